From an optimization exercise on the open Yosys and OpenROAD flow, aimed at small area; shortcuts taken in it are not production practice. Only simulation tests tie the RTL to the original design; equivalence was not proved. Runs are listed by start time; runs that overlapped did not see each other's results, and the first one shown may already differ from the original design. Some runs may be left out. An edit can pass the tests and still lose a function that they never use. Power and IR drop assume default switching activity.

<file path="flow/flow/run.sh">
#!/bin/bash
# Standard layout, except that ABC maps the logic for area (amap) instead of
# delay: a copy of the ORFS scripts folder with abc_area.script replaced.
set -euo pipefail
here=$(pwd)
rm -rf "$here/scripts_area"
cp -r "$FLOW_HOME/scripts" "$here/scripts_area"
cp "$here/flow/abc_area.script" "$here/scripts_area/abc_area.script"
export SCRIPTS_DIR="$here/scripts_area"
bash "$here/standard.sh" > "$here/standard_flow.log" 2>&1
</file>
<file path="flow/flow/abc_area.script">
strash
dch
amap
topo
dnsize -c
</file>
<file path="flow/standard.sh">
#!/bin/bash
# synth_recipe.tcl (not shown) runs the flow's synth.tcl, then flattens the netlist and writes it again
# the make line also repeats each setting of config.mk as NAME=value (left out here)
make -C /OpenROAD-flow-scripts/flow DESIGN_CONFIG=/design/flow/config.mk WORK_HOME=/design/flow/orfs CLKGATE_MAP_FILE= SYNTH_SCRIPT=/design/flow/synth_recipe.tcl "${@:-finish}"
</file>
<file path="flow/config.mk">
export PLATFORM = sky130hd
export DESIGN_NAME = gpu_lane
export DESIGN_NICKNAME = gpu_lane
export VERILOG_FILES = /design/flow/design.v
export SDC_FILE = /design/flow/constraint.sdc
export NUM_CORES = 4
export LEC_CHECK = 0
export ABC_AREA = 1
export CAP_MARGIN = 20
export CORE_MARGIN = 2
export CORE_UTILIZATION = 40
export SLEW_MARGIN = 20
export SYNTH_HIERARCHICAL = 1
</file>
<file path="flow/constraint.sdc">
create_clock -name core_clock -period 12.0 [get_ports {clk}]
set_input_delay 2.4000 -clock core_clock [delete_from_list [all_inputs] [get_ports {clk}]]
set_output_delay 2.4000 -clock core_clock [all_outputs]
set_load 0.01 [all_outputs]
</file>
<file path="flow/design.v">
module aoi222 (
    input  logic a1, a2, b1, b2, c1, c2,
    output logic y
);
assign y = ~((a1 & a2) | (b1 & b2) | (c1 & c2));
endmodule
module mux16oh (
    input  logic [15:0] d,
    input  logic [15:0] s,
    output logic        y
);
logic [5:0] n;
aoi222 G0 (d[0],  s[0],  d[1],  s[1],  d[2],  s[2],  n[0]);
aoi222 G1 (d[3],  s[3],  d[4],  s[4],  d[5],  s[5],  n[1]);
aoi222 G2 (d[6],  s[6],  d[7],  s[7],  d[8],  s[8],  n[2]);
aoi222 G3 (d[9],  s[9],  d[10], s[10], d[11], s[11], n[3]);
aoi222 G4 (d[12], s[12], d[13], s[13], d[14], s[14], n[4]);
assign n[5] = ~(d[15] & s[15]);
assign y = ~&n;
endmodule
module mux9oh (
    input  logic [8:0] d,
    input  logic [8:0] s,
    input  logic       extra,
    output logic       y
);
logic [2:0] n;
aoi222 G0 (d[0], s[0], d[1], s[1], d[2], s[2], n[0]);
aoi222 G1 (d[3], s[3], d[4], s[4], d[5], s[5], n[1]);
aoi222 G2 (d[6], s[6], d[7], s[7], d[8], s[8], n[2]);
assign y = ~(&n) | extra;
endmodule
module int_fu (
    input  logic [17:0] a,
    input  logic [17:0] b,
    input  logic [4:0]  func,
    output logic [17:0] res
);
localparam logic [4:0] F_ADD = 5'b00000, F_SUB = 5'b00001, F_ABS = 5'b00110,
    F_AND = 5'b00111, F_SLL = 5'b01010, F_SRL = 5'b01011, F_SLT = 5'b11100,
    F_SEQ = 5'b11101, F_LUI = 5'b11111;
logic        sub, cout;
logic [17:0] sum, sh_in, sh_out, a_rev, sh_rev;
always_comb begin
    sub = (func == F_SUB) || (func == F_SLT);
    for (int k = 0; k < 18; k++) a_rev[k] = a[17-k];
    sh_in = func[0] ? a_rev : a;
end
rca #(18) Add (.a(a), .b(b ^ {18{sub}}), .cin(sub), .s(sum), .cout(cout));
always_comb begin
    sh_out = sh_in << b[4:0];
    for (int k = 0; k < 18; k++) sh_rev[k] = sh_out[17-k];
    case (func)
        F_ADD, F_SUB: res = sum;
        F_ABS: res = {1'b0, a[16:0]};
        F_AND: res = a & b;
        F_SLL: res = sh_out;
        F_SRL: res = sh_rev;
        F_SLT: res = {17'b0, ~cout};
        F_SEQ: res = {17'b0, a == b};
        F_LUI: res = b;
        default: res = 18'h0;
    endcase
end
endmodule
module fadd_fu (
    input  logic [17:0] a,
    input  logic [17:0] b,
    input  logic [4:0]  func,
    output logic [17:0] cvtfi_res,
    output logic        d_s,
    output logic [6:0]  d_e,
    output logic [17:0] d_m
);
localparam logic [4:0] F_SUB = 5'b00001, F_CVTIF = 5'b10000, F_CVTFI = 5'b10001,
    F_SLT = 5'b11100, F_SEQ = 5'b11101;
logic        s1, s2, a_gt, is_cvt, fa_s, rb;
logic [6:0]  e1, e2, fa_e, sa, rsh;
logic [11:0] m1, m2, fa_g, fa_l, fa_u;
logic [17:0] sm, sr;
always_comb begin
    is_cvt = (func == F_CVTFI);
    s1 = a[17];
    e1 = a[16:10];
    m1 = {1'b0, e1 != 7'd0, a[9:0]};
    s2 = b[17] ^ (func == F_SUB || func == F_SLT || func == F_SEQ);
    e2 = b[16:10];
    m2 = {1'b0, e2 != 7'd0, b[9:0]};
    a_gt = a[16:0] > b[16:0];
    fa_g = a_gt ? m1 : m2;
    fa_e = a_gt ? e1 : e2;
    fa_s = a_gt ? s1 : s2;
    if (is_cvt) begin
        fa_l = m1;
        sa = 7'd79 - e1;
    end else if (a_gt) begin
        fa_l = m2;
        sa = e1 - e2;
    end else begin
        fa_l = m1;
        sa = e2 - e1;
    end
    sm = {fa_l, 6'b0};
    sr = sm >> sa;
    rsh = sa - 7'd1;
    rb = (rsh[4:0] < 5'd18) ? sm[rsh[4:0]] : 1'b0;
    cvtfi_res = s1 ? (~sr + 18'd1 + {17'b0, rb}) : (sr + {17'b0, rb});
    fa_u = (s1 == s2) ? fa_g + sr[17:6] : fa_g - sr[17:6];
    if (func == F_CVTIF) begin
        d_s = s1;
        d_e = 7'd63;
        d_m = s1 ? (18'd0 - a) : a;
    end else begin
        d_s = fa_s;
        d_e = fa_e - 7'd10;
        d_m = {6'b0, fa_u};
    end
end
endmodule
module cordic_stage
#(
    parameter int i = 1
)(
    input  logic [1:0]  mc,
    input  logic [16:0] x_i,
    input  logic [16:0] y_i,
    input  logic [16:0] z_i,
    output logic [16:0] x_o,
    output logic [16:0] y_o,
    output logic [16:0] z_o
);
localparam logic [11*17-1:0] arctan_table = {
    17'h04000, 17'h025c8, 17'h013f6, 17'h00a22, 17'h00516, 17'h0028c,
    17'h00146, 17'h000a3, 17'h00051, 17'h00029, 17'h00014
};
localparam logic [16:0] c_circ = arctan_table[(10-i)*17 +: 17];
localparam logic [16:0] c_lin  = 17'h04000 >> i;
logic sign, xsub, xlin;
logic [16:0] x_sh, y_sh, cc, xb, yb, zb;
always_comb begin
    sign = mc[1] ? (y_i[16] ~^ x_i[16]) : z_i[16];
    x_sh = 17'($signed(x_i) >>> i);
    y_sh = 17'($signed(y_i) >>> i);
    xsub = mc[0] ? sign : ~sign;
    xlin = mc[0] ^ mc[1];
    xb = xlin ? 17'h0 : (y_sh ^ {17{xsub}});
    yb = x_sh ^ {17{sign}};
    cc = (mc == 2'd0) ? c_circ : c_lin;
    zb = cc ^ {17{~sign}};
end
add17 AX (.a(x_i), .b(xb), .cin(~xlin & xsub), .s(x_o));
add17 AY (.a(y_i), .b(yb), .cin(sign), .s(y_o));
add17 AZ (.a(z_i), .b(zb), .cin(~sign), .s(z_o));
endmodule
module add17 (
    input  logic [16:0] a,
    input  logic [16:0] b,
    input  logic        cin,
    output logic [16:0] s
);
logic c8, u0;
logic [8:0] h0;
logic [8:1] t;
rca #(8) L  (.a(a[7:0]),  .b(b[7:0]),  .cin(cin),  .s(s[7:0]), .cout(c8));
rca #(9) H0 (.a(a[16:8]), .b(b[16:8]), .cin(1'b0), .s(h0),     .cout(u0));
and_prefix #(8) T (.h(h0[7:0]), .t(t));
assign s[16:8] = h0 ^ ({t, 1'b1} & {9{c8}});
endmodule
module and_prefix #(parameter int W = 8) (
    input  logic [W-1:0] h,
    output logic [W:1]   t
);
always_comb begin
    t[1] = h[0];
    for (int k = 2; k <= W; k++) t[k] = t[k-1] & h[k-1];
end
endmodule
module rca #(parameter int W = 8) (
    input  logic [W-1:0] a,
    input  logic [W-1:0] b,
    input  logic         cin,
    output logic [W-1:0] s,
    output logic         cout
);
always_comb begin
    logic c;
    c = cin;
    for (int k = 0; k < W; k++) begin
        s[k] = a[k] ^ b[k] ^ c;
        c = (a[k] & b[k]) | (c & (a[k] ^ b[k]));
    end
    cout = c;
end
endmodule
module cordic_preproc (
    input  logic [17:0] a,
    input  logic [17:0] b,
    input  logic [4:0]  func,
    output logic [16:0] cx,
    output logic [16:0] cy,
    output logic [16:0] cz,
    output logic [1:0]  mc,
    output logic [2:0]  kind,
    output logic        s,
    output logic [6:0]  e,
    output logic [1:0]  ov
);
localparam logic [4:0] F_MUL = 5'b00010, F_DIV = 5'b00100, F_SQRT = 5'b01000,
    F_CVTFR = 5'b10010;
logic [6:0]  e1, e2;
logic [16:0] sq_t, rad, z0;
always_comb begin
    e1 = a[16:10];
    e2 = b[16:10];
    sq_t = {3'b001, a[9:0], 4'b0};
    rad = a[17:1];
    cx = 17'h0;
    cy = 17'h0;
    cz = 17'h0;
    z0 = 17'h0;
    mc = 2'd1;
    s = 1'b0;
    e = 7'd0;
    ov = 2'd0;
    kind = 3'd2;
    case (func)
        F_MUL: begin
            mc = 2'd1;
            kind = 3'd2;
            s = a[17] ^ b[17];
            e = e1 + e2 - 7'd61;
            if (a[16:0] == 17'b0 || b[16:0] == 17'b0) ov = 2'd2;
            cx = {4'b0001, a[9:0], 3'b0};
            cz = {4'b0001, b[9:0], 3'b0};
        end
        F_DIV: begin
            mc = 2'd2;
            kind = 3'd3;
            s = a[17] ^ b[17];
            e = e1 - e2 + 7'd64;
            if (b[16:0] == 17'b0) ov = 2'd3;
            cx = {3'b001, b[9:0], 4'b0};
            cy = {4'b0001, a[9:0], 3'b0};
        end
        F_SQRT: begin
            mc = 2'd3;
            kind = 3'd4;
            e = {1'b0, e1[6:1]} + 7'd32;
            if (a[17]) ov = 2'd1;
            if (e1[0] == 1'b0) begin
                cx = (sq_t >> 1) + 17'h01754;
                cy = (sq_t >> 1) - 17'h01754;
            end else begin
                cx = sq_t + 17'h01754;
                cy = sq_t - 17'h01754;
            end
        end
        F_CVTFR: begin
            mc = 2'd2;
            kind = 3'd5;
            s = a[17];
            e = e1 - 7'd1;
            cx = {3'b001, 10'h248, 4'b0};
            cy = {4'b0001, a[9:0], 3'b0};
        end
        default: begin  
            mc = 2'd0;
            kind = func[0] ? 3'd4 : 3'd2;
            e = 7'd63;
            s = func[0] ? (rad[16] ^ rad[15]) : rad[16];
            z0 = (rad[16] ^ rad[15]) ? 17'h10000 - rad : rad;
            cx = 17'h026dd;
            cy = z0[16] ? 17'h1d923 : 17'h026dd;
            cz = z0[16] ? z0 + 17'h04000 : z0 - 17'h04000;
        end
    endcase
    if (a == 18'h3fe00 || b == 18'h3fe00) ov = 2'd1;
end
endmodule
module cordic_postproc (
    input  logic [2:0]  kind,
    input  logic        s_in,
    input  logic [6:0]  e_in,
    input  logic [16:0] x,
    input  logic [16:0] y,
    input  logic [16:0] z,
    output logic        s,
    output logic [6:0]  e,
    output logic [17:0] m
);
logic [16:0] im, mag;
always_comb begin
    case (kind)
        3'd3, 3'd5: im = z;
        3'd4: im = x;
        default: im = y;
    endcase
    mag = im[16] ? 17'd0 - im : im;
    s = s_in;
    case (kind)
        3'd0, 3'd1: begin
            e = e_in;
            m = {z[0], y};
        end
        3'd5: begin
            e = e_in;
            m = {im, 1'b0};
        end
        default: begin
            e = e_in - 7'd14;
            m = {1'b0, mag};
        end
    endcase
end
endmodule
module fp_normalise (
    input  logic        s,
    input  logic [6:0]  e,
    input  logic [17:0] m,
    input  logic        is_int,
    input  logic        is_cfr,
    input  logic        is_seq,
    input  logic [1:0]  ov,
    output logic [17:0] data,
    output logic        pval
);
logic [4:0]  pos;
logic        found, inc;
logic [6:0]  n_e, c_exp, c_sh;
logic [17:0] n_sh, c_m, c_shifted, rounded, res;
logic [16:0] n_m, c_out, o_m;
logic [14:0] c_r15;
always_comb begin
    pos = 5'd0;
    found = 1'b0;
    for (int b = 0; b < 18; b++) begin
        if (m[b]) begin
            pos = 5'(b);
            found = 1'b1;
        end
    end
    n_e = found ? ({2'b00, pos} + e) : 7'b0;
    n_sh = m << (5'd17 - pos);
    n_m = n_sh[16:0];
    if (m[17:14] == 4'b0001) begin
        c_exp = e - 7'd1;
        c_m = m << 1;
    end else if (m[17:13] == 5'b00001) begin
        c_exp = e - 7'd2;
        c_m = m << 2;
    end else begin
        c_exp = 7'h0;
        c_m = 18'h0;
    end
    c_shifted = 18'h0;
    c_sh = 7'h0;
    if (c_exp == 7'd63) begin
        c_r15 = c_m[14:0];
    end else if (c_exp > 7'd63) begin
        c_sh = c_exp - 7'd63;
        c_shifted = c_m << c_sh;
        c_r15 = (c_sh < 7'd14) ? c_shifted[14:0] : 15'h0;
    end else begin
        c_sh = 7'd63 - c_exp;
        c_shifted = c_m >> c_sh;
        c_r15 = (c_sh < 7'd14) ? c_shifted[14:0] : 15'h0;
    end
    c_out = s ? 17'b0 - {c_r15, 2'b0} : {c_r15, 2'b0};
    o_m = is_cfr ? c_out : n_m;
    inc = o_m[6] & (o_m[7] | (|o_m[5:0]));
    rounded = {s, n_e, o_m[16:7]} + {17'b0, inc};
    case (ov)
        2'd1: res = 18'h3fe00;
        2'd2: res = 18'h0;
        2'd3: res = {s, 17'h1fc00};
        default: res = is_cfr ? {o_m, 1'b0} : rounded;
    endcase
    if (is_int) begin
        data = m;
        pval = m[0];
    end else begin
        data = res;
        pval = is_seq ? (rounded[16:0] == 17'h0) : rounded[17];
    end
end
endmodule
module cvtfc_fu (
    input logic [17:0] tf18_value,
    output logic [8:0] colour_index
);
logic [6:0] shift_amount;
logic [10:0] shifted_value;
always_comb begin
    shifted_value = 11'h0;
    if (tf18_value[17]) begin
        colour_index = 9'd0;
        shift_amount = 7'h0;
    end else if (tf18_value >= 18'h0fc00) begin
        colour_index = 9'd511;
        shift_amount = 7'h0;
    end else if (tf18_value == 18'h800ff) begin
        colour_index = 9'd1;
        shift_amount = 7'h0;
    end else begin
        shift_amount = 7'd63 - tf18_value[16:10];
        shifted_value = {1'b1, tf18_value[9:0]} >> shift_amount;
        colour_index = shifted_value[9:1] + 9'b1;
    end
end
endmodule
module disp_fu (
    input logic [8:0] colour_index,
    output logic [23:0] rgb
);
logic [23:0] bgr;
localparam logic [64*24-1:0] colour_lookup = {
    24'h8000ff,
    24'h770dff,
    24'h6f19ff,
    24'h6726fe,
    24'h5f33fe,
    24'h573ffd,
    24'h4f4bfc,
    24'h4757fb,
    24'h3f63fa,
    24'h376ff9,
    24'h2f7af7,
    24'h2685f5,
    24'h1e90f4,
    24'h169af2,
    24'h0ea4f0,
    24'h06aded,
    24'h02b7eb,
    24'h0abfe8,
    24'h12c7e6,
    24'h1acfe3,
    24'h22d6e0,
    24'h2adddd,
    24'h33e3da,
    24'h3be8d6,
    24'h43edd3,
    24'h4bf2cf,
    24'h53f5cb,
    24'h5bf9c7,
    24'h63fbc3,
    24'h6bfdbf,
    24'h73febb,
    24'h7bffb7,
    24'h84ffb2,
    24'h8cfead,
    24'h94fda9,
    24'h9cfba4,
    24'ha4f99f,
    24'hacf59a,
    24'hb4f295,
    24'hbced90,
    24'hc4e88a,
    24'hcce385,
    24'hd4dd80,
    24'hddd67a,
    24'he5cf74,
    24'hedc76f,
    24'hf5bf69,
    24'hfdb763,
    24'hffad5d,
    24'hffa457,
    24'hff9a51,
    24'hff904b,
    24'hff8545,
    24'hff7a3f,
    24'hff6f39,
    24'hff6333,
    24'hff572c,
    24'hff4b26,
    24'hff3f20,
    24'hff3319,
    24'hff2613,
    24'hff190d,
    24'hff0d06,
    24'hff0000
};
logic [5:0] map_index;
logic [8:0] index_m1;
always_comb begin
    index_m1 = 9'h0;
    if (colour_index == 9'd511 || colour_index == 9'd0) begin
        map_index = 6'h0;
        bgr = 24'hffffff;
    end else if (colour_index == 9'd0) begin
        map_index = 6'h0;
        bgr = 24'h8000ff;
    end else begin
        index_m1 = colour_index - 9'd1;
        map_index = index_m1[8:3];
        bgr = colour_lookup[(6'd63 - map_index)*24 +: 24];
    end
	rgb = {bgr[7:0], bgr[15:8], bgr[23:16]};
end
endmodule
module gpu_lane
(
    input logic clk,
    input logic stall,
    input logic [31:0] instr,
    input logic [3:0] thread_num,
    input logic [17:0] block_idx,
    input logic [8:0] mmu_read_data,
    output logic mmu_write_en,
    output logic mmu_write_force,
    output logic [8:0] mmu_write_data,
    output logic [17:0] mmu_addr,
    output logic [23:0] rgb_val,
    output logic disp_valid
);
localparam logic [4:0] F_ADD = 5'b00000, F_SUB = 5'b00001, F_MUL = 5'b00010,
    F_DIV = 5'b00100, F_ABS = 5'b00110, F_AND = 5'b00111, F_SQRT = 5'b01000,
    F_SLL = 5'b01010, F_SRL = 5'b01011, F_CVTIF = 5'b10000, F_CVTFI = 5'b10001,
    F_CVTFR = 5'b10010, F_CVTFC = 5'b10011, F_SLT = 5'b11100, F_SEQ = 5'b11101,
    F_LUI = 5'b11111;
localparam logic [2:0] K_INT = 3'd0, K_FADD = 3'd1, K_CY = 3'd2, K_CZ = 3'd3,
    K_CX = 3'd4, K_CFR = 3'd5;
localparam logic [1:0] OV_NONE = 2'd0, OV_NAN = 2'd1, OV_ZERO = 2'd2, OV_INF = 2'd3;
logic [3:0]  d_thread;
logic [17:0] d_bidx;
logic [30:0] d_ins;      
always_ff @(posedge clk) begin
    if (!stall) begin
        d_thread <= thread_num;
        d_bidx <= block_idx;
        d_ins <= {instr[31:5], instr[3:0]};
    end
end
logic [31:0] ri;
logic [2:0]  r_opc;
logic        r_is_imm;
logic [17:0] r_imm;
logic [17:0] r_reg1, r_reg2;
logic        r_pred;
logic        w_wen, w_pwen, w_pval;
logic [17:0] w_data;
logic [3:0]  w_thr;
logic [2:0]  w_idx;
always_comb begin
    ri = {d_ins[30:4], 1'b0, d_ins[3:0]};
    r_opc = ri[31:29];
    r_is_imm = (r_opc == 3'b001) || (r_opc == 3'b010);
    r_imm = (r_opc == 3'b001) ? {{6{ri[27]}}, ri[26:15]} : {ri[27:15], ri[9:5]};
end
logic [16*144-1:0] rf_regs;
logic [15:0]       rf_preds;
logic [15:0]       rf_toh;
logic [143:0]      rf_row;
logic [8:0]        rs1_oh, rs2_oh;
always_comb begin
    for (int t = 0; t < 16; t++)
        rf_toh[t] = (d_thread == 4'(t));
    for (int k = 0; k < 8; k++) begin
        rs1_oh[k] = ({~ri[7], ri[6:5]} == 3'(k)) && (ri[8:7] != 2'b00);
        rs2_oh[k] = ({~ri[17], ri[16:15]} == 3'(k)) && (ri[18:17] != 2'b00);
    end
    rs1_oh[8] = (ri[8:5] == 4'd1);
    rs2_oh[8] = (ri[18:15] == 4'd1);
end
for (genvar b = 0; b < 144; b++) begin : g_row
    logic [15:0] col;
    always_comb
        for (int t = 0; t < 16; t++)
            col[t] = rf_regs[t*144 + b];
    mux16oh M (.d(col), .s(rf_toh), .y(rf_row[b]));
end
for (genvar b = 0; b < 18; b++) begin : g_port
    logic [8:0] d;
    logic e1, e2;
    always_comb begin
        for (int k = 0; k < 8; k++)
            d[k] = rf_row[k*18 + b];
        d[8] = d_bidx[b];
        e1 = ((b == 3) && ri[8:5] == 4'd2) || ((b == 0 || b == 2) && ri[8:5] == 4'd3);
        e2 = ((b == 3) && ri[18:15] == 4'd2) || ((b == 0 || b == 2) && ri[18:15] == 4'd3);
    end
    mux9oh P1 (.d(d), .s(rs1_oh), .extra(e1), .y(r_reg1[b]));
    mux9oh P2 (.d(d), .s(rs2_oh), .extra(e2), .y(r_reg2[b]));
end
mux16oh PredMux (.d(rf_preds), .s(rf_toh), .y(r_pred));
always_ff @(posedge clk) begin
    for (int t = 0; t < 16; t++) begin
        for (int k = 0; k < 8; k++) begin
            if (w_wen && w_thr == 4'(t) && w_idx == 3'(k))
                rf_regs[t*144 + k*18 +: 18] <= w_data;
        end
        if (w_pwen && w_thr == 4'(t))
            rf_preds[t] <= w_pval;
    end
end
logic [17:0] f_a, f_b;
logic [8:0]  f_w;
logic [2:0]  f_opc;
logic [4:0]  f_func;
logic        f_pred;
logic [3:0]  f_thread, f_rd;
always_ff @(posedge clk) begin
    if (!stall) begin
        f_a <= r_reg1;
        f_b <= r_is_imm ? r_imm : r_reg2;
        f_w <= r_reg2[8:0];
        f_opc <= r_opc;
        f_func <= ri[14:10];
        f_pred <= ~ri[28] | r_pred;
        f_thread <= d_thread;
        f_rd <= ri[3:0];
    end
end
logic is_f, is_int, is_fadd, is_cordic, is_mem, is_cvtfc, is_cvt, pred_setter;
always_comb begin
    is_f = (f_opc == 3'b011);
    is_int = (f_opc == 3'b000) || (f_opc == 3'b001) || (f_opc == 3'b010)
           || (is_f && f_func == F_ABS);
    is_fadd = is_f && (f_func == F_ADD || f_func == F_SUB || f_func == F_CVTIF
                    || f_func == F_CVTFI || f_func == F_SLT || f_func == F_SEQ);
    is_cordic = is_f && (f_func == F_MUL || f_func == F_DIV || f_func == F_SQRT
                      || f_func == F_SLL || f_func == F_SRL || f_func == F_CVTFR);
    is_mem = (f_opc == 3'b100);
    is_cvtfc = is_f && (f_func == F_CVTFC);
    is_cvt = (f_func == F_CVTFI);
    pred_setter = (f_func == F_SLT) || (f_func == F_SEQ);
    mmu_write_en = is_mem & f_func[0] & f_pred;
    mmu_write_force = is_mem & (f_func[1:0] == 2'b01);
    mmu_write_data = f_w;
    mmu_addr = f_a;
    disp_valid = (f_opc == 3'b110);
end
disp_fu DispFU (
    .colour_index(f_a[8:0]),
    .rgb(rgb_val)
);
logic [8:0] cvtfc_result;
cvtfc_fu CvtfcFU (
    .tf18_value(f_a),
    .colour_index(cvtfc_result)
);
logic [17:0] int_res, cvtfi_res, fd_m;
logic        fd_s;
logic [6:0]  fd_e;
logic [16:0] cx, cy, cz;
logic [1:0]  c_mc, c_ov;
logic        c_s;
logic [6:0]  c_e;
logic [2:0]  c_kind;
int_fu IntFU (.a(f_a), .b(f_b), .func(f_func), .res(int_res));
fadd_fu FAddFU (.a(f_a), .b(f_b), .func(f_func), .cvtfi_res(cvtfi_res),
                .d_s(fd_s), .d_e(fd_e), .d_m(fd_m));
cordic_preproc CordicPreproc (.a(f_a), .b(f_b), .func(f_func), .cx(cx), .cy(cy),
    .cz(cz), .mc(c_mc), .kind(c_kind), .s(c_s), .e(c_e), .ov(c_ov));
logic        int_rw, int_sp, fadd_v, cor_v, s_wen, s_pwen;
logic [17:0] s_data;
logic [16:0] s_x, s_y, s_z;
logic [1:0]  s_mc, s_ov;
logic [2:0]  s_kind;
logic        s_s;
logic [6:0]  s_e;
always_comb begin
    int_rw = (is_int | is_cvtfc | is_mem | is_cvt) & f_pred;
    int_sp = (is_int | is_cvtfc) & pred_setter & f_pred;
    fadd_v = is_fadd & ~is_cvt & f_pred;
    cor_v = is_cordic & f_pred;
    s_wen = (int_rw | fadd_v | cor_v) & (f_rd[3:2] != 2'b00);
    s_pwen = int_sp | (fadd_v & pred_setter);
    if (is_int | is_cvtfc)
        s_data = is_cvtfc ? {9'b0, cvtfc_result} : int_res;
    else if (is_cvt)
        s_data = cvtfi_res;
    else if (is_mem)
        s_data = 18'h0;      
    else
        s_data = fd_m;
    if (is_cordic) begin
        s_x = cx;
        s_y = cy;
        s_z = cz;
        s_mc = c_mc;
        s_kind = c_kind;
        s_s = c_s;
        s_e = c_e;
        s_ov = c_ov;
    end else begin
        s_x = 17'h0;
        s_y = s_data[16:0];
        s_z = {16'h0, s_data[17]};
        s_mc = 2'd1;
        s_kind = (int_rw | int_sp) ? K_INT : K_FADD;
        s_s = fd_s;
        s_e = fd_e;
        s_ov = {1'b0, f_func == F_SEQ};
    end
end
typedef struct packed {
    logic [1:0] mc;
    logic [2:0] kind;
    logic       s;
    logic [6:0] e;
    logic [1:0] ov;
    logic       wen;
    logic       pwen;
    logic [3:0] thr;
    logic [2:0] idx;
} meta_t;
meta_t       s_meta;
meta_t       p1_m, p2_m, p3_m, p4_m, p5_m, p6_m;
logic [16:0] p1_x, p1_y, p1_z, p2_x, p2_y, p2_z, p3_x, p3_y, p3_z;
logic [16:0] p4_x, p4_y, p4_z, p5_x, p5_y, p5_z, p6_x, p6_y, p6_z;
logic        p1_mem;
always_comb begin
    s_meta.mc = s_mc;
    s_meta.kind = s_kind;
    s_meta.s = s_s;
    s_meta.e = s_e;
    s_meta.ov = s_ov;
    s_meta.wen = s_wen;
    s_meta.pwen = s_pwen;
    s_meta.thr = f_thread;
    s_meta.idx = {~f_rd[2], f_rd[1:0]};
end
logic [16:0] a1x, a1y, a1z, a2x, a2y, a2z;
logic [16:0] a3x, a3y, a3z, a4x, a4y, a4z;
logic [16:0] b4x, b4y, b4z, a5x, a5y, a5z;
logic [16:0] a6x, a6y, a6z, a7x, a7y, a7z;
logic [16:0] a8x, a8y, a8z, a9x, a9y, a9z;
logic [16:0] a10x, a10y, a10z;
cordic_stage #(1)  St1  (p1_m.mc, p1_x, p1_y, p1_z, a1x, a1y, a1z);
cordic_stage #(2)  St2  (p1_m.mc, a1x, a1y, a1z, a2x, a2y, a2z);
cordic_stage #(3)  St3  (p2_m.mc, p2_x, p2_y, p2_z, a3x, a3y, a3z);
cordic_stage #(4)  St4a (p2_m.mc, a3x, a3y, a3z, a4x, a4y, a4z);
cordic_stage #(4)  St4b (p3_m.mc, p3_x, p3_y, p3_z, b4x, b4y, b4z);
cordic_stage #(5)  St5  (p3_m.mc, p3_m.mc == 2'd3 ? b4x : p3_x,
                                  p3_m.mc == 2'd3 ? b4y : p3_y,
                                  p3_m.mc == 2'd3 ? b4z : p3_z, a5x, a5y, a5z);
cordic_stage #(6)  St6  (p4_m.mc, p4_x, p4_y, p4_z, a6x, a6y, a6z);
cordic_stage #(7)  St7  (p4_m.mc, a6x, a6y, a6z, a7x, a7y, a7z);
cordic_stage #(8)  St8  (p5_m.mc, p5_x, p5_y, p5_z, a8x, a8y, a8z);
cordic_stage #(9)  St9  (p5_m.mc, a8x, a8y, a8z, a9x, a9y, a9z);
cordic_stage #(10) St10 (p6_m.mc, p6_x, p6_y, p6_z, a10x, a10y, a10z);
always_ff @(posedge clk) begin
    p1_m <= s_meta; p1_x <= s_x; p1_y <= s_y; p1_z <= s_z; p1_mem <= is_mem;
    p2_m <= p1_m;   p2_x <= a2x; p2_y <= a2y | {8'h0, {9{p1_mem}} & mmu_read_data}; p2_z <= a2z;
    p3_m <= p2_m;   p3_x <= a4x; p3_y <= a4y; p3_z <= a4z;
    p4_m <= p3_m;   p4_x <= a5x; p4_y <= a5y; p4_z <= a5z;
    p5_m <= p4_m;   p5_x <= a7x; p5_y <= a7y; p5_z <= a7z;
    p6_m <= p5_m;   p6_x <= a9x; p6_y <= a9y; p6_z <= a9z;
end
logic        q_s_in;
logic [6:0]  q_e_in;
logic [17:0] q_m_in;
cordic_postproc CordicPostproc (.kind(p6_m.kind), .s_in(p6_m.s), .e_in(p6_m.e),
    .x(a10x), .y(a10y), .z(a10z), .s(q_s_in), .e(q_e_in), .m(q_m_in));
logic        q_s, q_int, q_cfr, q_seq, q_wen, q_pwen;
logic [6:0]  q_e;
logic [17:0] q_m;
logic [1:0]  q_ov;
logic [3:0]  q_thr;
logic [2:0]  q_idx;
always_ff @(posedge clk) begin
    q_s <= q_s_in;
    q_e <= q_e_in;
    q_m <= q_m_in;
    q_int <= (p6_m.kind == K_INT);
    q_cfr <= (p6_m.kind == K_CFR);
    q_seq <= p6_m.ov[0];
    q_ov <= (p6_m.kind == K_INT || p6_m.kind == K_FADD) ? OV_NONE : p6_m.ov;
    q_wen <= p6_m.wen;
    q_pwen <= p6_m.pwen;
    q_thr <= p6_m.thr;
    q_idx <= p6_m.idx;
end
logic [17:0] r_data_in;
logic        pv;
fp_normalise FpNormalise (.s(q_s), .e(q_e), .m(q_m), .is_int(q_int), .is_cfr(q_cfr),
    .is_seq(q_seq), .ov(q_ov), .data(r_data_in), .pval(pv));
typedef struct packed {
    logic        wen;
    logic        pwen;
    logic        pval;
    logic [17:0] data;
    logic [3:0]  thr;
    logic [2:0]  idx;
} wb_t;
wb_t r_in, r8, r9, r10, r11;
always_comb begin
    r_in.wen = q_wen;
    r_in.pwen = q_pwen;
    r_in.pval = pv;
    r_in.data = r_data_in;
    r_in.thr = q_thr;
    r_in.idx = q_idx;
end
always_ff @(posedge clk) begin
    r8 <= r_in;
    r9 <= r8;
    r10 <= r9;
    r11 <= r10;
end
always_comb begin
    w_wen = r11.wen;
    w_pwen = r11.pwen;
    w_pval = r11.pval;
    w_data = r11.data;
    w_thr = r11.thr;
    w_idx = r11.idx;
end
endmodule
</file>
==> results.py, run 1 <==
metrics = {
    "place": {
        "placed_cells": 16000,
        "hpwlAfterDp_um": 307000,
        "port_buffers": 117,
        "gp_congestion": 0.958,
        "postPlaceCellArea_sq_um": 149000,
    },
    "run_status": {
        "status": "finished clean",
    },
    "critical_path": {
        "reg2reg_slack_ns": 0.65,
        "endpoint_kind": "flip-flop",
        "path_max_fanout": 28,
        "path_class": "reg2reg",
        "reg2reg_depth": 44,
        "r2r-start": "p2_x[16]",
        "start_kind": "flip-flop",
        "cp_common_cell": "fa_1",
        "cp_slowest_cell": "fa_1",
        "worstReg2RegEnd": "p3_x[16]",
        "slowest_delay_ns": 0.45,
        "required_ns": 12.70,
        "critPathArrivalTime_ns": 12.06,
    },
    "yosys": {
        "syn_inst": 11000,
        "postSynthAreaPerCell_sq_um": 12.7,
        "yosysWarnings": 29,
        "syn_area_sq_um": 139000,
    },
    "clock_tree": {
        "cts_num_sinks": 3038,
        "numCtsBuffers": 303,
        "h-tree-depth": 5,
        "cts_buffer_depth": 4,
        "cts-root-buf": "clkbuf_16",
        "insertion_delay_ns": 0.91,
        "cts_tree": "yes",
        "clkSlewWorstSetupHoldPaths_ns": 0.06,
    },
    "route": {
        "drt_iter0_markers": 15600,
        "drt_pass1_iterations": 15,
        "ant_nets": 0,
        "wirelength_um": 456000,
        "vias": 100000,
        "vias_per_cell": 6.07,
        "drc": 0,
        "wl_per_cell_um": 27.5,
    },
    "power_and_ir_drop": {
        "switchingPower_mw": 18.9,
        "clkPwrFrac_pct": 20.5,
        "sw_frac_of_total_pct": 41.7,
        "combPwrFrac_pct": 46.4,
        "ir_drop_mv": 0.351,
        "leakagePower_nw": 53.2,
        "power_frac_seq_pct": 33.1,
        "intPower_mw": 26.5,
        "power.total_mw": 45.4,
        "p_per_area_nw_per_um2": 285,
    },
    "timing": {
        "slew_headroom_pct": 18.0,
        "finalMaxSlewViolations": 0,
        "hold_viol": 0,
        "period_share_pct": 94.6,
        "clock_skew_ns": 0.0876,
        "rsz0062_at_grt": "false",
        "setup_viol": 0,
        "finalCriticalPeriod_ns": 11.35,
        "worst_pin_slew_ns": 1.23,
        "timing.hold.ws_ns": 0.275,
        "fmax_ghz": 0.0881,
    },
    "floorplanning": {
        "die_w_um": 593,
        "die_h_um": 593,
        "core-area_sq_um": 346000,
        "pin_count": 119,
        "initial_core_util_pct": 40.1,
        "row_count": 216,
        "die_area_sq_um": 352000,
    },
    "cells_and_area": {
        "design_area_sq_um": 159000,
        "area_delta_synth_final_pct": 14.6,
        "multiInputGateArea_sq_um": 50000,
        "seq_area_sq_um": 85300,
        "final-instance-count-excl-fill": 16600,
        "n_fill_cell": 30800,
        "drive_gt1_share_pct": 8.28,
        "fin_nets": 12500,
    },
    "hold_path": {
        "hp-start": "r10[8]",
        "hold_end": "r11[8]",
        "holdPathStages": 0,
        "hold_path_class": "reg2reg",
    },
    "global_routing": {
        "grt_max_degree": 123,
        "antenna_found_initial": 15,
        "first_global_vias": 97100,
        "grt.total_usage_pct": 25.3,
        "grt-ovfl-total": 0,
        "grt_pass1_wl_um": 658000,
    },
    "job": {
        "maxCapViolCount": 0,
    },
}
[stage by stage]
step	setup WS [ns]	TNS (ns)	util [%]
after floorplan	-0.00915	-0.00915	-
after global placement	0.794	0	43.2
after detailed placement	0.628	0	43.2
after CTS	0.587	0	46.0
after global routing	0.0403	0	46.0
final	0.647	0	46.0
[timing repair]
action | 4_1_cts | 5_1_grt
endpoints found under the hold margin | 0 | 0
setup buffers | 0 | 0
resized for setup | 0 | 3
hold buffers | 0 | 0
endpoints found under the setup margin | 0 | 10
[power groups by stage]
stage / clock network (mW) / logic (mW) / registers [mW]
after global routing: 9.83 / 23.9 / 15.1
after global placement: 0 / 20.4 / 15.1
after CTS: 9.43 / 21.1 / 15.0
final: 9.29 / 21.1 / 15.0
after floorplan: 0 / 14.5 / 15.0
after detailed placement: 0 / 21.0 / 15.2
[placed cells by master, fill, tap and decap left out, types with 37 or more instances in the layout]
cell type,count
nand4b_1,38
nor3_1,152
clkdlybuf4s50_1,117
nor2_4,39
o32a_1,37
o22ai_1,270
o221ai_1,94
clkbuf_16,312
clkbuf_1,50
and2_0,103
edfxtp_1,2435
o22a_1,68
a221oi_1,52
o21ai_0,655
ha_1,127
a21oi_1,394
or2_0,40
a22o_1,73
or3_1,37
a31oi_1,43
nor2_1,933
nand2_1,1061
o32ai_1,48
dfxtp_1,585
nor2b_1,68
a22oi_1,59
fa_1,587
clkinv_1,1175
a211oi_1,153
nand4_1,177
and3_1,135
buf_4,351
conb_1,65
a222oi_1,853
clkinv_2,56
nand3_1,53
nor2_2,74
[flip-flops by register name (all words and copies together), names as in the netlist, 18 cells and up]
signal and flops:
d_bidx 18, q_m 18, p5_m 24, p4_m 24
p6_m 24, p2_m 24, r9 28, rf_regs 2304
f_b 18, r11 28, r8 28, p3_m 24
f_a 18, r10 28, p1_m 24, d_ins 31
[worst max-delay path by stage]
stage,from,end,depth (start not counted)
3_5_place_dp,p2_x[16],p3_x[16],42
4_1_cts,p2_x[16],p3_x[16],42
6_report,p2_x[16],p3_x[16],44
2_1_floorplan,f_a[1],rgb_val[18],14
3_3_place_gp,p1_m[23],p2_x[16],44
5_1_grt,p2_x[16],p3_x[16],45
[worst max-delay path: cells and delay by family, from the launching register on]
kind	cells	cell delay [ns]
compound gates	10	2.14
fa+ha+maj	18	6.69
buf+inv	13	1.63
flops	1	0.41
simple gates	3	0.34
[area by class of cell]
class	count	area share, %
Clock inverter	167	0.978
Sequential cell	3038	53.6
Antenna cell	3	0.00472
Tap cell	4578	3.60
Clock buffer	374	5.13
Timing Repair Buffer	490	2.63
Multi-Input combinational cell	6772	31.4
Inverter	1134	2.69
[per-layer routing]
layer  up-vias  routed length (um)  GRT usage (%)
met1     49800              185000           35.4
met3       864               47800           4.71
li1      44200                   -              -
met5         -                  26              0
met4         4               19100           9.77
met2      5576              204000           39.3
==> run 2: changes to the inputs <==
==> flow/run.sh (new file) <==
#!/bin/bash
# synth_recipe.tcl (not shown) runs the flow's synth.tcl, then flattens the netlist and writes it again
# the make line also repeats each setting of config.mk as NAME=value (left out here)
make -C /OpenROAD-flow-scripts/flow DESIGN_CONFIG=/design/flow/config.mk WORK_HOME=/design/flow/orfs CLKGATE_MAP_FILE= SYNTH_SCRIPT=/design/flow/synth_recipe.tcl finish
removed: flow/flow/run.sh
removed: flow/flow/abc_area.script
removed: flow/standard.sh
==> results.py, run 2 <==
metrics = {
    "run_status": {
        "status": "finished clean",
    },
    "clock_tree": {
        "h-tree-depth": 5,
        "cts_buffer_depth": 4,
        "numCtsBuffers": 322,
        "insertion_delay_ns": 0.94,
        "cts_hold_buf": 0,
        "cts_tree": "yes",
        "cts-root-buf": "clkbuf_16",
        "clkSlewWorstSetupHoldPaths_ns": 0.08,
        "cts_num_sinks": 3038,
        "cts_resized": 0,
        "postCtsSetupRepairBufs": 0,
    },
    "timing": {
        "worst_pin_slew_ns": 1.15,
        "setup_viol": 0,
        "clock_skew_ns": 0.0962,
        "rsz0062_at_grt": "false",
        "finalCriticalPeriod_ns": 10.43,
        "finalMaxSlewViolations": 0,
        "fmax_ghz": 0.0958,
        "period_share_pct": 87.0,
        "slew_headroom_pct": 23.5,
        "hold_viol": 0,
        "finalSetupTns_ns": 0,
    },
    "floorplanning": {
        "die_area_sq_um": 424000,
        "core-area_sq_um": 417000,
        "die_h_um": 651,
        "pin_count": 119,
        "die_w_um": 651,
        "initial_core_util_pct": 40.2,
        "row_count": 237,
    },
    "route": {
        "wirelength_um": 499000,
        "vias_per_cell": 4.92,
        "ant_nets": 0,
        "drt_iter0_markers": 11900,
        "vias": 123000,
        "wl_per_cell_um": 20.0,
        "drt_pass1_iterations": 6,
        "drc": 0,
    },
    "critical_path": {
        "slowest_delay_ns": 0.63,
        "critPathArrivalTime_ns": 11.20,
        "start_kind": "flip-flop",
        "cp_slowest_cell": "dfxtp_1",
        "endpoint_kind": "flip-flop",
        "path_max_fanout": 27,
        "path_class": "reg2reg",
        "cp_common_cell": "fa_1",
        "required_ns": 12.76,
    },
    "power_and_ir_drop": {
        "p_per_area_nw_per_um2": 283,
        "switchingPower_mw": 24.0,
        "power.total_mw": 52.5,
        "leakagePower_nw": 86.8,
        "clkPwrFrac_pct": 18.2,
        "ir_drop_mv": 0.370,
        "power_frac_seq_pct": 28.7,
        "intPower_mw": 28.5,
        "sw_frac_of_total_pct": 45.8,
        "combPwrFrac_pct": 53.0,
    },
    "job": {
        "maxCapViolCount": 0,
    },
    "global_routing": {
        "grt_pass1_wl_um": 737000,
        "grt.total_usage_pct": 23.1,
        "antenna_found_initial": 15,
        "grt-ovfl-total": 0,
        "first_global_vias": 115000,
        "grt_max_degree": 108,
    },
    "yosys": {
        "postSynthAreaPerCell_sq_um": 8.88,
        "syn_inst": 18900,
        "yosysWarnings": 29,
        "syn_area_sq_um": 168000,
    },
    "place": {
        "hpwlAfterDp_um": 336000,
        "port_buffers": 117,
        "gp_congestion": 0.954,
    },
    "hold_path": {
        "hold_path_class": "reg2reg",
    },
    "cells_and_area": {
        "area_delta_synth_final_pct": 10.7,
        "layout_common_cells": "6645 x nand2_1, 2894 x inv_1, 2435 x edfxtp_1, 1301 x nand3_1, 1028 x nor2_2",
        "final_util_pct": 44.5,
        "top_regs": "rf_regs (2304), d_ins (31)",
        "n_fill_cell": 40100,
        "fin_nets": 20000,
        "regMostFlops": "rf_regs",
        "drive_gt1_share_pct": 13.1,
        "mostFrequentLayoutCell": "nand2_1",
        "largest_reg_flops": 2304,
    },
}
[run 2: final timing paths]
| check | startpoint | end | slack, ns | cells after the start |
|---|---|---|---|---|
| setup reg to reg | p5_m[23] | p6_y[16] | 1.57 | 45 |
| hold reg to reg | r10[9] | r11[9] | 0.31 | 0 |
| setup / recovery | p5_m[23] | p6_y[16] | 1.57 | 45 |
| hold / removal | r10[9] | r11[9] | 0.31 | 0 |
[run 2: through the flow]
stage / cells / cell area, sq um / hold slack, ns / setup slack [ns]
after floorplan: 18900 / 168000 / 0.310 / 2.45
after global placement: 24400 / 175000 / 0.310 / 1.58
after detailed placement: 24400 / 175000 / 0.312 / 1.55
after CTS: 25000 / 185000 / 0.307 / 1.51
after global routing: 25000 / 185000 / 0.318 / 0.838
final: 25000 / 185000 / 0.306 / 1.57
[run 2: power by group through the flow]
stage	Combinational (mW)	Clock, mW	Sequential [mW]
after floorplan	21.6	0	15.0
final	27.8	9.55	15.1
after CTS	27.9	9.74	15.1
after global routing	31.8	10.1	15.2
after global placement	27.3	0	15.3
after detailed placement	27.8	0	15.3
[run 2: worst max-delay path: cells and delay by family, from the launching register on]
| kind | cells | cell delay (ns) |
|---|---|---|
| xor+xnor | 1 | 0.11 |
| flops | 1 | 0.63 |
| buf+inv | 13 | 1.44 |
| fa+ha+maj | 18 | 6.49 |
| simple gates | 13 | 1.60 |
[run 2: cell type report]
class,instances,area (sq um),area share (%)
tap,5497,6880,3.71
inverter,2992,11300,6.07
sequential,3038,85300,46.0
clock buffer,412,8680,4.68
clock inverter,169,1340,0.724
multi-input combinational,12500,68400,36.9
timing repair buffer,412,3600,1.94
antenna,10,25.0,0.0135
[run 2: per-layer routing]
metal	global-route usage (%)	share of wire [%]	wire [um]
met1	31.9	44	218000
met2	36.8	45	225000
met3	3.47	7.3	36500
met4	8.37	3.9	19700
met5	0	0.0026	13
==> run 3: changes to the inputs <==
--- a/flow/design.v
+++ b/flow/design.v
@@ -75,5 +75,6 @@
 localparam logic [4:0] F_SUB = 5'b00001, F_CVTIF = 5'b10000, F_CVTFI = 5'b10001,
     F_SLT = 5'b11100, F_SEQ = 5'b11101;
-logic        s1, s2, a_gt, is_cvt, fa_s, rb;
+logic        s1, s2, a_gt, is_cvt, fa_s, rb, fa_sub;
+logic [17:0] a_neg;
 logic [6:0]  e1, e2, fa_e, sa, rsh;
 logic [11:0] m1, m2, fa_g, fa_l, fa_u;
@@ -105,10 +106,10 @@
     rsh = sa - 7'd1;
     rb = (rsh[4:0] < 5'd18) ? sm[rsh[4:0]] : 1'b0;
-    cvtfi_res = s1 ? (~sr + 18'd1 + {17'b0, rb}) : (sr + {17'b0, rb});
-    fa_u = (s1 == s2) ? fa_g + sr[17:6] : fa_g - sr[17:6];
+    fa_sub = (s1 != s2);
+    fa_u = fa_g + (sr[17:6] ^ {12{fa_sub}}) + {11'b0, fa_sub};
     if (func == F_CVTIF) begin
         d_s = s1;
         d_e = 7'd63;
-        d_m = s1 ? (18'd0 - a) : a;
+        d_m = a_neg;
     end else begin
         d_s = fa_s;
@@ -117,4 +118,16 @@
     end
 end
+cvt_add CvtAdd (.a(sr ^ {18{s1}}), .c1(s1), .c2(rb), .s(cvtfi_res));
+cvt_add Neg (.a(a ^ {18{s1}}), .c1(s1), .c2(1'b0), .s(a_neg));
+endmodule
+module cvt_add (
+    input  logic [17:0] a,
+    input  logic        c1,
+    input  logic        c2,
+    output logic [17:0] s
+);
+logic c;
+fa1 F (.a(a[0]), .b(c1), .ci(c2), .s(s[0]), .co(c));
+inc_cs #(17) I (.a(a[17:1]), .cin(c), .s(s[17:1]));
 endmodule
 module cordic_stage
@@ -124,9 +137,9 @@
     input  logic [1:0]  mc,
     input  logic [16:0] x_i,
-    input  logic [16:0] y_i,
-    input  logic [16:0] z_i,
+    input  logic [15:0] y_i,
+    input  logic [15:0] z_i,
     output logic [16:0] x_o,
-    output logic [16:0] y_o,
-    output logic [16:0] z_o
+    output logic [15:0] y_o,
+    output logic [15:0] z_o
 );
 localparam logic [11*17-1:0] arctan_table = {
@@ -134,22 +147,24 @@
     17'h00146, 17'h000a3, 17'h00051, 17'h00029, 17'h00014
 };
-localparam logic [16:0] c_circ = arctan_table[(10-i)*17 +: 17];
-localparam logic [16:0] c_lin  = 17'h04000 >> i;
+localparam logic [16:0] c_circ17 = arctan_table[(10-i)*17 +: 17];
+localparam logic [15:0] c_circ = c_circ17[15:0];
+localparam logic [15:0] c_lin  = 16'h4000 >> i;
 logic sign, xsub, xlin;
-logic [16:0] x_sh, y_sh, cc, xb, yb, zb;
+logic [16:0] x_sh, y_sh, xb;
+logic [15:0] cc, yb, zb;
 always_comb begin
-    sign = mc[1] ? (y_i[16] ~^ x_i[16]) : z_i[16];
+    sign = mc[1] ? (y_i[15] ~^ x_i[16]) : z_i[15];
     x_sh = 17'($signed(x_i) >>> i);
-    y_sh = 17'($signed(y_i) >>> i);
+    y_sh = 17'($signed({y_i[15], y_i}) >>> i);
     xsub = mc[0] ? sign : ~sign;
     xlin = mc[0] ^ mc[1];
     xb = xlin ? 17'h0 : (y_sh ^ {17{xsub}});
-    yb = x_sh ^ {17{sign}};
+    yb = x_sh[15:0] ^ {16{sign}};
     cc = (mc == 2'd0) ? c_circ : c_lin;
-    zb = cc ^ {17{~sign}};
+    zb = cc ^ {16{~sign}};
 end
 add17 AX (.a(x_i), .b(xb), .cin(~xlin & xsub), .s(x_o));
-add17 AY (.a(y_i), .b(yb), .cin(sign), .s(y_o));
-add17 AZ (.a(z_i), .b(zb), .cin(~sign), .s(z_o));
+add16 AY (.a(y_i), .b(yb), .cin(sign), .s(y_o));
+add16 AZ (.a(z_i), .b(zb), .cin(~sign), .s(z_o));
 endmodule
 module add17 (
@@ -167,4 +182,18 @@
 assign s[16:8] = h0 ^ ({t, 1'b1} & {9{c8}});
 endmodule
+module add16 (
+    input  logic [15:0] a,
+    input  logic [15:0] b,
+    input  logic        cin,
+    output logic [15:0] s
+);
+logic c8, u0;
+logic [7:0] h0;
+logic [7:1] t;
+rca #(8) L  (.a(a[7:0]),  .b(b[7:0]),  .cin(cin),  .s(s[7:0]), .cout(c8));
+rca #(8) H0 (.a(a[15:8]), .b(b[15:8]), .cin(1'b0), .s(h0),     .cout(u0));
+and_prefix #(7) T (.h(h0[6:0]), .t(t));
+assign s[15:8] = h0 ^ ({t, 1'b1} & {8{c8}});
+endmodule
 module and_prefix #(parameter int W = 8) (
     input  logic [W-1:0] h,
@@ -183,13 +212,20 @@
     output logic         cout
 );
-always_comb begin
-    logic c;
-    c = cin;
-    for (int k = 0; k < W; k++) begin
-        s[k] = a[k] ^ b[k] ^ c;
-        c = (a[k] & b[k]) | (c & (a[k] ^ b[k]));
-    end
-    cout = c;
+logic [W:0] c;
+assign c[0] = cin;
+for (genvar k = 0; k < W; k++) begin : g_bit
+    fa1 F (.a(a[k]), .b(b[k]), .ci(c[k]), .s(s[k]), .co(c[k+1]));
 end
+assign cout = c[W];
+endmodule
+module fa1 (
+    input  logic a,
+    input  logic b,
+    input  logic ci,
+    output logic s,
+    output logic co
+);
+assign s = a ^ b ^ ci;
+assign co = (a & b) | (ci & (a ^ b));
 endmodule
 module cordic_preproc (
@@ -209,10 +245,23 @@
     F_CVTFR = 5'b10010;
 logic [6:0]  e1, e2;
-logic [16:0] sq_t, rad, z0;
+logic [16:0] sq_t, sq_t2, sq_x, sq_y, rad, z0, z0n;
+function automatic logic [16:0] radd17(input logic [16:0] a, input logic [16:0] b,
+                                       input logic cin);
+    logic c;
+    c = cin;
+    for (int k = 0; k < 17; k++) begin
+        radd17[k] = a[k] ^ b[k] ^ c;
+        c = (a[k] & b[k]) | (c & (a[k] ^ b[k]));
+    end
+endfunction
 always_comb begin
     e1 = a[16:10];
     e2 = b[16:10];
     sq_t = {3'b001, a[9:0], 4'b0};
+    sq_t2 = e1[0] ? sq_t : (sq_t >> 1);
+    sq_x = radd17(sq_t2, 17'h01754, 1'b0);
+    sq_y = radd17(sq_t2, ~17'h01754, 1'b1);
     rad = a[17:1];
+    z0n = radd17(~rad, 17'h10000, 1'b1);
     cx = 17'h0;
     cy = 17'h0;
@@ -248,11 +297,6 @@
             e = {1'b0, e1[6:1]} + 7'd32;
             if (a[17]) ov = 2'd1;
-            if (e1[0] == 1'b0) begin
-                cx = (sq_t >> 1) + 17'h01754;
-                cy = (sq_t >> 1) - 17'h01754;
-            end else begin
-                cx = sq_t + 17'h01754;
-                cy = sq_t - 17'h01754;
-            end
+            cx = sq_x;
+            cy = sq_y;
         end
         F_CVTFR: begin
@@ -269,8 +313,8 @@
             e = 7'd63;
             s = func[0] ? (rad[16] ^ rad[15]) : rad[16];
-            z0 = (rad[16] ^ rad[15]) ? 17'h10000 - rad : rad;
+            z0 = (rad[16] ^ rad[15]) ? z0n : rad;
             cx = 17'h026dd;
             cy = z0[16] ? 17'h1d923 : 17'h026dd;
-            cz = z0[16] ? z0 + 17'h04000 : z0 - 17'h04000;
+            cz = {z0[16:14] + (z0[16] ? 3'b001 : 3'b111), z0[13:0]};
         end
     endcase
@@ -296,10 +340,9 @@
         default: im = y;
     endcase
-    mag = im[16] ? 17'd0 - im : im;
     s = s_in;
     case (kind)
         3'd0, 3'd1: begin
             e = e_in;
-            m = {z[0], y};
+            m = {z[1:0], y[15:0]};
         end
         3'd5: begin
@@ -313,4 +356,5 @@
     endcase
 end
+inc_cs #(17) Mag (.a(im ^ {17{im[16]}}), .cin(im[16]), .s(mag));
 endmodule
 module fp_normalise (
@@ -325,54 +369,50 @@
     output logic        pval
 );
-logic [4:0]  pos;
-logic        found, inc;
-logic [6:0]  n_e, c_exp, c_sh;
-logic [17:0] n_sh, c_m, c_shifted, rounded, res;
-logic [16:0] n_m, c_out, o_m;
+logic        found, inc, c_ok;
+logic [4:0]  lz;
+logic [17:0] v1, v2, v3, v4, v5, c_m, rounded, res;
+logic [6:0]  n_e, c_exp, c_amt;
+logic [30:0] c_w;
 logic [14:0] c_r15;
+logic [16:0] c_out;
+always_comb begin
+    found = |m;
+    lz[4] = (m[17:2] == 16'h0);
+    v1 = lz[4] ? {m[1:0], 16'h0} : m;
+    lz[3] = (v1[17:10] == 8'h0);
+    v2 = lz[3] ? {v1[9:0], 8'h0} : v1;
+    lz[2] = (v2[17:14] == 4'h0);
+    v3 = lz[2] ? {v2[13:0], 4'h0} : v2;
+    lz[1] = (v3[17:16] == 2'h0);
+    v4 = lz[1] ? {v3[15:0], 2'h0} : v3;
+    lz[0] = ~v4[17];
+    v5 = lz[0] ? {v4[16:0], 1'b0} : v4;
+    n_e = found ? e + 7'd17 - {2'b00, lz} : 7'd0;
+    inc = v5[6] & (v5[7] | (|v5[5:0]));
+end
+inc_cs #(18) Round (.a({s, n_e, v5[16:7]}), .cin(inc), .s(rounded));
 always_comb begin
-    pos = 5'd0;
-    found = 1'b0;
-    for (int b = 0; b < 18; b++) begin
-        if (m[b]) begin
-            pos = 5'(b);
-            found = 1'b1;
-        end
-    end
-    n_e = found ? ({2'b00, pos} + e) : 7'b0;
-    n_sh = m << (5'd17 - pos);
-    n_m = n_sh[16:0];
     if (m[17:14] == 4'b0001) begin
         c_exp = e - 7'd1;
-        c_m = m << 1;
+        c_m = {m[16:0], 1'b0};
     end else if (m[17:13] == 5'b00001) begin
         c_exp = e - 7'd2;
-        c_m = m << 2;
+        c_m = {m[15:0], 2'b0};
     end else begin
         c_exp = 7'h0;
         c_m = 18'h0;
     end
-    c_shifted = 18'h0;
-    c_sh = 7'h0;
-    if (c_exp == 7'd63) begin
-        c_r15 = c_m[14:0];
-    end else if (c_exp > 7'd63) begin
-        c_sh = c_exp - 7'd63;
-        c_shifted = c_m << c_sh;
-        c_r15 = (c_sh < 7'd14) ? c_shifted[14:0] : 15'h0;
-    end else begin
-        c_sh = 7'd63 - c_exp;
-        c_shifted = c_m >> c_sh;
-        c_r15 = (c_sh < 7'd14) ? c_shifted[14:0] : 15'h0;
-    end
-    c_out = s ? 17'b0 - {c_r15, 2'b0} : {c_r15, 2'b0};
-    o_m = is_cfr ? c_out : n_m;
-    inc = o_m[6] & (o_m[7] | (|o_m[5:0]));
-    rounded = {s, n_e, o_m[16:7]} + {17'b0, inc};
+    c_ok = (c_exp >= 7'd50) && (c_exp <= 7'd76);
+    c_amt = 7'd76 - c_exp;
+    c_w = {c_m, 13'h0};
+    c_r15 = c_ok ? 15'(c_w >> c_amt[4:0]) : 15'h0;
+end
+inc_cs #(17) CNeg (.a({c_r15, 2'b0} ^ {17{s}}), .cin(s), .s(c_out));
+always_comb begin
     case (ov)
         2'd1: res = 18'h3fe00;
         2'd2: res = 18'h0;
         2'd3: res = {s, 17'h1fc00};
-        default: res = is_cfr ? {o_m, 1'b0} : rounded;
+        default: res = is_cfr ? {c_out, 1'b0} : rounded;
     endcase
     if (is_int) begin
@@ -385,4 +425,32 @@
 end
 endmodule
+module inc_cs #(parameter int W = 18) (
+    input  logic [W-1:0] a,
+    input  logic         cin,
+    output logic [W-1:0] s
+);
+localparam int L = W / 2;
+logic [L:0]   c;
+logic [W-L:0] d;
+logic [W-1:L] h1;
+assign c[0] = cin;
+for (genvar k = 0; k < L; k++) begin : g_lo
+    ha1 H (.a(a[k]), .b(c[k]), .s(s[k]), .co(c[k+1]));
+end
+assign d[0] = 1'b1;
+for (genvar k = L; k < W; k++) begin : g_hi
+    ha1 H (.a(a[k]), .b(d[k-L]), .s(h1[k]), .co(d[k-L+1]));
+end
+assign s[W-1:L] = c[L] ? h1 : a[W-1:L];
+endmodule
+module ha1 (
+    input  logic a,
+    input  logic b,
+    output logic s,
+    output logic co
+);
+assign s = a ^ b;
+assign co = a & b;
+endmodule
 module cvtfc_fu (
     input logic [17:0] tf18_value,
@@ -413,87 +481,125 @@
     output logic [23:0] rgb
 );
-logic [23:0] bgr;
-localparam logic [64*24-1:0] colour_lookup = {
-    24'h8000ff,
-    24'h770dff,
-    24'h6f19ff,
-    24'h6726fe,
-    24'h5f33fe,
-    24'h573ffd,
-    24'h4f4bfc,
-    24'h4757fb,
-    24'h3f63fa,
-    24'h376ff9,
-    24'h2f7af7,
-    24'h2685f5,
-    24'h1e90f4,
-    24'h169af2,
-    24'h0ea4f0,
-    24'h06aded,
-    24'h02b7eb,
-    24'h0abfe8,
-    24'h12c7e6,
-    24'h1acfe3,
-    24'h22d6e0,
-    24'h2adddd,
-    24'h33e3da,
-    24'h3be8d6,
-    24'h43edd3,
-    24'h4bf2cf,
-    24'h53f5cb,
-    24'h5bf9c7,
-    24'h63fbc3,
-    24'h6bfdbf,
-    24'h73febb,
-    24'h7bffb7,
-    24'h84ffb2,
-    24'h8cfead,
-    24'h94fda9,
-    24'h9cfba4,
-    24'ha4f99f,
-    24'hacf59a,
-    24'hb4f295,
-    24'hbced90,
-    24'hc4e88a,
-    24'hcce385,
-    24'hd4dd80,
-    24'hddd67a,
-    24'he5cf74,
-    24'hedc76f,
-    24'hf5bf69,
-    24'hfdb763,
-    24'hffad5d,
-    24'hffa457,
-    24'hff9a51,
-    24'hff904b,
-    24'hff8545,
-    24'hff7a3f,
-    24'hff6f39,
-    24'hff6333,
-    24'hff572c,
-    24'hff4b26,
-    24'hff3f20,
-    24'hff3319,
-    24'hff2613,
-    24'hff190d,
-    24'hff0d06,
-    24'hff0000
+localparam logic [32*8-1:0] ch_b = {
+    8'hff,
+    8'hfe,
+    8'hfd,
+    8'hfb,
+    8'hf9,
+    8'hf5,
+    8'hf2,
+    8'hed,
+    8'he8,
+    8'he3,
+    8'hdd,
+    8'hd6,
+    8'hcf,
+    8'hc7,
+    8'hbf,
+    8'hb7,
+    8'had,
+    8'ha4,
+    8'h9a,
+    8'h90,
+    8'h85,
+    8'h7a,
+    8'h6f,
+    8'h63,
+    8'h57,
+    8'h4b,
+    8'h3f,
+    8'h33,
+    8'h26,
+    8'h19,
+    8'h0d,
+    8'h00
+};
+localparam logic [64*8-1:0] ch_c = {
+    8'h00,
+    8'h06,
+    8'h0d,
+    8'h13,
+    8'h19,
+    8'h20,
+    8'h26,
+    8'h2c,
+    8'h33,
+    8'h39,
+    8'h3f,
+    8'h45,
+    8'h4b,
+    8'h51,
+    8'h57,
+    8'h5d,
+    8'h63,
+    8'h69,
+    8'h6f,
+    8'h74,
+    8'h7a,
+    8'h80,
+    8'h85,
+    8'h8a,
+    8'h90,
+    8'h95,
+    8'h9a,
+    8'h9f,
+    8'ha4,
+    8'ha9,
+    8'had,
+    8'hb2,
+    8'hb7,
+    8'hbb,
+    8'hbf,
+    8'hc3,
+    8'hc7,
+    8'hcb,
+    8'hcf,
+    8'hd3,
+    8'hd6,
+    8'hda,
+    8'hdd,
+    8'he0,
+    8'he3,
+    8'he6,
+    8'he8,
+    8'heb,
+    8'hed,
+    8'hf0,
+    8'hf2,
+    8'hf4,
+    8'hf5,
+    8'hf7,
+    8'hf9,
+    8'hfa,
+    8'hfb,
+    8'hfc,
+    8'hfd,
+    8'hfe,
+    8'hfe,
+    8'hff,
+    8'hff,
+    8'hff
 };
-logic [5:0] map_index;
 logic [8:0] index_m1;
-always_comb begin
-    index_m1 = 9'h0;
-    if (colour_index == 9'd511 || colour_index == 9'd0) begin
-        map_index = 6'h0;
-        bgr = 24'hffffff;
-    end else if (colour_index == 9'd0) begin
-        map_index = 6'h0;
-        bgr = 24'h8000ff;
-    end else begin
-        index_m1 = colour_index - 9'd1;
-        map_index = index_m1[8:3];
-        bgr = colour_lookup[(6'd63 - map_index)*24 +: 24];
-    end
-	rgb = {bgr[7:0], bgr[15:8], bgr[23:16]};
+logic [5:0] i;
+logic [3:0] j;
+logic [4:0] ib;
+logic [7:0] a, b, c;
+logic white;
+always_comb begin
+    white = (colour_index == 9'd511) || (colour_index == 9'd0);
+    index_m1 = colour_index - 9'd1;
+    i = index_m1[8:3];
+    j = i[3:0];
+    if (i[5:4] == 2'b00)
+        a = (j == 4'd0) ? 8'h80 : {1'b0, ~j, 2'b11, j < 4'd11};
+    else if (i[5:4] == 2'b11)
+        a = 8'hff;
+    else
+        a = {i[5], j, i[5] ? (j >= 4'd11 ? 3'd5 : 3'd4) : (j >= 4'd6 ? 3'd3 : 3'd2)};
+    ib = i[5] ? ~i[4:0] : i[4:0];
+    b = ch_b[ib*8 +: 8];
+    c = ch_c[i*8 +: 8];
+    rgb = white ? 24'hffffff : {c, b, a};
 end
 endmodule
@@ -654,5 +760,6 @@
 logic        int_rw, int_sp, fadd_v, cor_v, s_wen, s_pwen;
 logic [17:0] s_data;
-logic [16:0] s_x, s_y, s_z;
+logic [16:0] s_x;
+logic [15:0] s_y, s_z;
 logic [1:0]  s_mc, s_ov;
 logic [2:0]  s_kind;
@@ -676,6 +783,6 @@
     if (is_cordic) begin
         s_x = cx;
-        s_y = cy;
-        s_z = cz;
+        s_y = cy[15:0];
+        s_z = cz[15:0];
         s_mc = c_mc;
         s_kind = c_kind;
@@ -685,6 +792,6 @@
     end else begin
         s_x = 17'h0;
-        s_y = s_data[16:0];
-        s_z = {16'h0, s_data[17]};
+        s_y = s_data[15:0];
+        s_z = {14'h0, s_data[17:16]};
         s_mc = 2'd1;
         s_kind = (int_rw | int_sp) ? K_INT : K_FADD;
@@ -707,6 +814,7 @@
 meta_t       s_meta;
 meta_t       p1_m, p2_m, p3_m, p4_m, p5_m, p6_m;
-logic [16:0] p1_x, p1_y, p1_z, p2_x, p2_y, p2_z, p3_x, p3_y, p3_z;
-logic [16:0] p4_x, p4_y, p4_z, p5_x, p5_y, p5_z, p6_x, p6_y, p6_z;
+logic [16:0] p1_x, p2_x, p3_x, p4_x, p5_x, p6_x;
+logic [15:0] p1_y, p1_z, p2_y, p2_z, p3_y, p3_z;
+logic [15:0] p4_y, p4_z, p5_y, p5_z, p6_y, p6_z;
 logic        p1_mem;
 always_comb begin
@@ -721,10 +829,11 @@
     s_meta.idx = {~f_rd[2], f_rd[1:0]};
 end
-logic [16:0] a1x, a1y, a1z, a2x, a2y, a2z;
-logic [16:0] a3x, a3y, a3z, a4x, a4y, a4z;
-logic [16:0] b4x, b4y, b4z, a5x, a5y, a5z;
-logic [16:0] a6x, a6y, a6z, a7x, a7y, a7z;
-logic [16:0] a8x, a8y, a8z, a9x, a9y, a9z;
-logic [16:0] a10x, a10y, a10z;
+logic [16:0] a1x, a2x, a3x, a4x, b4x, a5x, a6x, a7x, a8x, a9x, a10x;
+logic [15:0] a1y, a1z, a2y, a2z;
+logic [15:0] a3y, a3z, a4y, a4z;
+logic [15:0] b4y, b4z, a5y, a5z;
+logic [15:0] a6y, a6z, a7y, a7z;
+logic [15:0] a8y, a8z, a9y, a9z;
+logic [15:0] a10y, a10z;
 cordic_stage #(1)  St1  (p1_m.mc, p1_x, p1_y, p1_z, a1x, a1y, a1z);
 cordic_stage #(2)  St2  (p1_m.mc, a1x, a1y, a1z, a2x, a2y, a2z);
@@ -742,5 +851,5 @@
 always_ff @(posedge clk) begin
     p1_m <= s_meta; p1_x <= s_x; p1_y <= s_y; p1_z <= s_z; p1_mem <= is_mem;
-    p2_m <= p1_m;   p2_x <= a2x; p2_y <= a2y | {8'h0, {9{p1_mem}} & mmu_read_data}; p2_z <= a2z;
+    p2_m <= p1_m;   p2_x <= a2x; p2_y <= a2y | {7'h0, {9{p1_mem}} & mmu_read_data}; p2_z <= a2z;
     p3_m <= p2_m;   p3_x <= a4x; p3_y <= a4y; p3_z <= a4z;
     p4_m <= p3_m;   p4_x <= a5x; p4_y <= a5y; p4_z <= a5z;
@@ -752,5 +861,5 @@
 logic [17:0] q_m_in;
 cordic_postproc CordicPostproc (.kind(p6_m.kind), .s_in(p6_m.s), .e_in(p6_m.e),
-    .x(a10x), .y(a10y), .z(a10z), .s(q_s_in), .e(q_e_in), .m(q_m_in));
+    .x(a10x), .y({a10y[15], a10y}), .z({a10z[15], a10z}), .s(q_s_in), .e(q_e_in), .m(q_m_in));
 logic        q_s, q_int, q_cfr, q_seq, q_wen, q_pwen;
 logic [6:0]  q_e;
==> flow/flow/run.sh (new file) <==
#!/bin/bash
# Standard layout with two changes:
#  - ABC maps the logic for area (amap) instead of delay: a copy of the ORFS
#    scripts folder with abc_area.script replaced;
#  - clock tree: larger sink clusters and no dummy loads.
set -euo pipefail
here=$(pwd)
rm -rf "$here/scripts_area"
cp -r "$FLOW_HOME/scripts" "$here/scripts_area"
cp "$here/flow/abc_area.script" "$here/scripts_area/abc_area.script"
export SCRIPTS_DIR="$here/scripts_area"
export CTS_ARGS="-sink_clustering_enable -repair_clock_nets -buf_list sky130_fd_sc_hd__clkbuf_8 -dont_use_dummy_load -sink_clustering_size 14 -sink_clustering_max_diameter 55"
bash "$here/standard.sh" > "$here/standard_flow.log" 2>&1
==> flow/flow/abc_area.script (new file) <==
strash
dch
amap
topo
dnsize -c
==> flow/standard.sh (new file) <==
#!/bin/bash
# synth_recipe.tcl (not shown) runs the flow's synth.tcl, then flattens the netlist and writes it again
# the make line also repeats each setting of config.mk as NAME=value (left out here)
make -C /OpenROAD-flow-scripts/flow DESIGN_CONFIG=/design/flow/config.mk WORK_HOME=/design/flow/orfs CLKGATE_MAP_FILE= SYNTH_SCRIPT=/design/flow/synth_recipe.tcl "${@:-finish}"
removed: flow/run.sh
==> results.py, run 3 <==
metrics = {
    "timing": {
        "finalCriticalPeriod_ns": 11.43,
        "fmax_ghz": 0.0875,
        "timing.hold.ws_ns": 0.275,
        "finalMaxSlewViolations": 0,
        "worst_pin_slew_ns": 1.23,
        "rsz0062_at_grt": "false",
        "finalSetupTns_ns": 0,
        "hold_viol": 0,
        "slew_headroom_pct": 18.1,
        "setup_viol": 0,
        "period_share_pct": 95.2,
        "clock_skew_ns": 0.198,
    },
    "clock_tree": {
        "cts_hold_buf": 0,
        "h-tree-depth": 5,
        "numCtsBuffers": 291,
        "cts-root-buf": "clkbuf_8",
        "cts_num_sinks": 3026,
        "cts_buffer_depth": 4,
        "cts_tree": "yes",
        "insertion_delay_ns": 1.13,
        "clkSlewWorstSetupHoldPaths_ns": 0.09,
    },
    "cells_and_area": {
        "mostFrequentLayoutCell": "edfxtp_1",
        "top_regs": "rf_regs (2304), d_ins (31)",
        "largest_reg_flops": 2304,
        "regMostFlops": "rf_regs",
        "final-instance-count-excl-fill": 14300,
        "layout_common_cells": "2435 x edfxtp_1, 934 x nand2_1, 852 x a222oi_1, 573 x dfxtp_1, 566 x fa_1",
        "area_delta_synth_final_pct": 10.6,
        "fin_nets": 10800,
        "drive_gt1_share_pct": 7.88,
    },
    "hold_path": {
        "hp-start": "r10[18]",
        "hold_path_class": "reg2reg",
    },
    "place": {
        "placed_cells": 14000,
        "gp_congestion": 0.961,
        "hpwlAfterDp_um": 257000,
        "port_buffers": 117,
    },
    "global_routing": {
        "grt.total_usage_pct": 22.7,
        "grt_max_degree": 100,
        "grt_pass1_wl_um": 564000,
        "first_global_vias": 84200,
        "antenna_found_initial": 10,
        "grt-ovfl-total": 0,
    },
    "route": {
        "wl_met3_um": 39100,
        "vias": 87100,
        "wl_met1_um": 159000,
        "drt_iter0_markers": 13800,
        "vias_per_cell": 6.11,
        "wirelength_um": 389000,
        "top_layer_used": "met5",
        "drc": 0,
        "wl_per_cell_um": 27.3,
        "met2_length_um": 175000,
        "ant_nets": 0,
        "drt_pass1_iterations": 15,
    },
    "floorplanning": {
        "die_area_sq_um": 333000,
        "pin_count": 119,
        "row_count": 210,
        "core-area_sq_um": 327000,
        "die_h_um": 577,
        "die_w_um": 577,
        "initial_core_util_pct": 40.2,
    },
    "power_and_ir_drop": {
        "sw_frac_of_total_pct": 40.3,
        "power_frac_seq_pct": 39.7,
        "intPower_mw": 22.2,
        "p_per_area_nw_per_um2": 256,
        "ir_drop_mv": 0.283,
        "leakagePower_nw": 48.8,
        "clkPwrFrac_pct": 14.4,
        "combPwrFrac_pct": 45.9,
        "switchingPower_mw": 15.0,
    },
    "critical_path": {
        "path_max_fanout": 18,
        "cp_common_cell": "fa_1",
        "r2r-start": "p5_m[23]",
        "critPathArrivalTime_ns": 12.27,
        "slowest_delay_ns": 0.64,
        "path_class": "reg2reg",
        "cp_slowest_cell": "o21ai_0",
        "startpoint": "p5_m[23]",
        "required_ns": 12.84,
        "start_kind": "flip-flop",
        "endpoint_kind": "flip-flop",
    },
    "yosys": {
        "postSynthAreaPerCell_sq_um": 14.3,
        "syn_area_sq_um": 131000,
        "syn_inst": 9207,
        "yosysWarnings": 27,
    },
    "run_status": {
        "status": "finished clean",
    },
    "job": {
        "maxCapViolCount": 0,
    },
}
-- run 3: repair_timing --
item,4_1_cts,5_1_grt
setup endpoints to repair,0,28
buffers inserted,0,1
hold endpoints to repair,0,0
gates resized for setup,0,5
-- run 3: power by group through the flow --
stage	sequential, mW	combinational [mW]	clock (mW)
final	14.8	17.1	5.36
after global routing	14.9	19.3	5.84
after CTS	14.8	16.9	5.50
after detailed placement	15.0	16.9	0
after global placement	15.0	16.2	0
after floorplan	14.9	11.6	0
-- run 3: per-layer routing --
| metal | track usage, % | vias up |
|---|---|---|
| met4 | 8.63 | 2 |
| met3 | 3.64 | 659 |
| li1 | - | 38400 |
| met1 | 32.0 | 43500 |
| met5 | 0 | - |
| met2 | 35.4 | 4629 |
-- run 3: path summary, 6_finish.rpt --
path | cells after the start | slack (ns) | end
max | 31 | 0.57 | p6_x[16]
min | 0 | 0.28 | r11[18]
max reg2reg | 31 | 0.57 | p6_x[16]
min reg2reg | 0 | 0.28 | r11[18]
-- run 3: critical path: cells and delay by family (launching register included) --
| family | cells | cell delay, ns |
|---|---|---|
| AO/OA/AOI/OAI | 9 | 2.44 |
| adder cells (fa/ha/maj) | 18 | 7.39 |
| buffers and inverters | 4 | 0.95 |
| flip-flops | 1 | 0.55 |
-- run 3: through the flow --
step	utilization, %	worst slack, ns	instance area (sq um)	total power [mW]
6_report	44.4	0.575	145000	37.2
2_1_floorplan	-	-0.110	132000	26.5
4_1_cts	44.3	0.410	145000	37.3
3_3_place_gp	43.1	0.694	141000	31.2
5_1_grt	44.4	0.0316	145000	40.0
3_5_place_dp	43.1	0.386	141000	31.9
-- run 3: final cells by class --
class | count | area (sq um)
clock buffer | 291 | 4010
sequential | 3026 | 85000
fill | 29100 | 182000
tap | 4346 | 5440
multi-input combinational | 5794 | 45700
inverter | 383 | 1460
antenna | 5 | 12.5
timing repair buffer | 424 | 3710
==> run 4: changes to the inputs <==
--- a/flow/design.v
+++ b/flow/design.v
@@ -31,4 +31,31 @@
 assign y = ~(&n) | extra;
 endmodule
+module rf_wdec (
+    input  logic         wen,
+    input  logic         pwen,
+    input  logic [3:0]   thr,
+    input  logic [2:0]   idx,
+    output logic [127:0] en,
+    output logic [127:0] en_n,
+    output logic [15:0]  pen,
+    output logic [15:0]  pen_n
+);
+always_comb begin
+    for (int w = 0; w < 128; w++) begin
+        en[w] = wen && ({thr, idx} == 7'(w));
+        en_n[w] = ~en[w];
+    end
+    for (int t = 0; t < 16; t++) begin
+        pen[t] = pwen && (thr == 4'(t));
+        pen_n[t] = ~pen[t];
+    end
+end
+endmodule
+module inv1 (
+    input  logic a,
+    output logic y
+);
+assign y = ~a;
+endmodule
 module int_fu (
     input  logic [17:0] a,
@@ -43,5 +70,5 @@
 logic [17:0] sum, sh_in, sh_out, a_rev, sh_rev;
 always_comb begin
-    sub = (func == F_SUB) || (func == F_SLT);
+    sub = (func == F_SUB) || (func == F_SLT) || (func == F_SEQ);
     for (int k = 0; k < 18; k++) a_rev[k] = a[17-k];
     sh_in = func[0] ? a_rev : a;
@@ -58,5 +85,5 @@
         F_SRL: res = sh_rev;
         F_SLT: res = {17'b0, ~cout};
-        F_SEQ: res = {17'b0, a == b};
+        F_SEQ: res = {17'b0, sum == 18'h0};
         F_LUI: res = b;
         default: res = 18'h0;
@@ -168,4 +195,25 @@
 add16 AZ (.a(z_i), .b(zb), .cin(~sign), .s(z_o));
 endmodule
+module cordic_stage4h (
+    input  logic [1:0]  mc,
+    input  logic [16:0] x_i,
+    input  logic [15:0] y_i,
+    output logic [16:0] x_o,
+    output logic [15:0] y_o
+);
+logic hyp, sign;
+logic [16:0] x_sh, y_sh, xb;
+logic [15:0] yb;
+always_comb begin
+    hyp = (mc == 2'd3);
+    sign = y_i[15] ~^ x_i[16];
+    x_sh = 17'($signed(x_i) >>> 4);
+    y_sh = 17'($signed({y_i[15], y_i}) >>> 4);
+    xb = hyp ? (y_sh ^ {17{sign}}) : 17'h0;
+    yb = hyp ? (x_sh[15:0] ^ {16{sign}}) : 16'h0;
+end
+add17 AX (.a(x_i), .b(xb), .cin(hyp & sign), .s(x_o));
+add16 AY (.a(y_i), .b(yb), .cin(hyp & sign), .s(y_o));
+endmodule
 module add17 (
     input  logic [16:0] a,
@@ -630,10 +678,10 @@
 logic [17:0] d_bidx;
 logic [30:0] d_ins;      
+logic ld;
+inv1 StallN (.a(stall), .y(ld));
 always_ff @(posedge clk) begin
-    if (!stall) begin
-        d_thread <= thread_num;
-        d_bidx <= block_idx;
-        d_ins <= {instr[31:5], instr[3:0]};
-    end
+    d_thread <= (thread_num & {4{ld}}) | (d_thread & {4{stall}});
+    d_bidx <= (block_idx & {18{ld}}) | (d_bidx & {18{stall}});
+    d_ins <= ({instr[31:5], instr[3:0]} & {31{ld}}) | (d_ins & {31{stall}});
 end
 logic [31:0] ri;
@@ -689,13 +737,13 @@
 end
 mux16oh PredMux (.d(rf_preds), .s(rf_toh), .y(r_pred));
+logic [127:0] rf_we, rf_we_n;
+logic [15:0]  rf_pe, rf_pe_n;
+rf_wdec WDec (.wen(w_wen), .pwen(w_pwen), .thr(w_thr), .idx(w_idx), .en(rf_we),
+              .en_n(rf_we_n), .pen(rf_pe), .pen_n(rf_pe_n));
 always_ff @(posedge clk) begin
-    for (int t = 0; t < 16; t++) begin
-        for (int k = 0; k < 8; k++) begin
-            if (w_wen && w_thr == 4'(t) && w_idx == 3'(k))
-                rf_regs[t*144 + k*18 +: 18] <= w_data;
-        end
-        if (w_pwen && w_thr == 4'(t))
-            rf_preds[t] <= w_pval;
-    end
+    for (int w = 0; w < 128; w++)
+        rf_regs[w*18 +: 18] <= (w_data & {18{rf_we[w]}})
+                             | (rf_regs[w*18 +: 18] & {18{rf_we_n[w]}});
+    rf_preds <= ({16{w_pval}} & rf_pe) | (rf_preds & rf_pe_n);
 end
 logic [17:0] f_a, f_b;
@@ -706,14 +754,12 @@
 logic [3:0]  f_thread, f_rd;
 always_ff @(posedge clk) begin
-    if (!stall) begin
-        f_a <= r_reg1;
-        f_b <= r_is_imm ? r_imm : r_reg2;
-        f_w <= r_reg2[8:0];
-        f_opc <= r_opc;
-        f_func <= ri[14:10];
-        f_pred <= ~ri[28] | r_pred;
-        f_thread <= d_thread;
-        f_rd <= ri[3:0];
-    end
+    f_a <= (r_reg1 & {18{ld}}) | (f_a & {18{stall}});
+    f_b <= ((r_is_imm ? r_imm : r_reg2) & {18{ld}}) | (f_b & {18{stall}});
+    f_w <= (r_reg2[8:0] & {9{ld}}) | (f_w & {9{stall}});
+    f_opc <= (r_opc & {3{ld}}) | (f_opc & {3{stall}});
+    f_func <= (ri[14:10] & {5{ld}}) | (f_func & {5{stall}});
+    f_pred <= ((~ri[28] | r_pred) & ld) | (f_pred & stall);
+    f_thread <= (d_thread & {4{ld}}) | (f_thread & {4{stall}});
+    f_rd <= (ri[3:0] & {4{ld}}) | (f_rd & {4{stall}});
 end
 logic is_f, is_int, is_fadd, is_cordic, is_mem, is_cvtfc, is_cvt, pred_setter;
@@ -832,5 +878,5 @@
 logic [15:0] a1y, a1z, a2y, a2z;
 logic [15:0] a3y, a3z, a4y, a4z;
-logic [15:0] b4y, b4z, a5y, a5z;
+logic [15:0] b4y, a5y, a5z;
 logic [15:0] a6y, a6z, a7y, a7z;
 logic [15:0] a8y, a8z, a9y, a9z;
@@ -840,8 +886,6 @@
 cordic_stage #(3)  St3  (p2_m.mc, p2_x, p2_y, p2_z, a3x, a3y, a3z);
 cordic_stage #(4)  St4a (p2_m.mc, a3x, a3y, a3z, a4x, a4y, a4z);
-cordic_stage #(4)  St4b (p3_m.mc, p3_x, p3_y, p3_z, b4x, b4y, b4z);
-cordic_stage #(5)  St5  (p3_m.mc, p3_m.mc == 2'd3 ? b4x : p3_x,
-                                  p3_m.mc == 2'd3 ? b4y : p3_y,
-                                  p3_m.mc == 2'd3 ? b4z : p3_z, a5x, a5y, a5z);
+cordic_stage4h    St4b (p3_m.mc, p3_x, p3_y, b4x, b4y);
+cordic_stage #(5)  St5  (p3_m.mc, b4x, b4y, p3_z, a5x, a5y, a5z);
 cordic_stage #(6)  St6  (p4_m.mc, p4_x, p4_y, p4_z, a6x, a6y, a6z);
 cordic_stage #(7)  St7  (p4_m.mc, a6x, a6y, a6z, a7x, a7y, a7z);
==> results.py, run 4 <==
metrics = {
    "run_status": {
        "status": "finished clean",
    },
    "clock_tree": {
        "clkSlewWorstSetupHoldPaths_ns": 0.08,
        "cts_tree": "yes",
        "numCtsBuffers": 292,
        "insertion_delay_ns": 1.10,
        "cts-root-buf": "clkbuf_8",
        "cts_num_sinks": 3026,
        "cts_buffer_depth": 4,
        "h-tree-depth": 5,
        "cts_hold_buf": 0,
    },
    "critical_path": {
        "critPathArrivalTime_ns": 12.16,
        "path_max_fanout": 12,
        "cp_num_cells": 34,
        "start_kind": "flip-flop",
        "cp_common_cell": "fa_1",
        "path_buf_inv": 4,
        "endpoint_kind": "flip-flop",
        "critPathTopFamily": "adder cells",
        "path_class": "reg2reg",
        "slowest_delay_ns": 0.48,
        "reg2reg_depth": 34,
        "required_ns": 12.90,
        "cp_slowest_cell": "fa_1",
    },
    "power_and_ir_drop": {
        "leakagePower_nw": 51.0,
        "p_per_area_nw_per_um2": 255,
        "power.total_mw": 35.9,
        "ir_drop_mv": 0.269,
    },
    "floorplanning": {
        "initial_core_util_pct": 40.2,
        "row_count": 207,
        "core-area_sq_um": 318000,
        "die_h_um": 570,
        "die_area_sq_um": 325000,
        "pin_count": 119,
        "die_w_um": 570,
    },
    "timing": {
        "worst_pin_slew_ns": 1.38,
        "slew_headroom_pct": 8.07,
        "setup_viol": 0,
        "finalMaxSlewViolations": 0,
        "hold_viol": 0,
        "rsz0062_at_grt": "false",
        "period_share_pct": 93.8,
        "fmax_ghz": 0.0888,
        "finalSetupTns_ns": 0,
        "clock_skew_ns": 0.138,
        "finalCriticalPeriod_ns": 11.26,
    },
    "global_routing": {
        "grt_pass1_wl_um": 674000,
        "grt-ovfl-total": 0,
        "first_global_vias": 104000,
        "grt_max_degree": 112,
        "antenna_found_initial": 21,
        "grt.total_usage_pct": 27.0,
    },
    "cells_and_area": {
        "multiInputGateArea_sq_um": 65300,
        "largest_reg_flops": 2304,
        "design_area_sq_um": 141000,
        "n_fill_cell": 31400,
        "mostFrequentLayoutCell": "nand2_1",
        "fin_nets": 15600,
        "layout_common_cells": "3248 x nand2_1, 3024 x dfxtp_1, 2842 x o21ai_0, 853 x a222oi_1, 668 x nor2_1",
        "drive_gt1_share_pct": 4.06,
        "area_delta_synth_final_pct": 9.79,
        "regMostFlops": "rf_regs",
        "seq_area_sq_um": 60600,
        "top_regs": "rf_regs (2304), d_ins (31)",
    },
    "route": {
        "ant_nets": 0,
        "drc": 0,
        "vias": 112000,
        "drt_iter0_markers": 15800,
        "wl_per_cell_um": 24.0,
        "drt_pass1_iterations": 15,
        "wirelength_um": 454000,
        "vias_per_cell": 5.93,
    },
    "hold_path": {
        "holdPathStages": 0,
        "hold_path_class": "reg2reg",
    },
    "yosys": {
        "syn_area_sq_um": 128000,
        "postSynthAreaPerCell_sq_um": 9.06,
        "syn_inst": 14100,
        "yosysWarnings": 29,
    },
    "job": {
        "maxCapViolCount": 0,
    },
    "place": {
        "postPlaceCellArea_sq_um": 137000,
        "port_buffers": 117,
        "hpwlAfterDp_um": 298000,
        "gp_congestion": 0.986,
    },
}
run 4: cell types whose count changed in the layout (fill, tap and decap cells not counted), sizes merged, moves of 13 or more:
cell and change:
a22o +26, buf -93, clkinv +267, dfxtp +2435, edfxtp -2435, fa -16, ha -19, inv +19
nand2 +2314, nand4 -18, nor2 +17, o21ai +2334, or3 +13
run 4: path summary, 6_finish.rpt:
check             slack [ns]  startpoint       end
setup / recovery        0.74    p1_x[16]  p2_x[16]
hold / removal          0.27      r8[10]    r9[10]
setup reg to reg        0.74    p1_x[16]  p2_x[16]
hold reg to reg         0.27      r8[10]    r9[10]
run 4: through the flow:
stage	instances	utilization, %	hold WS, ns	setup slack [ns]
2_1_floorplan	14200	-	0.310	-0.110
3_3_place_gp	18600	42.9	0.310	0.453
6_report	19000	44.2	0.272	0.743
4_1_cts	18900	44.2	0.268	0.218
3_5_place_dp	18600	42.9	0.312	0.287
5_1_grt	18900	44.2	0.276	0.0130
run 4: layer usage:
layer / track usage, % / wire length, um
met5: 0 / 48
met4: 11.9 / 22300
met3: 4.87 / 44400
met2: 39.3 / 190000
met1: 38.6 / 198000
run 4: where the power goes:
group	total (mW)	leakage (nW)	switching [mW]	internal [mW]
Clock	5.52	2.10	3.35	2.17
Combinational	17.7	24.2	11.3	6.42
Sequential	12.7	24.6	0.946	11.7
Total	35.9	51.0	15.6	20.3
run 4: cell type report:
| type | count | area share (%) |
|---|---|---|
| inverters | 668 | 1.86 |
| well taps | 4180 | 3.72 |
| diodes | 10 | 0.0178 |
| multi-input cells | 10400 | 46.4 |
| clock buffers | 292 | 2.86 |
| repair buffers | 331 | 2.06 |
| flip-flops and latches | 3026 | 43.1 |
run 4: what timing repair did:
| action | CTS | global route |
|---|---|---|
| setup endpoints to repair | 0 | 31 |
| buffers inserted | 0 | 2 |
| resized for setup | 0 | 6 |
==> run 5: changes to the inputs <==
--- a/flow/flow/run.sh
+++ b/flow/flow/run.sh
@@ -10,4 +10,4 @@
 cp "$here/flow/abc_area.script" "$here/scripts_area/abc_area.script"
 export SCRIPTS_DIR="$here/scripts_area"
-export CTS_ARGS="-sink_clustering_enable -repair_clock_nets -buf_list sky130_fd_sc_hd__clkbuf_8 -dont_use_dummy_load -sink_clustering_size 14 -sink_clustering_max_diameter 55"
+export CTS_ARGS="-sink_clustering_enable -repair_clock_nets -buf_list sky130_fd_sc_hd__clkbuf_8 -dont_use_dummy_load -sink_clustering_size 16 -sink_clustering_max_diameter 60"
 bash "$here/standard.sh" > "$here/standard_flow.log" 2>&1
==> results.py, run 5 <==
metrics = {
    "yosys": {
        "yosysWarnings": 29,
        "syn_inst": 14100,
        "postSynthAreaPerCell_sq_um": 9.06,
        "syn_area_sq_um": 128000,
    },
    "timing": {
        "clock_skew_ns": 0.191,
        "timing.hold.ws_ns": 0.285,
        "worst_pin_slew_ns": 1.32,
        "finalCriticalPeriod_ns": 11.34,
        "fmax_ghz": 0.0882,
        "rsz0062_at_grt": "false",
        "setup_viol": 0,
        "finalMaxSlewViolations": 0,
        "period_share_pct": 94.5,
        "hold_viol": 0,
        "setup_ws_ns": 0.656,
        "slew_headroom_pct": 11.7,
    },
    "cells_and_area": {
        "area_delta_synth_final_pct": 9.21,
        "layout_common_cells": "3248 x nand2_1, 3024 x dfxtp_1, 2842 x o21ai_0, 853 x a222oi_1, 668 x nor2_1",
        "drive_gt1_share_pct": 3.71,
        "n_fill_cell": 31500,
        "top_regs": "rf_regs (2304), d_ins (31)",
        "final_util_pct": 43.9,
        "mostFrequentLayoutCell": "nand2_1",
        "fin_nets": 15600,
        "largest_reg_flops": 2304,
        "regMostFlops": "rf_regs",
    },
    "route": {
        "ant_nets": 0,
        "wirelength_um": 453000,
        "drt_iter0_markers": 16400,
        "vias_per_cell": 5.92,
        "drt_pass1_iterations": 14,
        "wl_per_cell_um": 24.0,
        "drc": 0,
        "vias": 112000,
    },
    "global_routing": {
        "grt_max_degree": 112,
        "grt.total_usage_pct": 26.9,
        "grt-ovfl-total": 0,
        "grt_pass1_wl_um": 674000,
        "antenna_found_initial": 22,
        "first_global_vias": 103000,
    },
    "power_and_ir_drop": {
        "combPwrFrac_pct": 50.0,
        "leakagePower_nw": 50.6,
        "ir_drop_mv": 0.268,
        "switchingPower_mw": 15.5,
        "intPower_mw": 19.9,
        "power_frac_seq_pct": 35.8,
        "clkPwrFrac_pct": 14.1,
        "sw_frac_of_total_pct": 43.7,
        "p_per_area_nw_per_um2": 253,
    },
    "clock_tree": {
        "h-tree-depth": 4,
        "clkSlewWorstSetupHoldPaths_ns": 0.10,
        "cts_num_sinks": 3026,
        "cts_hold_buf": 0,
        "cts-root-buf": "clkbuf_8",
        "cts_tree": "yes",
        "numCtsBuffers": 236,
        "cts_buffer_depth": 4,
        "insertion_delay_ns": 1.15,
    },
    "floorplanning": {
        "die_h_um": 570,
        "row_count": 207,
        "initial_core_util_pct": 40.2,
        "core-area_sq_um": 318000,
        "die_w_um": 570,
        "die_area_sq_um": 325000,
        "pin_count": 119,
    },
    "critical_path": {
        "critPathArrivalTime_ns": 12.27,
        "cp_slowest_cell": "fa_1",
        "endpoint_kind": "flip-flop",
        "slowest_delay_ns": 0.46,
        "r2r-start": "p1_y[15]",
        "startpoint": "p1_y[15]",
        "required_ns": 12.93,
        "cp_common_cell": "fa_1",
        "path_max_fanout": 12,
        "start_kind": "flip-flop",
        "path_class": "reg2reg",
    },
    "job": {
        "maxCapViolCount": 0,
    },
    "place": {
        "hpwlAfterDp_um": 298000,
        "gp_congestion": 0.986,
        "post-place-ws_ns": 0.287,
        "port_buffers": 117,
    },
    "run_status": {
        "status": "finished clean",
    },
    "hold_path": {
        "hp-start": "p4_m[1]",
        "hold_path_class": "reg2reg",
    },
}
[run 5: metrics by stage]
step | total power [mW] | setup TNS, ns | cell area [sq um] | cells
2_1_floorplan | 24.9 | -0.110 | 128000 | 14200
3_3_place_gp | 30.2 | 0 | 137000 | 18600
3_5_place_dp | 30.5 | 0 | 137000 | 18600
4_1_cts | 35.4 | 0 | 140000 | 18900
5_1_grt | 38.5 | 0 | 140000 | 18900
6_report | 35.4 | 0 | 140000 | 18900
[run 5: layout make-up]
class                      instances  area [sq um]  share of cell area [%]
antenna                           14          35.0                  0.0250
clock buffer                     236          3250                    2.32
inverter                         668          2610                    1.87
multi-input combinational      10400         65300                    46.7
sequential                      3026         60600                    43.3
tap                             4180          5230                    3.74
timing repair buffer             334          2920                    2.09
[run 5: path summary, 6_finish.rpt]
| path | depth (start not counted) | endpoint | slack [ns] |
|---|---|---|---|
| setup / recovery | 34 | p2_x[16] | 0.66 |
| hold / removal | 0 | p5_m[1] | 0.28 |
| setup reg to reg | 34 | p2_x[16] | 0.66 |
| hold reg to reg | 0 | p5_m[1] | 0.28 |
[run 5: critical path, delay by kind of cell, from the launching register on]
| family | cells | cell delay, ns |
|---|---|---|
| AOI/OAI and AO/OA | 10 | 2.46 |
| and+or+nand+nor | 2 | 0.27 |
| DFF | 1 | 0.43 |
| adders and majority gates | 18 | 7.36 |
| buffers and inverters | 4 | 0.74 |
[run 5: routing by layer]
| layer | up-vias | track usage [%] | wire length (um) |
|---|---|---|---|
| met5 | - | 0 | 41 |
| met4 | 6 | 10.9 | 20200 |
| met3 | 794 | 4.33 | 43300 |
| met2 | 5137 | 39.7 | 191000 |
| met1 | 53300 | 39.0 | 199000 |
| li1 | 52700 | - | - |
[run 5: repair_timing]
item	CTS	global route
endpoints found under the setup margin	0	29
setup buffers	0	2
endpoints found under the hold margin	0	0
resized for setup	0	5
[run 5: power groups by stage]
stage	registers, mW	clock network, mW	logic, mW
floorplan	12.6	0	12.3
global placement	12.9	0	17.3
detailed placement	12.9	0	17.6
CTS	12.7	5.10	17.7
global route	12.8	5.46	20.2
finish	12.7	5.00	17.7

## what the ideal ports hide
The results above use ideal ports. As a check the final layouts listed here were re-extracted and re-timed, cells and wires unchanged.
Step 1, drivers: a clkbuf_16 drives clk and a buf_2 each remaining input, both assumed.
Step 2 also shifts input and output timing later by t, the mid clock arrival at the registers, as if the neighbouring blocks saw the same clock.
Three values: no drivers, after step 1, after step 2; two values: the first two.
run	shift t [ns]	slack for setup (ns)	clock arrival spread, ns	worst slew at a driven data input, ns
run 1	0.963	0.647 / 0.647 / 0.647	0.099 / 0.099	0.08
run 2	1.012	1.566 / 1.566 / 1.566	0.097 / 0.097	0.07
run 3	1.095	0.575 / 0.575 / 0.575	0.255 / 0.254	0.07
run 4	1.132	0.743 / 0.743 / 0.743	0.166 / 0.166	0.15
run 5	1.149	0.656 / 0.656 / 0.656	0.205 / 0.204	0.16
After both steps every run listed still meets setup and hold.
